What follows belongs to an exercise in optimizing a design on an open flow for small area; a production flow would make more cautious choices.
In this exercise RTL edits were held to simulation tests only and were not proved equivalent to the original.
The runs stand in the order in which they began. Some may have run side by side, so a run need not build on the results above it, and the first need not be the original design.
Some runs may be left out. An edit can pass the tests and still lose a function that they never use.
Power and IR drop assume default switching activity. The flow treats the clock pin as an ideal source, which a real chip does not have.

--- design.v ---
`default_nettype none
module cordic
( input  var        i_clk
, input  var        i_ld    
, input  var [ 4:0] i_it    
, input  var [15:0] i_ph    
, input  var [15:0] i_phf   
, output var [15:0] o_sin   
);
logic [15:0] qph;   
always_comb qph = i_ph[14] ? {~i_ph[13:0], 2'b11} : {i_ph[13:0], 2'b01};
logic [15:0] qphf;
always_comb qphf = i_phf[14] ? {~i_phf[13:0], 2'b11} : {i_phf[13:0], 2'b01};
logic [22:0] angle;
always_comb
  case (i_it)
    5'd1:  angle = 23'h25C80A;
    5'd2:  angle = 23'h13F670;
    5'd3:  angle = 23'h0A2223;
    5'd4:  angle = 23'h05161A;
    5'd5:  angle = 23'h028BAF;
    5'd6:  angle = 23'h0145EC;
    5'd7:  angle = 23'h00A2F8;
    5'd8:  angle = 23'h00517C;
    5'd9:  angle = 23'h0028BE;
    5'd10: angle = 23'h00145F;
    5'd11: angle = 23'h000A2F;
    5'd12: angle = 23'h000517;
    5'd13: angle = 23'h00028B;
    5'd14: angle = 23'h000145;
    5'd15: angle = 23'h0000A2;
    5'd16: angle = 23'h000051;
    5'd17: angle = 23'h000028;
    5'd18: angle = 23'h000014;
    5'd19: angle = 23'h00000A;
    default: angle = 23'h000000;
  endcase
logic signed [18:0] x, y;
logic        [22:0] p;
logic signed [18:0] xs, ys;
always_comb begin
  xs = x >>> i_it;
  ys = y >>> i_it;
end
always_ff @(posedge i_clk)
  if (i_ld) begin
    x <= qph[15] ? 19'd0 : {1'b0, 16'hDBD9, 2'b00};
    y <= qph[15] ? {1'b0, 16'hDBD9, 2'b00} : 19'd0;
    p <= {qph, 7'd0};
  end else if (p[22]) begin
    x <= x + ys;
    y <= y - xs;
    p <= p + angle;
  end else begin
    x <= x - ys;
    y <= y + xs;
    p <= p - angle;
  end
always_comb
  if (qphf > 16'd65508)   o_sin = 16'hFFFE;
  else if (qphf < 16'd32) o_sin = qphf + (qphf >> 1);
  else                    o_sin = y[17:2];
endmodule
`default_nettype none
module saw2sin
( input  var [15:0] i_saw
, input  var [15:0] i_qsin
, output var [15:0] o_sin
);
logic invert;
always_comb invert = i_saw[15];
logic reverse;
always_comb reverse = i_saw[14];
logic [16:0] sin;
always_comb sin = reverse
  ? (invert ? ~{1'b1, i_qsin[15:0]}           
            : {1'b1, i_qsin[15:0]} + 17'd1)   
  : (invert ? ~{1'b1, i_qsin[15:0]} + 17'd2   
            : {1'b1, i_qsin[15:0]} + 17'd0);  
always_comb o_sin = {~sin[16], sin[15:1]};
endmodule
`default_nettype none
module genWave
( input  var        i_clk48     
, input  var        i_rst48_n   
, input  var        i_pause     
, input  var [ 4:0] i_osc_sel   
, input  var [23:0] i_t_freq    
, input  var        i_tf_valid  
, input  var [ 7:0] i_wav_sel   
, input  var        i_ws_valid  
, output var [15:0] o_sample    
, output var        o_pulse     
);
localparam int L  = 21;         
localparam int TF = 20;         
localparam int PEND = 1 + 31 * L + TF;  
logic [9:0] c;
always_ff @(posedge i_clk48)
  if (!i_rst48_n)         c <= 10'd999;
  else if (c == 10'd999)  c <= 10'd0;
  else                    c <= c + 10'd1;
always_comb o_pulse = (c == 10'd0);
logic [4:0] rot;
always_ff @(posedge i_clk48) rot <= rot + 5'd1;
logic [23:0] int_phase_step;
always_comb int_phase_step = 24'd699 * i_t_freq;
logic [14:0] st_in;
always_comb st_in = int_phase_step[23:9];
logic [1:0] w_in;
always_comb w_in = (i_wav_sel[7:2] == 6'd0) ? i_wav_sel[1:0] : 2'd0;
logic [4:0] wpos;  
always_comb wpos = i_osc_sel + rot + 5'd1;
logic [15:0] ph_r [0:31];
logic [14:0] st_r [0:31];
logic [ 1:0] w_r  [0:31];
logic        vis;      
logic        fin;      
logic [15:0] ph_new;   
for (genvar p = 0; p < 32; p++) begin: l_ring
  localparam int Q = (p + 31) % 32;
  if (p == 1) begin: l_upd
    always_ff @(posedge i_clk48) ph_r[p] <= vis ? ph_new : ph_r[Q];
  end else begin: l_shift
    always_ff @(posedge i_clk48) ph_r[p] <= ph_r[Q];
  end
  always_ff @(posedge i_clk48) begin
    st_r[p] <= (i_tf_valid && wpos == 5'(p)) ? st_in : st_r[Q];
    w_r[p]  <= (i_ws_valid && wpos == 5'(p)) ? w_in  : w_r[Q];
  end
end
logic fp;  
logic [4:0] cyc;
always_ff @(posedge i_clk48)
  if (c == 10'd0 || cyc == 5'(L - 1)) cyc <= 5'd0;
  else                                 cyc <= cyc + 5'd1;
logic in_sweep;
always_comb in_sweep = (c != 10'd0) && (c <= 10'(PEND));
always_comb vis = in_sweep && (cyc == 5'd0);
always_comb fin = in_sweep && (cyc == 5'(TF));
always_ff @(posedge i_clk48)
  if (!i_rst48_n)                   fp <= 1'b1;
  else if (fin && c == 10'(PEND))   fp <= 1'b0;
logic [15:0] ph0, ph;
logic [14:0] st0;
logic [ 1:0] w;
always_comb begin
  ph0 = ph_r[0];
  st0 = st_r[0];
  ph  = ph_r[TF];  
  w   = w_r[TF];
end
always_comb
  if (fp)                ph_new = 16'd0;
  else if (st0 == 15'd0) ph_new = {ph0[15], ph0[15:1]};
  else if (!i_pause)     ph_new = ph0 + {1'b0, st0};
  else                   ph_new = ph0;
logic [15:0] qsin;
cordic m_cordic
( .i_clk (i_clk48)
, .i_ld  (cyc == 5'd0)
, .i_it  (cyc)
, .i_ph  (ph_new)
, .i_phf (ph)
, .o_sin (qsin)
);
logic [15:0] sine;
saw2sin m_saw2sin
( .i_saw  (ph)
, .i_qsin (qsin)
, .o_sin  (sine)
);
logic [15:0] sample;
always_comb
  case (w)
    2'd0: sample = ph;
    2'd1: sample = {~ph[15], {15{ph[15]}}};
    2'd2: sample = ph[15] ? {ph[14], ~ph[13:0], 1'b1} : {~ph[14], ph[13:0], 1'b0};
    default: sample = sine;
  endcase
logic [20:0] acc;
logic [ 5:0] m;  
logic post;
always_comb post = (c > 10'(PEND));
always_ff @(posedge i_clk48)
  if (c == 10'd0) begin
    acc <= 21'd0;
    m   <= 6'h3F;
  end else if (fin) begin
    acc <= acc + {{5{sample[15]}}, sample};
    m   <= m + {5'd0, (ph != 16'd0)};
  end else if (post && m != 6'd0) begin
    acc <= {acc[20], acc[20:1]};
    m   <= {1'b0, m[5:1]};
  end
always_comb o_sample = acc[15:0];
endmodule
--- run.sh ---
#!/bin/bash
# synth_recipe.tcl (not shown) runs the flow's synth.tcl, then flattens the netlist and writes it again
# the make line also repeats each setting of config.mk as NAME=value (left out here)
make -C /OpenROAD-flow-scripts/flow DESIGN_CONFIG=/design/flow/config.mk WORK_HOME=/design/flow/orfs CLKGATE_MAP_FILE= SYNTH_SCRIPT=/design/flow/synth_recipe.tcl finish
--- config.mk ---
export PLATFORM = sky130hd
export DESIGN_NAME = genWave
export DESIGN_NICKNAME = genWave
export VERILOG_FILES = /design/flow/design.v
export SDC_FILE = /design/flow/constraint.sdc
export NUM_CORES = 4
export LEC_CHECK = 0
export CAP_MARGIN = 20
export CORE_MARGIN = 2
export CORE_UTILIZATION = 40
export PLACE_DENSITY = 0.6
export SLEW_MARGIN = 20
--- constraint.sdc ---
create_clock -name core_clock -period 20.8 [get_ports {i_clk48}]
set_input_delay 4.1600 -clock core_clock [delete_from_list [all_inputs] [get_ports {i_clk48}]]
set_output_delay 4.1600 -clock core_clock [all_outputs]
set_load 0.01 [all_outputs]
==> notes.md, run 1 <==
TritonCTS clock tree=done; largest family of logic cells by synthesized area=compound AO/OA/AOI/OAI gates; slew of the pin with the lowest slew margin=approximately 1100 ps; Synth-to-Final Area Change=12.6%; overall routing resource usage=0.164; RR Endpoint=acc[20]$_SDFFE_PP0P_; status=finished clean; Final HPWL DP=between 60000 and 70000 um; Mapped Area=between 0.04 and 0.05 mm2; GR Overflow Total=0; flop-to-flop setup slack=~13000 ps; Final Util=0.452; M3 GR Usage=0.0267; Post-layout nets=4908; Clock Tree Root=clkbuf_16; DRT iter0 DRCs=between 1500 and 2000; top cell type's share of synthesized area=0.511; num rows=approximately 130; initial core utilization=0.402; die footprint=roughly 0.12 mm2; CTS clk-pin slew, worst paths=roughly 60 ps; 1st-pass router iterations=5; largest stage delay on the critical path=630 ps; H-tree level count=3; Post-Synthesis Cells=around 4600; Post-synth EDFFs=0; GR Util met1=0.232; Startpoint Class=primary input; Core ar.=around 0.12 mm2; Final Non-Filler Cells=just over 6000; Synthesis Warnings=6; Die Ht=~340 um; drt drc=0; Final Slew Violations=0; setup violators final=0; Syn Nets=slightly below 5000; post-synthesis compound-gate area fraction=0.127; Critical Path RT=roughly 21000 ps; Final Cycle Share=0.470; Arr. time, crit path=slightly above 10000 ps; Setup TNS=0 ps; hold path depth=0; share of cells above drive strength 1=0.111; synth top area cells=dfxtp_1 51%, ha_1 5.6%, o21ai_0 5.2%; Clock Path Buffers=3; HP Class=flip-flop to flip-flop; maxcap violations=0; Most common cell on crit path=fa_1; post-synthesis simple-gate area fraction=0.112; CP max FO=32; via density per instance=about 5; register area share after synthesis=0.511; worst path cell trace=clkdlybuf4s50_1, ha_1, fa_1, inv_1, fa_1, fa_1, inv_1, fa_1, ha_1, nand3_1, o21ai_0, nand2_1, a211oi_1, o31ai_1, o2111ai_1, a21o_1, a21oi_1, xnor2_4, o21ai_0; register bit count reported by yosys=1187; most common cell in the netlist=dfxtp_1; Tmin final=about 9800 ps; Reg2Reg Depth=27; WL final=between 90000 and 100000 um; multiplexer share of the synthesized area=0.0730; Die Wd=around 340 um; Setup crit end kind=flip-flop; syn avg cell area=about 10 um2; grt met2 use=0.256; fmax=between 0.1 and 0.15 GHz; Synth top cells by count=1187 x dfxtp_1, 615 x nand2_1, 479 x o21ai_0, 220 x nor2_1; global placer's final weighted congestion=0.855; crit path kind=primary input to flip-flop; Setup Buffers After CTS=0; Worst R2R Start=ph_r[20][14]$_DFF_P_; cts bufs inserted=between 100 and 150; Skew-Pair Late Insertion Delay=around 720 ps; post-CTS sizing=0; asr flop ratio synth=0; clk_skew=between 60 and 70 ps; HP Start=ph_r[15][15]$_DFF_P_; post-synth cell types=83; commonest register cell after synthesis=dfxtp_1; placed cell count=approximately 6000; Hold Crit Endpoint=ph_r[16][15]$_DFF_P_; Fin Hold WS=279 ps; vias=31000; number of global-route vias before repair=29800; Synth Area in XOR/XNOR=0.0443; GRT busiest layer=met2; largest net degree at the start of global routing=62; largest area contributor in the netlist=dfxtp_1; initial antenna violation count=2; post-detailed-route count of antenna-violating nets=0; RSZ-0062 raised after global routing=false; first-pass GRT wire length=~160000 um; IO Count=59; CTS Sinks=1187; Hold-fix buffers, CTS=0; # port buffers=58; Hold Violations, Final=0; Adder-Cell Fraction of Synth Area=0.0927; Slew HR=0.254; slowest CP cell=xnor2_4; Routed WL per cell=roughly 16 um
[cells in the final DEF (no fill, tap or decap), types with 58 or more instances in the layout]
cell,synthesis,final
nor3_1,71,70
mux2_2,181,181
nor2_1,220,220
dfxtp_1,1187,1183
ha_1,207,207
nand2_1,615,615
fa_1,86,86
xor2_1,108,106
xnor2_1,127,117
inv_1,207,207
clkdlybuf4s50_1,0,58
a21oi_1,170,170
o21ai_0,479,479
nand3_1,62,62
clkbuf_16,0,116
[routing by layer]
metal	up-vias	part of all wire
met3	153	0.040
met5	-	0
met2	547	0.44
met1	14600	0.49
met4	0	0.024
li1	15700	-
[critical path, delay by kind of cell]
| kind | cells | cell delay (ps) |
|---|---|---|
| compound gates | 7 | 1900 |
| xor+xnor | 1 | 630 |
| fa+ha+maj | 6 | 2720 |
| buf+inv | 3 | 670 |
| simple gates | 2 | 230 |
[stage by stage]
step	area, um2	setup slack, ps
2_1_floorplan	46500	11860
3_3_place_gp	48300	9980
3_5_place_dp	48300	10220
4_1_cts	52300	10970
5_1_grt	52400	10570
6_report	52400	11020
[cells by family after synthesis]
| family | Yosys count |
|---|---|
| adder cells (fa/ha/maj) | 293 |
| flip-flops | 1187 |
| AND/OR/NAND/NOR | 1176 |
| multiplexers | 269 |
| AO/OA/AOI/OAI | 986 |
| buffers and inverters | 468 |
| XOR/XNOR | 235 |
[state kept, by name, summed over array words and instances, names as in the netlist]
| signal | count |
|---|---|
| ph_r | 512 |
| cyc | 5 |
| w_r | 64 |
| c | 10 |
| m_cordic.p | 23 |
| m_cordic.x | 19 |
| st_r | 480 |
| rot | 5 |
| acc | 21 |
| fp | 1 |
| m_cordic.y | 19 |
| m | 6 |
| m_cordic.angle | 22 |
[worst max path at each step]
stage / end / startpoint / slack, ps
2_1_floorplan: st_r[0][14]$_DFF_P_ / i_t_freq[3] / 11860
3_3_place_gp: st_r[21][14]$_DFF_P_ / i_t_freq[7] / 9980
3_5_place_dp: st_r[14][14]$_DFF_P_ / i_t_freq[7] / 10220
4_1_cts: st_r[14][14]$_DFF_P_ / i_t_freq[7] / 10970
5_1_grt: st_r[1][14]$_DFF_P_ / i_t_freq[5] / 10570
6_report: st_r[17][14]$_DFF_P_ / i_t_freq[5] / 11020
[layout make-up]
class                   instances  area (um2)
clock inverters                58         696
well taps                    1524        1910
flip-flops and latches       1187       23800
multi-input cells            2959       21000
diodes                          1        2.50
inverters                     207         777
repair buffers                103         933
clock buffers                 159        3290
fillers                     11000       63400
Power of run 1 is not shown: the default activity estimate is doubtful for this run.
==> run 2, diff against run 1 <==
==> design.v (replaced) <==
`default_nettype none
module cordic
( input  var        i_clk
, input  var        i_ld    
, input  var [ 4:0] i_it    
, input  var [15:0] i_ph    
, input  var [15:0] i_phf   
, output var [15:0] o_sin   
);
logic [15:0] qph;   
always_comb qph = i_ph[14] ? {~i_ph[13:0], 2'b11} : {i_ph[13:0], 2'b01};
logic [15:0] qphf;
always_comb qphf = i_phf[14] ? {~i_phf[13:0], 2'b11} : {i_phf[13:0], 2'b01};
logic [22:0] angle;
always_comb
  case (i_it)
    5'd1:  angle = 23'h25C80A;
    5'd2:  angle = 23'h13F670;
    5'd3:  angle = 23'h0A2223;
    5'd4:  angle = 23'h05161A;
    5'd5:  angle = 23'h028BAF;
    5'd6:  angle = 23'h0145EC;
    5'd7:  angle = 23'h00A2F8;
    5'd8:  angle = 23'h00517C;
    5'd9:  angle = 23'h0028BE;
    5'd10: angle = 23'h00145F;
    5'd11: angle = 23'h000A2F;
    5'd12: angle = 23'h000517;
    5'd13: angle = 23'h00028B;
    5'd14: angle = 23'h000145;
    5'd15: angle = 23'h0000A2;
    5'd16: angle = 23'h000051;
    5'd17: angle = 23'h000028;
    5'd18: angle = 23'h000014;
    5'd19: angle = 23'h00000A;
    default: angle = 23'h000000;
  endcase
logic [17:0] x, y;
logic [22:0] p;
logic        d;  
always_comb d = p[22];
logic [17:0] xs, ys;
always_comb begin
  xs = x >> i_it;
  ys = y >> i_it;
end
logic [17:0] x_n, y_n;
logic [22:0] p_n;
gw_add #(.W(18)) m_xadd (.i_a(x), .i_b(ys ^ {18{!d}}),    .i_c(!d), .o_s(x_n));
gw_add #(.W(18)) m_yadd (.i_a(y), .i_b(xs ^ {18{d}}),     .i_c(d),  .o_s(y_n));
gw_add #(.W(23)) m_padd (.i_a(p), .i_b(angle ^ {23{!d}}), .i_c(!d), .o_s(p_n));
always_ff @(posedge i_clk)
  if (i_ld) begin
    x <= qph[15] ? 18'd0 : {16'hDBD9, 2'b00};
    y <= qph[15] ? {16'hDBD9, 2'b00} : 18'd0;
    p <= {qph, 7'd0};
  end else begin
    x <= x_n;
    y <= y_n;
    p <= p_n;
  end
always_comb
  if (qphf > 16'd65508)   o_sin = 16'hFFFE;
  else if (qphf < 16'd32) o_sin = qphf + (qphf >> 1);
  else                    o_sin = y[17:2];
endmodule
`default_nettype none
module saw2sin
( input  var [15:0] i_saw
, input  var [15:0] i_qsin
, output var [15:0] o_sin
, output var        o_c
);
logic invert;
always_comb invert = i_saw[15];
logic reverse;
always_comb reverse = i_saw[14];
always_comb o_sin = {invert, i_qsin[15:1] ^ {15{invert}}};
always_comb o_c   = reverse ? (!invert && i_qsin[0]) : invert;
endmodule
`default_nettype none
module genWave
( input  var        i_clk48     
, input  var        i_rst48_n   
, input  var        i_pause     
, input  var [ 4:0] i_osc_sel   
, input  var [23:0] i_t_freq    
, input  var        i_tf_valid  
, input  var [ 7:0] i_wav_sel   
, input  var        i_ws_valid  
, output var [15:0] o_sample    
, output var        o_pulse     
);
logic [5:0] slot;
logic [4:0] cyc;
logic       slot_end;
always_comb slot_end = (slot == 6'd47) ? (cyc == 5'd12) : (cyc == 5'd20);
always_ff @(posedge i_clk48)
  if (!i_rst48_n) begin
    slot <= 6'd47;
    cyc  <= 5'd12;
  end else if (slot_end) begin
    slot <= (slot == 6'd47) ? 6'd0 : slot + 6'd1;
    cyc  <= 5'd0;
  end else begin
    cyc  <= cyc + 5'd1;
  end
logic sweep;       
logic pulse;
logic vis;         
logic fin;         
always_comb begin
  sweep = !slot[5];
  pulse = (slot == 6'd0) && (cyc == 5'd0);
  vis   = sweep && (cyc == 5'd0);
  fin   = sweep && (cyc == 5'd20);
end
always_comb o_pulse = pulse;
logic fp;  
always_ff @(posedge i_clk48)
  if (!i_rst48_n)                  fp <= 1'b1;
  else if (fin && slot == 6'd31)   fp <= 1'b0;
logic [4:0] rot;
always_ff @(posedge i_clk48) rot <= rot + 5'd1;
logic [14:0] st_in;
gw_step m_step
( .i_f  (i_t_freq)
, .o_st (st_in)
);
logic [1:0] w_in;
always_comb w_in = (i_wav_sel[7:2] == 6'd0) ? i_wav_sel[1:0] : 2'd0;
logic [4:0] wpos;  
always_comb wpos = i_osc_sel + rot;
logic [15:0] ph_r [0:31];
logic [14:0] st_r [0:31];
logic [ 1:0] w_r  [0:31];
logic [15:0] ph_new;   
for (genvar p = 0; p < 32; p++) begin: l_ring
  localparam int Q = (p + 31) % 32;
  logic wst, wws;
  always_comb begin
    wst = i_tf_valid && (wpos == 5'(p));
    wws = i_ws_valid && (wpos == 5'(p));
  end
  if (p == 1) begin: l_upd
    always_ff @(posedge i_clk48) ph_r[p] <= ph_new;
  end else begin: l_shift
    always_ff @(posedge i_clk48) ph_r[p] <= ph_r[Q];
  end
  if (p % 2 == 0) begin: l_even
    always_ff @(posedge i_clk48) begin
      st_r[p] <= ~(wst ? ~st_in : st_r[Q]);
      w_r[p]  <= ~(wws ? ~w_in  : w_r[Q]);
    end
  end else begin: l_odd
    always_ff @(posedge i_clk48) begin
      st_r[p] <= ~(wst ? st_in : st_r[Q]);
      w_r[p]  <= ~(wws ? w_in  : w_r[Q]);
    end
  end
end
logic [15:0] ph0;
logic [14:0] st0;
always_comb begin
  ph0 = ph_r[0];
  st0 = st_r[0];
end
logic st_zero, do_add, do_half;
always_comb begin
  st_zero = (st0 == 15'd0);
  do_add  = vis && !st_zero && !i_pause;
  do_half = vis && st_zero;
end
logic [15:0] ph_sum;
gw_add #(.W(16)) m_phadd
( .i_a  (ph0)
, .i_b  ({1'b0, st0 & {15{do_add}}})
, .i_c  (1'b0)
, .o_s  (ph_sum)
);
always_comb
  if (vis && fp)    ph_new = 16'd0;
  else if (do_half) ph_new = {ph0[15], ph0[15:1]};
  else              ph_new = ph_sum;
logic [15:0] ph;
logic [ 1:0] w;
always_comb begin
  ph = ph_r[20];  
  w  = w_r[20];
end
logic [15:0] qsin;
cordic m_cordic
( .i_clk (i_clk48)
, .i_ld  (cyc == 5'd0)
, .i_it  (cyc)
, .i_ph  (ph_new)
, .i_phf (ph)
, .o_sin (qsin)
);
logic [15:0] sine;   
logic        sine_c;
saw2sin m_saw2sin
( .i_saw  (ph)
, .i_qsin (qsin)
, .o_sin  (sine)
, .o_c    (sine_c)
);
logic [15:0] sample;
logic        sample_c;
always_comb begin
  sample_c = 1'b0;
  case (w)
    2'd0: sample = ph;
    2'd1: sample = {~ph[15], {15{ph[15]}}};
    2'd2: sample = ph[15] ? {ph[14], ~ph[13:0], 1'b1} : {~ph[14], ph[13:0], 1'b0};
    default: begin
      sample   = sine;
      sample_c = sine_c;
    end
  endcase
end
logic [20:0] acc;
logic [ 5:0] m;  
logic        shift;
always_comb shift = slot[5] && (m != 6'd0);
logic [15:0] addend;
always_comb addend = sample & {16{fin}};
logic [20:0] acc_in, acc_sum;
always_comb acc_in = shift ? {acc[20], acc[20:1]} : acc;
gw_add #(.W(21)) m_accadd
( .i_a  (acc_in)
, .i_b  ({{5{addend[15]}}, addend})
, .i_c  (fin && sample_c)
, .o_s  (acc_sum)
);
always_ff @(posedge i_clk48)
  if (pulse) begin
    acc <= 21'd0;
    m   <= 6'h3F;
  end else begin
    acc <= acc_sum;
    if (fin)        m <= m + {5'd0, (ph != 16'd0)};
    else if (shift) m <= {1'b0, m[5:1]};
  end
always_comb o_sample = acc[15:0];
endmodule
module gw_add #(parameter int W = 8)
( input  var [W-1:0] i_a
, input  var [W-1:0] i_b
, input  var         i_c
, output var [W-1:0] o_s
);
logic [W:0] c;
always_comb c[0] = i_c;
for (genvar i = 0; i < W; i++) begin: l_bit
  always_comb begin
    o_s[i]  = i_a[i] ^ i_b[i] ^ c[i];
    c[i+1]  = (i_a[i] & i_b[i]) | (i_a[i] & c[i]) | (i_b[i] & c[i]);
  end
end
endmodule
module gw_step
( input  var [23:0] i_f
, output var [14:0] o_st
);
logic [23:0] t0, t1, t2, t3, t4;
always_comb begin
  t0 = {i_f[14:0], 9'd0};
  t1 = {i_f[16:0], 7'd0};
  t2 = {i_f[17:0], 6'd0};
  t3 = ~{i_f[21:0], 2'd0};
  t4 = ~i_f;
end
logic [23:0] s0, c0, s1, c1, s2, c2;
always_comb begin
  s0 = t0 ^ t1 ^ t2;
  c0 = {((t0[22:0] & t1[22:0]) | (t0[22:0] & t2[22:0]) | (t1[22:0] & t2[22:0])), 1'b0} | 24'd2;
  s1 = s0 ^ c0 ^ t3;
  c1 = {((s0[22:0] & c0[22:0]) | (s0[22:0] & t3[22:0]) | (c0[22:0] & t3[22:0])), 1'b0};
  s2 = s1 ^ c1 ^ t4;
  c2 = {((s1[22:0] & c1[22:0]) | (s1[22:0] & t4[22:0]) | (c1[22:0] & t4[22:0])), 1'b0};
end
logic [23:0] prod;
gw_add #(.W(24)) m_add
( .i_a (s2)
, .i_b (c2)
, .i_c (1'b0)
, .o_s (prod)
);
always_comb o_st = prod[23:9];
endmodule
--- a/config.mk
+++ b/config.mk
@@ -6,7 +6,9 @@
 export NUM_CORES = 4
 export LEC_CHECK = 0
+export ABC_AREA = 1
 export CAP_MARGIN = 20
 export CORE_MARGIN = 2
-export CORE_UTILIZATION = 40
-export PLACE_DENSITY = 0.6
+export CORE_UTILIZATION = 70
+export CTS_BUF_LIST = sky130_fd_sc_hd__clkbuf_8
+export PLACE_DENSITY = 0.78
 export SLEW_MARGIN = 20
==> run 2 against run 1 <==
Still clean. First-iteration DRC count is 24% higher. Die area is 51% lower. Final cell count is 18% lower. Setup slack worse by 3500 ps. Critical path depth is 11 higher. Worst hold slack better by 21 ps. Clock skew is 20 ps lower. Synthesized area is 14% lower. Fmax is 27% lower. Wire length is 3.1% lower. Critical endpoint is now st_r[12][14]$_DFF_P_.
==> notes.md, run 2 <==
status=finished clean; vias=28100 (-9.2%); maxcap violations=0 (unchanged); Critical Path RT=21460 ps (+110 ps); Setup crit end kind=flip-flop; most common cell after layout, fill and taps aside=dfxtp_1; Hold Violations, Final=0 (unchanged); Post-synth EDFFs=0 (unchanged); synth top area cells=dfxtp_1 58%, a21oi_1 7.7%, fa_1 7.4%; register bit count reported by yosys=1159 (-2.4%); syn avg cell area=9.48 um2 (-5.9%); post-detailed-route count of antenna-violating nets=0 (unchanged); register area share after synthesis=0.583 (+0.0718); Area after DPL=0.0406 mm2 (-16%); number of global-route vias before repair=27600 (-7.1%); Final Util=0.780 (+0.328); WL final=94200 um (-3.1%); CTS Sinks=1159 (-2.4%); most frequent cells in the layout=1158 x dfxtp_1, 712 x nor2_1, 610 x a21oi_1; largest registers=ph_r: 512 flops, st_r: 480 flops, w_r: 64 flops; Reg2Reg Depth=30 (+11%); RR Endpoint=m_cordic.p[21]$_DFF_P_; Clock Path Buffers=3 (unchanged); Worst Setup SP=i_t_freq[2]; largest net degree at the start of global routing=76 (+23%); top cell type's share of synthesized area=0.583 (+0.0718); overall routing resource usage=0.324 (+0.160); global placer's final weighted congestion=0.947 (+11%); Sw Share=0.368; Slew HR=0.305 (+0.0512); Setup Buffers After CTS=0 (unchanged); fmax=0.0751 GHz (-27%); cts bufs inserted=165 (+43%); # port buffers=58 (unchanged); drt drc=0 (unchanged); IO Count=59 (unchanged); Synth-to-Final Area Change=10.3%; share of cells above drive strength 1=0.0815 (-0.0291); Synth top cells by count=1159 x dfxtp_1, 712 x nor2_1, 611 x a21oi_1, 368 x nand2_1, 311 x inv_1; HP Class=flip-flop to flip-flop; CTS clk-pin slew, worst paths=70 ps (about the same); crit path kind=primary input to flip-flop; Int Pwr=4.70 mW; Mapped Area=0.0398 mm2 (-14%); Die Ht=242 um (-30%); first-pass GRT wire length=149000 um (-6.5%); Worst R2R Start=cyc[3]$_SDFF_PN1_; CP max FO=17 (-47%); Setup TNS=0 ps (unchanged); Final Slew Violations=0 (unchanged); post-CTS sizing=0 (unchanged); Most common cell on crit path=fa_1; setup violators final=0 (unchanged); Clock Tree Root=clkbuf_8; num rows=87 (-30%); Routed WL per cell=18.5 um (+18%); via density per instance=5.52 (+10%); Core ar.=0.0563 mm2 (-51%); post-synth cell types=52 (-37%); Post-layout nets=4460 (-9.1%); commonest register cell after synthesis=dfxtp_1; Lkg Pwr=between 15 and 20 nW; Synthesis Warnings=12 (+6); Die Wd=242 um (-30%); Arr. time, crit path=13980 ps (+3650 ps); most common cell in the netlist=dfxtp_1; Comb power frac=0.341; Startpoint Class=primary input; 1st-pass router iterations=6 (+1); Final HPWL DP=59900 um (-7.9%); largest area contributor in the netlist=dfxtp_1; DRT iter0 DRCs=2404 (+24%); Final Cycle Share=0.640 (+0.170); Design Area, Final=0.0439 mm2 (-16%); Reg with most FFs=ph_r; pwr/cell area=169 mW/mm2; largest stage delay on the critical path=750 ps (+120 ps); die footprint=0.0588 mm2 (-51%); initial antenna violation count=4 (+2); slowest CP cell=xor2_2; GR Overflow Total=0 (unchanged); asr flop ratio synth=0 (unchanged); RSZ-0062 raised after global routing=false; Skew-Pair Late Insertion Delay=820 ps (+100 ps); flop-to-flop setup slack=8930 ps (-4380 ps); Syn Nets=4432 (-10%); worst setup path end=st_r[12][14]$_DFF_P_; Post-Synthesis Cells=4198 (-9.0%); Fin Hold WS=300 ps (+21.1 ps); Hold-fix buffers, CTS=0 (unchanged); Largest register FFs=512 (unchanged); Tmin final=13320 ps (+3540 ps); Max VDD drop=~0.00014 V; slew of the pin with the lowest slew margin=1040 ps (-80.0 ps); H-tree level count=4 (+1); clk_skew=47.2 ps (-19.8 ps); Reg power frac=0.423; Clock power frac=0.236; initial core utilization=0.707 (+0.306); TritonCTS clock tree=done; Switch Pwr=about 2.7 mW
run 2: how the worst min path moves through the flow:
stage	startpoint	end	slack, ps	cells past startpoint
2_1_floorplan	ph_r[31][0]$_DFF_P_	ph_r[0][0]$_DFF_P_	310	0
3_3_place_gp	ph_r[3][6]$_DFF_P_	ph_r[4][6]$_DFF_P_	310	0
5_1_grt	ph_r[21][0]$_DFF_P_	ph_r[22][0]$_DFF_P_	300	0
3_5_place_dp	ph_r[9][2]$_DFF_P_	ph_r[10][2]$_DFF_P_	310	0
6_report	ph_r[7][14]$_DFF_P_	ph_r[8][14]$_DFF_P_	300	0
4_1_cts	ph_r[21][0]$_DFF_P_	ph_r[22][0]$_DFF_P_	290	0
run 2: per-stage QoR:
stage / setup WS, ps / cells / total power, mW
global route: 6980 / 5099 / 7.92
finish: 7480 / 5099 / 7.44
CTS: 7540 / 5098 / 7.44
floorplan: 8270 / 4198 / 4.89
detailed placement: 6760 / 4815 / 5.66
global placement: 6810 / 4815 / 5.59
run 2: final cells by class:
class / instances / area (um2)
antenna: 1 / 2.50
inverter: 333 / 1250
multi-input combinational: 2456 / 14200
tap: 756 / 946
fill: 3757 / 12400
sequential: 1159 / 23200
clock inverter: 87 / 576
timing repair buffer: 111 / 973
clock buffer: 196 / 2700
run 2: worst max-delay path: cells and delay by family:
| family | cells | cell delay [ps] |
|---|---|---|
| adder cells (fa/ha/maj) | 17 | 6940 |
| buffers and inverters | 6 | 1250 |
| XOR/XNOR | 3 | 1020 |
| AO/OA/AOI/OAI | 3 | 370 |
| AND/OR/NAND/NOR | 1 | 220 |
run 2: cell families (layout without fill, tap and decap cells):
kind of cell               count (synthesis)  count (layout)  synth area share
buffers and inverters                    583             727            0.0600
adders and majority gates                192             192            0.0881
muxes                                      8               8           0.00201
xor gates and xnor gates                  91              91            0.0206
other                                      0               1                 0
AOI/OAI and AO/OA                        850             850             0.112
and+or+nand+nor                         1315            1315             0.135
DFF                                     1159            1159             0.583
run 2: layer usage:
metal | GRT usage | part of all wire | vias up
li1 | - | - | 13400
met1 | 0.425 | 0.42 | 13500
met2 | 0.526 | 0.47 | 1035
met3 | 0.0719 | 0.077 | 186
met4 | 0.127 | 0.030 | 4
met5 | 0 | 0.00028 | -
run 2: power by group through the flow:
stage / combinational (mW) / clock (mW) / sequential [mW]
after detailed placement: 2.49 / 0 / 3.17
after CTS: 2.52 / 1.78 / 3.14
after global placement: 2.43 / 0 / 3.16
after floorplan: 1.81 / 0 / 3.08
final: 2.53 / 1.76 / 3.14
after global routing: 2.85 / 1.87 / 3.19
==> run 3, diff against run 2 <==
--- a/config.mk
+++ b/config.mk
@@ -10,5 +10,7 @@
 export CORE_MARGIN = 2
 export CORE_UTILIZATION = 70
-export CTS_BUF_LIST = sky130_fd_sc_hd__clkbuf_8
+export CTS_BUF_LIST = sky130_fd_sc_hd__clkbuf_16
+export CTS_CLUSTER_DIAMETER = 100
+export CTS_CLUSTER_SIZE = 30
 export PLACE_DENSITY = 0.78
 export SLEW_MARGIN = 20
==> run 3 against run 2 <==
Still clean on timing, DRC and antenna. Sequential share of layout area rose by 2.6 points. Fmax fell by 0.37%. Synthesized area did not move. Clock power fell by about 40%. Total power fell by 9.7%. Utilization fell by 3.6 points. Critical path type unchanged. Largest power group unchanged.
==> notes.md, run 3 <==
setup violators final=0 (unchanged); die footprint=0.0588 mm2 (unchanged); Synth top cells by count=1159 x dfxtp_1, 712 x nor2_1, 611 x a21oi_1, 368 x nand2_1, 311 x inv_1; slowest CP cell=xor2_2; maxcap violations=0 (unchanged); Die Wd=242 um (unchanged); Clock Tree Root=clkbuf_16; synth top area cells=dfxtp_1 58%, a21oi_1 7.7%, fa_1 7.4%; Fin Hold WS=328 ps (+27.9 ps); overall routing resource usage=0.303 (-0.0209); Post-layout nets=4340 (-2.7%); global placer's final weighted congestion=0.947 (unchanged); fmax=0.0748 GHz (-0.37%); Final Cycle Share=0.643 (+0.00238); drt drc=0 (unchanged); Lkg Pwr=18.3 nW (-6.6%); most frequent cells in the layout=1158 x dfxtp_1, 712 x nor2_1, 610 x a21oi_1; number of global-route vias before repair=25600 (-7.4%); syn avg cell area=9.48 um2 (unchanged); Slew HR=0.306 (+0.00156); TritonCTS clock tree=done; Routed WL per cell=18.3 um (-1.1%); IO Count=59 (unchanged); slew of the pin with the lowest slew margin=1040 ps (-0.224 ps); largest area contributor in the netlist=dfxtp_1; WL final=89000 um (-5.5%); HP Start=ph_r[29][13]$_DFF_P_; Post-synth EDFFs=0 (unchanged); Final HPWL DP=59900 um (unchanged); clk_skew=15.8 ps (-31.4 ps); largest stage delay on the critical path=710 ps (-40 ps); pwr/cell area=160 mW/mm2 (-5.3%); Worst R2R Start=cyc[3]$_SDFF_PN1_; CTS clk-pin slew, worst paths=110 ps (+40 ps); most common cell after layout, fill and taps aside=dfxtp_1; total chip power=6.71 mW (-9.7%); cts bufs inserted=45 (-73%); Reg2Reg Depth=30 (unchanged); slack of the critical path=7430 ps (-49.5 ps); commonest register cell after synthesis=dfxtp_1; Buf+Inv Stages, Crit Path=6 (unchanged); RR Endpoint=m_cordic.p[21]$_DFF_P_; initial antenna violation count=2 (-2); via density per instance=5.54 (+0.37%); first-pass GRT wire length=141000 um (-5.3%); DRT iter0 DRCs=2557 (+6.4%); 1st-pass router iterations=5 (-1); top cell type's share of synthesized area=0.583 (unchanged); Core ar.=0.0563 mm2 (unchanged); largest net degree at the start of global routing=76 (unchanged); GR Overflow Total=0 (unchanged); Setup TNS=0 ps (unchanged); Hold-fix buffers, CTS=0 (unchanged); Critical Path RT=21290 ps (-170 ps); Clock Path Buffers=3 (unchanged); register area share after synthesis=0.583 (unchanged); HP Class=flip-flop to flip-flop; hold path depth=0 (unchanged); flop-to-flop setup slack=8980 ps (+50 ps); Die Ht=242 um (unchanged); post-CTS sizing=0 (unchanged); most common cell in the netlist=dfxtp_1; crit path kind=primary input to flip-flop; Reg with most FFs=ph_r; Post-Synthesis Cells=4198 (unchanged); Setup Buffers After CTS=0 (unchanged); largest registers=ph_r: 512 flops, st_r: 480 flops, w_r: 64 flops; Tmin final=13370 ps (+49.5 ps); filler cell count=4059 (+8.0%); Syn Nets=4432 (unchanged); Arr. time, crit path=13860 ps (-120 ps); Mapped Area=0.0398 mm2 (unchanged); Most common cell on crit path=fa_1; Hold Violations, Final=0 (unchanged); H-tree level count=2 (-2); Setup crit end kind=flip-flop; status=finished clean; Max VDD drop=0.000133 V (-6.0%); Hold Crit Endpoint=ph_r[30][13]$_DFF_P_; Startpoint Class=primary input; Skew-Pair Late Insertion Delay=620 ps (-200 ps); pre-CTS WS=6760 ps (unchanged); # port buffers=58 (unchanged); post-detailed-route count of antenna-violating nets=0 (unchanged); Largest register FFs=512 (unchanged); initial core utilization=0.707 (unchanged); asr flop ratio synth=0 (unchanged); delay-heaviest family, CP=adder cells; register bit count reported by yosys=1159 (unchanged); Synth-to-Final Area Change=5.16%; WP depth=30 (unchanged); Synthesis Warnings=12 (unchanged); CP max FO=17 (unchanged); Final Slew Violations=0 (unchanged); RSZ-0062 raised after global routing=false; share of cells above drive strength 1=0.0438 (-0.0378); num rows=87 (unchanged); CTS Sinks=1159 (unchanged); vias=27000 (-4.2%); post-synth cell types=52 (unchanged)
run 3: cell counts after synthesis:
Identical to the previous run, type by type.
run 3: report_power, final:
| group | total, mW | switching (mW) | leakage [nW] | internal, mW |
|---|---|---|---|---|
| Sequential | 3.13 | 0.241 | 9.69 | 2.89 |
| Clock | 1.06 | 0.643 | 0.608 | 0.415 |
| Combinational | 2.52 | 1.63 | 8.04 | 0.893 |
| Total | 6.71 | 2.51 | 18.3 | 4.20 |
run 3: worst max path at each step:
stage / start / end / slack (ps)
floorplan: i_t_freq[1] / st_r[10][14]$_DFF_P_ / 8270
global placement: i_t_freq[2] / st_r[24][14]$_DFF_P_ / 6810
detailed placement: i_t_freq[2] / st_r[24][14]$_DFF_P_ / 6760
CTS: i_t_freq[2] / st_r[24][14]$_DFF_P_ / 7400
global route: i_t_freq[2] / st_r[26][14]$_DFF_P_ / 6880
finish: i_t_freq[2] / st_r[26][14]$_DFF_P_ / 7430
run 3: per-layer routing:
layer  GRT usage  part of all wire  up-vias
met5           0           0.00030        -
li1            -                 -    13100
met4      0.0714             0.022        4
met1       0.429              0.44    12800
met2       0.494              0.46      927
met3      0.0467             0.077      121
run 3: through the flow:
stage / utilization / instances / cell area [um2]
floorplan: - / 4198 / 39800
global placement: 0.722 / 4815 / 40600
detailed placement: 0.722 / 4815 / 40600
CTS: 0.744 / 4868 / 41900
global route: 0.744 / 4868 / 41900
finish: 0.744 / 4869 / 41900
run 3: area by class of cell:
| class | instances | area (um2) | area share |
|---|---|---|---|
| Clock inverter | 6 | 61.3 | 0.00146 |
| Sequential cell | 1159 | 23200 | 0.554 |
| Multi-Input combinational cell | 2456 | 14200 | 0.340 |
| Timing Repair Buffer | 111 | 973 | 0.0233 |
| Tap cell | 756 | 946 | 0.0226 |
| Antenna cell | 1 | 2.50 | 0.0000598 |
| Inverter | 333 | 1250 | 0.0300 |
| Clock buffer | 47 | 1180 | 0.0281 |
run 3: kinds of logic (layout without fill, tap and decap cells):
group,after synthesis,count (layout),synth area share
fa+ha+maj,192,192,0.0881
compound gates,850,850,0.112
xor+xnor,91,91,0.0206
other cells,0,1,0
mux,8,8,0.00201
simple gates,1315,1315,0.135
buf+inv,583,497,0.0600
flops,1159,1159,0.583
==> run 4, diff against run 3 <==
--- a/config.mk
+++ b/config.mk
@@ -10,7 +10,7 @@
 export CORE_MARGIN = 2
 export CORE_UTILIZATION = 70
-export CTS_BUF_LIST = sky130_fd_sc_hd__clkbuf_16
-export CTS_CLUSTER_DIAMETER = 100
-export CTS_CLUSTER_SIZE = 30
+export CTS_BUF_LIST = sky130_fd_sc_hd__clkbuf_4 sky130_fd_sc_hd__clkbuf_8
+export CTS_CLUSTER_DIAMETER = 60
+export CTS_CLUSTER_SIZE = 20
 export PLACE_DENSITY = 0.78
 export SLEW_MARGIN = 20
==> run 4 against run 3 <==
Still clean. Combinational power barely moved. Total power fell by 0.40%. Sequential power barely moved. Fmax rose by 0.55%. Clock skew rose by 28 ps. Worst hold slack got worse by 4.1 ps. Utilization barely moved. Count of clock-buffer cells in the layout rose by 28. Die area did not move.
==> notes.md, run 4 <==
largest registers=ph_r: 512 flops, st_r: 480 flops, w_r: 64 flops; register area share after synthesis=0.583 (unchanged); Critical Path RT=21390 ps (+100 ps); Lkg Pwr=18.4 nW (+0.16%); syn avg cell area=9.48 um2 (unchanged); setup violators final=0 (unchanged); Die Wd=242 um (unchanged); maxcap violations=0 (unchanged); Fin Hold WS=324 ps (-4.09 ps); Post-Synthesis Cells=4198 (unchanged); overall routing resource usage=0.303 (-0.000348); delay-heaviest family, CP=adder cells; GR Overflow Total=0 (unchanged); Clock power frac=0.156 (-0.002); Hold-fix buffers, CTS=0 (unchanged); CP max FO=17 (unchanged); Synth-to-Final Area Change=5.18% (about the same); slew of the pin with the lowest slew margin=1040 ps (-0.511 ps); vias=27100 (+0.38%); DRT iter0 DRCs=2342 (-8.4%); # port buffers=58 (unchanged); cts bufs inserted=72 (+60%); commonest register cell after synthesis=dfxtp_1; Tmin final=13300 ps (-73.7 ps); IO Count=59 (unchanged); Slew HR=0.305 (-0.00107); Arr. time, crit path=13890 ps (+30 ps); status=finished clean; WP depth=30 (unchanged); Setup crit end kind=flip-flop; worst setup path end=st_r[16][14]$_DFF_P_; drt drc=0 (unchanged); Synthesis Warnings=12 (unchanged); first-pass GRT wire length=140000 um (-0.47%); RSZ-0062 raised after global routing=false; num rows=87 (unchanged); Hold Violations, Final=0 (unchanged); largest stage delay on the critical path=720 ps (about the same); HP Class=flip-flop to flip-flop; Post-synth EDFFs=0 (unchanged); RR Endpoint=m_cordic.p[21]$_DFF_P_; Startpoint Class=primary input; Reg2Reg Depth=31 (+3.3%); synth top area cells=dfxtp_1 58%, a21oi_1 7.7%, fa_1 7.4%; H-tree level count=3 (+1); Clock Tree Root=clkbuf_8; most common cell after layout, fill and taps aside=dfxtp_1; Skew-Pair Late Insertion Delay=730 ps (+110 ps); Sw Share=0.379 (+0.00434); die footprint=0.0588 mm2 (unchanged); Clock Path Buffers=3 (unchanged); WL final=88400 um (-0.74%); largest net degree at the start of global routing=76 (unchanged); most common cell in the netlist=dfxtp_1; Buf+Inv Stages, Crit Path=6 (unchanged); slowest CP cell=xor2_2; Largest register FFs=512 (unchanged); CTS Sinks=1159 (unchanged); fmax=0.0752 GHz (+0.55%); initial core utilization=0.707 (unchanged); Max VDD drop=0.000141 V (+6.3%); Worst R2R Start=cyc[0]$_SDFF_PP0_; Reg with most FFs=ph_r; via density per instance=5.52 (-0.40%); register bit count reported by yosys=1159 (unchanged); Synth top cells by count=1159 x dfxtp_1, 712 x nor2_1, 611 x a21oi_1, 368 x nand2_1, 311 x inv_1; Syn Nets=4432 (unchanged); Mapped Area=0.0398 mm2 (unchanged); Most common cell on crit path=fa_1; Die Ht=242 um (unchanged); Setup TNS=0 ps (unchanged); 1st-pass router iterations=5 (unchanged); TritonCTS clock tree=done; pwr/cell area=160 mW/mm2 (-0.42%); post-detailed-route count of antenna-violating nets=0 (unchanged); share of cells above drive strength 1=0.0525 (+0.00876); global placer's final weighted congestion=0.947 (unchanged); post-CTS sizing=0 (unchanged); most frequent cells in the layout=1158 x dfxtp_1, 712 x nor2_1, 610 x a21oi_1; Routed WL per cell=18.0 um (-1.5%); flop-to-flop setup slack=8960 ps (-20 ps); number of global-route vias before repair=25800 (+0.66%); Int Pwr=4.15 mW (-1.1%); Final HPWL DP=59900 um (unchanged); Comb power frac=0.376 (about the same); initial antenna violation count=3 (+1); crit path kind=primary input to flip-flop; total chip power=6.69 mW (-0.40%); asr flop ratio synth=0 (unchanged); top cell type's share of synthesized area=0.583 (unchanged); CTS clk-pin slew, worst paths=120 ps (about the same); Setup Buffers After CTS=0 (unchanged); clk_skew=43.8 ps (+28.0 ps); largest area contributor in the netlist=dfxtp_1; Final Cycle Share=0.639 (-0.00354); Core ar.=0.0563 mm2 (unchanged); Final Slew Violations=0 (unchanged); Worst Setup SP=i_t_freq[2]; Switch Pwr=2.53 mW (+0.76%); Reg power frac=0.468 (about the same); post-synth cell types=52 (unchanged); Post-layout nets=4367 (+0.62%)
[run 4: cell counts after synthesis]
Identical to the previous run, type by type.
[run 4: metal layers]
| layer | global-route usage | wire, um | vias to the layer above | part of all wire |
|---|---|---|---|---|
| met1 | 0.425 | 38900 | 12900 | 0.44 |
| met4 | 0.0830 | 2060 | 4 | 0.023 |
| li1 | - | - | 13100 | - |
| met5 | 0 | 27 | - | 0.00031 |
| met2 | 0.485 | 40500 | 897 | 0.46 |
| met3 | 0.0567 | 6910 | 143 | 0.078 |
[run 4: cells by family (layout without fill, tap and decap cells)]
| logic type | count (synthesis) | after routing | share of synthesized area |
|---|---|---|---|
| DFF | 1159 | 1159 | 0.583 |
| xor gates and xnor gates | 91 | 91 | 0.0206 |
| muxes | 8 | 8 | 0.00201 |
| buffers and inverters | 583 | 535 | 0.0600 |
| and+or+nand+nor | 1315 | 1315 | 0.135 |
| other | 0 | 1 | 0 |
| adders and majority gates | 192 | 192 | 0.0881 |
| AOI/OAI and AO/OA | 850 | 850 | 0.112 |
[run 4: how the worst min path moves through the flow]
stage / startpoint / slack [ps] / endpoint / cells after the start
global route: ph_r[2][13]$_DFF_P_ / 320 / ph_r[3][13]$_DFF_P_ / 0
global placement: ph_r[3][6]$_DFF_P_ / 310 / ph_r[4][6]$_DFF_P_ / 0
floorplan: ph_r[31][0]$_DFF_P_ / 310 / ph_r[0][0]$_DFF_P_ / 0
detailed placement: ph_r[9][2]$_DFF_P_ / 310 / ph_r[10][2]$_DFF_P_ / 0
CTS: ph_r[2][13]$_DFF_P_ / 320 / ph_r[3][13]$_DFF_P_ / 0
finish: ph_r[2][13]$_DFF_P_ / 320 / ph_r[3][13]$_DFF_P_ / 0
[run 4: area by class of cell]
class                           count  area [um2]
Antenna cell                        1        2.50
Clock inverter                     16         213
Fill cell                        4082       14400
Tap cell                          756         946
Timing Repair Buffer              111         973
Clock buffer                       75        1030
Multi-Input combinational cell   2456       14200
Inverter                          333        1250
Sequential cell                  1159       23200
[run 4: power by group through the flow]
stage / Sequential, mW / Combinational [mW] / Clock [mW]
global route: 3.18 / 2.85 / 1.13
global placement: 3.16 / 2.43 / 0
floorplan: 3.08 / 1.81 / 0
detailed placement: 3.17 / 2.49 / 0
finish: 3.13 / 2.51 / 1.04
CTS: 3.12 / 2.51 / 1.06
[run 4: worst reg2reg max path: cells and delay by family (launching register included)]
kind | cells | cell delay (ps)
AOI/OAI and AO/OA | 1 | 170
DFF | 1 | 330
buffers and inverters | 3 | 1040
adders and majority gates | 22 | 9550
and+or+nand+nor | 5 | 680
[run 4: metrics by stage]
stage                     worst slack [ps]   util  std cells  instance area (um2)
final                                 7500  0.744       4907                41900
after global routing                  7000  0.744       4906                41900
after CTS                             7520  0.744       4906                41900
after detailed placement              6760  0.722       4815                40600
after floorplan                       8270      -       4198                39800
after global placement                6810  0.722       4815                40600
==> run 5, diff against run 4 <==
==> flow/run.sh (new file) <==
#!/bin/bash
# The standard layout (standard.sh), changed in three ways:
#  - synthesis maps the logic with ABC's area mapper (amap, flow/abc_area.script),
#    which turns the ring shift registers' write selects into one o22ai per bit;
#  - clock tree synthesis inserts no dummy loads;
#  - the ports are buffered with the smallest buffer.
# Registers, their names and their cell types are those of the standard synthesis:
# only the combinational mapping differs.
set -euo pipefail
WORK=$(pwd)
rm -rf "$WORK/scripts"
cp -r "$FLOW_HOME/scripts" "$WORK/scripts"
cp "$WORK/flow/abc_area.script" "$WORK/scripts/abc_area.script"
export SCRIPTS_DIR="$WORK/scripts"
export CTS_ARGS="-sink_clustering_enable -repair_clock_nets -sink_clustering_size 30 -sink_clustering_max_diameter 100 -buf_list sky130_fd_sc_hd__clkbuf_16 -dont_use_dummy_load"
export BUFFER_PORTS_ARGS="-buffer_cell sky130_fd_sc_hd__buf_1"
bash standard.sh synth > "$WORK/synth.log" 2>&1
bash standard.sh > "$WORK/layout.log" 2>&1
==> flow/abc_area.script (new file) <==
strash
dch
amap
==> standard.sh (new file) <==
#!/bin/bash
# synth_recipe.tcl (not shown) runs the flow's synth.tcl, then flattens the netlist and writes it again
# the make line also repeats each setting of config.mk as NAME=value (left out here)
make -C /OpenROAD-flow-scripts/flow DESIGN_CONFIG=/design/flow/config.mk WORK_HOME=/design/flow/orfs CLKGATE_MAP_FILE= SYNTH_SCRIPT=/design/flow/synth_recipe.tcl "${@:-finish}"
--- a/config.mk
+++ b/config.mk
@@ -10,7 +10,7 @@
 export CORE_MARGIN = 2
 export CORE_UTILIZATION = 70
-export CTS_BUF_LIST = sky130_fd_sc_hd__clkbuf_4 sky130_fd_sc_hd__clkbuf_8
-export CTS_CLUSTER_DIAMETER = 60
-export CTS_CLUSTER_SIZE = 20
+export CTS_BUF_LIST = sky130_fd_sc_hd__clkbuf_16
+export CTS_CLUSTER_DIAMETER = 100
+export CTS_CLUSTER_SIZE = 30
 export PLACE_DENSITY = 0.78
 export SLEW_MARGIN = 20
removed: run.sh
==> run 5 against run 4 <==
Worst hold slack worse by 28 ps. First-iteration DRC count is 7.6% higher. Sequential power hardly changed. Count of clock-buffer cells in the layout is 30 lower. Via count is 4.0% lower. Non-clock buffer count is 4 lower. Final area is 6.0% lower. Largest cell class unchanged. Still clean. Synthesized area is 7.4% lower. Combinational power is 6% higher.
==> notes.md, run 5 <==
Most common cell on crit path=fa_1; vias=26000 (-4.0%); most frequent cells in the layout=1159 x dfxtp_1, 658 x o22ai_1, 342 x clkinv_1; first-pass GRT wire length=144000 um (+2.4%); post-CTS sizing=0 (unchanged); largest registers=ph_r: 512 flops, st_r: 480 flops, w_r: 64 flops; clk_skew=71.2 ps (+27.4 ps); Routed WL per cell=23.0 um (+27%); Max VDD drop=0.000168 V (+19%); Adder-Cell Fraction of Synth Area=0.0951 (+0.00707); Reg area=0.0232 mm2 (about the same); number of diodes=0 (-1); status=finished clean; slowest CP cell=xor2_2; DR top layer=met4; Core ar.=0.0523 mm2 (-7.0%); Buf+Inv Stages, Crit Path=5 (-1); Fin Hold WS=296 ps (-28.1 ps); WL final=93300 um (+5.5%); CTS Sinks=1159 (unchanged); global placer's final weighted congestion=0.934 (-1.4%); crit path kind=primary input to flip-flop; placed cell count=4015 (-17%); number of global-route vias before repair=25800 (-0.093%); # port buffers=58 (unchanged); commonest register cell after synthesis=dfxtp_1; Final Util=0.752 (+0.00771); synth top area cells=dfxtp_1 63%, o22ai_1 11%, fa_1 8.0%; Post-Synthesis Cells=3238 (-23%); syn avg cell area=11.4 um2 (+20%); DRT iter0 DRCs=2519 (+7.6%); CP max FO=17 (unchanged); Hold Violations, Final=0 (unchanged); Largest register FFs=512 (unchanged); post-detailed-route count of antenna-violating nets=0 (unchanged); TritonCTS clock tree=done; 1st-pass router iterations=6 (+1); drt drc=0 (unchanged); Final Non-Filler Cells=4062 (-17%); post-synthesis simple-gate area fraction=0.0604 (-0.0744); multi-input gate area in the final layout=0.0123 mm2 (-14%); Clock Tree Root=clkbuf_16; slew of the pin with the lowest slew margin=1230 ps (+195 ps); Skew-Pair Late Insertion Delay=620 ps (-110 ps); share of cells above drive strength 1=0.0314 (-0.0211); Tmin final=14120 ps (+821 ps); HP Class=flip-flop to flip-flop; die footprint=0.0545 mm2 (-7.3%); Mapped Area=0.0369 mm2 (-7.4%); Reg with most FFs=ph_r; via density per instance=6.40 (+16%); initial core utilization=0.704 (-0.00332); total chip power=6.82 mW (+2.0%); Die Ht=233 um (-3.7%); Setup Buffers After CTS=0 (unchanged); Arr. time, crit path=14620 ps (+730 ps); most common cell after layout, fill and taps aside=dfxtp_1; filler cell count=3389 (-17%); initial antenna violation count=0 (-3); Slew HR=0.176 (-0.129); register bit count reported by yosys=1159 (unchanged); multiplexer share of the synthesized area=0 (-0.00201); GR Overflow Total=0 (unchanged); Setup TNS=0 ps (unchanged); Critical Path RT=21300 ps (-90 ps); H-tree level count=2 (-1); Synth top cells by count=1159 x dfxtp_1, 658 x o22ai_1, 342 x clkinv_1, 242 x nor2_1, 147 x fa_1; Startpoint Class=primary input; top cell type's share of synthesized area=0.630 (+0.0468); fmax=0.0708 GHz (-5.8%); cts bufs inserted=45 (-38%); Final Cycle Share=0.679 (+0.0395); largest net degree at the start of global routing=59 (-22%); Final Slew Violations=0 (unchanged); IO Count=59 (unchanged); Hold-fix buffers, CTS=0 (unchanged); DR WL met2=45100 um (+11%); Final HPWL DP=61400 um (+2.5%); wire length on met3=6460 um (-6.5%); CTS clk-pin slew, worst paths=110 ps (about the same); delay-heaviest family, CP=adder cells; setup violators final=0 (unchanged); register area share after synthesis=0.630 (+0.0468); Synth Area in XOR/XNOR=0.000713 (-0.0199); Post-synth EDFFs=0 (unchanged); RSZ-0062 raised after global routing=false; Setup crit end kind=flip-flop; most common cell in the netlist=dfxtp_1; Synth-to-Final Area Change=6.77%; overall routing resource usage=0.341 (+0.0386); Synthesis Warnings=12 (unchanged); Metal-1 WL=36100 um (-7.2%); post-synth cell types=46 (-12%); post-synthesis compound-gate area fraction=0.176 (+0.0643); asr flop ratio synth=0 (unchanged); maxcap violations=0 (unchanged); Post-layout nets=3610 (-17%); num rows=84 (-3.4%); largest family of logic cells by synthesized area=compound AO/OA/AOI/OAI gates; pwr/cell area=173 mW/mm2 (+8.6%); largest area contributor in the netlist=dfxtp_1; Clock Path Buffers=3 (unchanged); Die Wd=233 um (-3.7%); Lkg Pwr=14.9 nW (-19%); largest stage delay on the critical path=720 ps (about the same); Syn Nets=3472 (-22%)
run 5: path summary, 6_finish.rpt:
check / startpoint / to / slack [ps] / depth (start not counted)
min: ph_r[3][1]$_DFF_P_ / ph_r[4][1]$_DFF_P_ / 300 / 0
max: i_t_freq[0] / st_r[31][14]$_DFF_P_ / 6680 / 31
max reg2reg: ph_r[20][14]$_DFF_P_ / acc[20]$_SDFF_PP0_ / 8290 / 35
min reg2reg: ph_r[3][1]$_DFF_P_ / ph_r[4][1]$_DFF_P_ / 300 / 0
run 5: cell type report:
type | count | area share
Inverter | 342 | 0.0326
Timing Repair Buffer | 107 | 0.0149
Multi-Input combinational cell | 1721 | 0.312
Tap cell | 688 | 0.0219
Clock buffer | 45 | 0.0286
Sequential cell | 1159 | 0.590
run 5: kinds of logic (layout without fill, tap and decap cells):
| family | Yosys count | after routing |
|---|---|---|
| AO/OA/AOI/OAI | 1028 | 1028 |
| XOR/XNOR | 3 | 3 |
| adder cells (fa/ha/maj) | 192 | 192 |
| buffers and inverters | 358 | 494 |
| flip-flops | 1159 | 1159 |
| AND/OR/NAND/NOR | 498 | 498 |
run 5: per-layer routing:
metal	vias up	GRT usage
met5	-	0
met4	0	0.190
met3	325	0.0472
met2	1350	0.577
met1	12500	0.424
li1	11800	-
run 5: worst reg2reg max path: cells and delay by family (launching register included):
family / cells / cell delay, ps
buffers and inverters: 3 / 980
DFF: 1 / 340
and+or+nand+nor: 3 / 620
adders and majority gates: 21 / 8390
AOI/OAI and AO/OA: 8 / 2130
run 5: report_power, final:
group          switching, mW  internal (mW)  total (mW)
logic                   1.75          0.922        2.67
registers              0.260           2.87        3.13
clock network          0.628          0.391        1.02
total                   2.64           4.19        6.82
run 5: through the flow:
step                      cell area [um2]  worst slack, ps
after floorplan                     36900             7300
after global placement              38200             6380
after detailed placement            38200             6170
after CTS                           39300             6770
after global routing                39300             6280
final                               39300             6680
==> run 6, diff against run 5 <==
--- a/config.mk
+++ b/config.mk
@@ -7,10 +7,10 @@
 export LEC_CHECK = 0
 export ABC_AREA = 1
-export CAP_MARGIN = 20
+export CAP_MARGIN = 0
 export CORE_MARGIN = 2
-export CORE_UTILIZATION = 70
+export CORE_UTILIZATION = 72
 export CTS_BUF_LIST = sky130_fd_sc_hd__clkbuf_16
 export CTS_CLUSTER_DIAMETER = 100
 export CTS_CLUSTER_SIZE = 30
-export PLACE_DENSITY = 0.78
-export SLEW_MARGIN = 20
+export PLACE_DENSITY = 0.8
+export SLEW_MARGIN = 0
==> run 6 against run 5 <==
Count of clock-buffer cells in the layout did not move. Clock power barely moved. Setup slack improved by 50 ps. Synthesized area did not move. Synthesized cell count did not move. First-iteration DRC count rose by 16%. Sequential share of layout area rose by 0.062 points. Clock skew rose by 39 ps. Via count rose by 2.2%. Utilization rose by 2.8 points. Global-route usage rose by 2.2 points. Fmax rose by 0.36%. Critical path type unchanged. Largest power group unchanged.
==> notes.md, run 6 <==
status=finished clean; Mapped Area=0.0369 mm2 (unchanged); Final Util=0.780 (+0.0285); Clock Path Buffers=3 (unchanged); initial core utilization=0.732 (+0.0275); asr flop ratio synth=0 (unchanged); Largest register FFs=512 (unchanged); Die Wd=230 um (-1.4%); commonest register cell after synthesis=dfxtp_1; Arr. time, crit path=14580 ps (-40 ps); post-CTS sizing=0 (unchanged); Die Ht=230 um (-1.4%); Final Slew Violations=0 (unchanged); GR Overflow Total=0 (unchanged); top cell type's share of synthesized area=0.630 (unchanged); Worst R2R Start=ph_r[20][14]$_DFF_P_; Routed WL per cell=23.8 um (+3.7%); first-pass GRT wire length=149000 um (+4.1%); cts bufs inserted=45 (unchanged); IO Count=59 (unchanged); register area share after synthesis=0.630 (unchanged); largest net degree at the start of global routing=59 (unchanged); Post-Synthesis Cells=3238 (unchanged); slowest CP cell=xor2_2; setup violators final=0 (unchanged); via density per instance=6.57 (+2.6%); flop-to-flop setup slack=8400 ps (+110 ps); post-detailed-route count of antenna-violating nets=0 (unchanged); pwr/cell area=173 mW/mm2 (about the same); delay-heaviest family, CP=adder cells; most common cell after layout, fill and taps aside=dfxtp_1; crit path kind=primary input to flip-flop; HP Start=ph_r[13][14]$_DFF_P_; hold path depth=0 (unchanged); Core ar.=0.0504 mm2 (-3.8%); maxcap violations=0 (unchanged); Setup crit end kind=flip-flop; Reg2Reg Depth=35 (unchanged); vias=26600 (+2.2%); synth top area cells=dfxtp_1 63%, o22ai_1 11%, fa_1 8.0%; Buf+Inv Stages, Crit Path=6 (+1); RSZ-0062 raised after global routing=false; Syn Nets=3472 (unchanged); slew of the pin with the lowest slew margin=1360 ps (+126 ps); Synthesis Warnings=12 (unchanged); Hold Crit Endpoint=ph_r[14][14]$_DFF_P_; CTS clk-pin slew, worst paths=110 ps (about the same); number of global-route vias before repair=26800 (+4.2%); largest registers=ph_r: 512 flops, st_r: 480 flops, w_r: 64 flops; num rows=82 (-2.4%); global placer's final weighted congestion=0.966 (+3.3%); TritonCTS clock tree=done; H-tree level count=2 (unchanged); most common cell in the netlist=dfxtp_1; Slew HR=0.0935 (-0.0829); Lkg Pwr=14.9 nW (about the same); WP depth=31 (unchanged); WL final=96400 um (+3.4%); Most common cell on crit path=fa_1; Setup Buffers After CTS=0 (unchanged); largest area contributor in the netlist=dfxtp_1; Setup TNS=0 ps (unchanged); Reg with most FFs=ph_r; CP max FO=17 (unchanged); overall routing resource usage=0.363 (+0.0216); Skew-Pair Late Insertion Delay=670 ps (+50 ps); DRT iter0 DRCs=2917 (+16%); die footprint=0.0530 mm2 (-2.7%); Critical Path RT=21320 ps (+20 ps); HP Class=flip-flop to flip-flop; # port buffers=58 (unchanged); fmax=0.0711 GHz (+0.36%); post-synth cell types=46 (unchanged); syn avg cell area=11.4 um2 (unchanged); register bit count reported by yosys=1159 (unchanged); share of cells above drive strength 1=0.0287 (-0.00267); largest stage delay on the critical path=770 ps (+50 ps); Final Cycle Share=0.676 (-0.00242); Post-layout nets=3610 (unchanged); Post-synth EDFFs=0 (unchanged); Tmin final=14070 ps (-50.4 ps); Synth-to-Final Area Change=6.66%; Startpoint Class=primary input; 1st-pass router iterations=8 (+2); Hold-fix buffers, CTS=0 (unchanged); Synth top cells by count=1159 x dfxtp_1, 658 x o22ai_1, 342 x clkinv_1, 242 x nor2_1, 147 x fa_1; Hold Violations, Final=0 (unchanged); Clock Tree Root=clkbuf_16; Max VDD drop=0.000244 V (+45%); CTS Sinks=1159 (unchanged); Final HPWL DP=62900 um (+2.4%); clk_skew=110 ps (+38.6 ps); most frequent cells in the layout=1159 x dfxtp_1, 658 x o22ai_1, 342 x clkinv_1; RR Endpoint=acc[20]$_SDFF_PP0_; initial antenna violation count=3 (+3); drt drc=0 (unchanged)
[run 6: cell counts after synthesis]
Identical to the previous run, type by type.
[run 6: per-layer routing]
metal | GRT usage | part of all wire | vias up
met3 | 0.0621 | 0.076 | 412
met4 | 0.215 | 0.065 | 0
li1 | - | - | 11800
met5 | 0 | 0 | -
met2 | 0.608 | 0.48 | 1557
met1 | 0.443 | 0.37 | 12800
[run 6: stage by stage]
stage | std cells | power (mW) | setup WS, ps | hold WS [ps] | instance area [um2]
floorplan | 3238 | 4.80 | 7300 | 310 | 36900
finish | 4048 | 6.82 | 6730 | 304 | 39300
global route | 4046 | 7.15 | 6220 | 298 | 39300
CTS | 4046 | 6.74 | 6800 | 298 | 39300
detailed placement | 4001 | 5.71 | 6200 | 312 | 38200
global placement | 4001 | 5.55 | 6330 | 309 | 38200
[run 6: kinds of logic after synthesis]
group,Yosys count,share of synthesized area
AOI/OAI and AO/OA,1028,0.176
xor gates and xnor gates,3,0.000713
adders and majority gates,192,0.0951
buffers and inverters,358,0.0381
DFF,1159,0.630
and+or+nand+nor,498,0.0604
[run 6: worst reg2reg max path: cells and delay by family (launching register included)]
family,cells,cell delay (ps)
fa+ha+maj,21,8440
buf+inv,3,1070
simple gates,3,580
flops,1,330
compound gates,8,1830
[run 6: worst max path at each step]
stage,start,end,slack (ps)
after floorplan,i_t_freq[1],st_r[11][14]$_DFF_P_,7300
after global placement,i_t_freq[0],st_r[1][14]$_DFF_P_,6330
after detailed placement,i_t_freq[2],st_r[5][14]$_DFF_P_,6200
after CTS,i_t_freq[2],st_r[7][14]$_DFF_P_,6800
after global routing,i_t_freq[2],st_r[13][14]$_DFF_P_,6220
final,i_t_freq[2],st_r[7][14]$_DFF_P_,6730
[run 6: cell type report]
type	count	area (um2)
Tap cell	672	841
Multi-Input combinational cell	1721	12300
Antenna cell	2	5.00
Fill cell	2936	11100
Clock buffer	45	1130
Inverter	342	1280
Timing Repair Buffer	107	586
Sequential cell	1159	23200
[run 6: report_power, final]
part           total, mW  leakage (nW)  switching (mW)  internal (mW)
clock network       1.03         0.555           0.637          0.391
registers           3.15          9.67           0.272           2.87
logic               2.65          4.66            1.73          0.916
==> run 7, diff against run 6 <==
--- a/design.v
+++ b/design.v
@@ -60,8 +60,15 @@
     p <= p_n;
   end
+logic at_edge, edge_hi;
+always_comb begin
+  at_edge = (qphf[15:5] == 11'h7FF) || (qphf[15:5] == 11'h000);
+  edge_hi = qphf[15] && (qphf[4:0] > 5'd4);
+end
+logic [5:0] lo_val;
+always_comb lo_val = {1'b0, qphf[4:0]} + {2'b0, qphf[4:1]};
 always_comb
-  if (qphf > 16'd65508)   o_sin = 16'hFFFE;
-  else if (qphf < 16'd32) o_sin = qphf + (qphf >> 1);
-  else                    o_sin = y[17:2];
+  if (!at_edge)        o_sin = y[17:2];
+  else if (edge_hi) o_sin = 16'hFFFE;
+  else              o_sin = qphf[15] ? y[17:2] : {10'd0, lo_val};
 endmodule
 `default_nettype none
@@ -76,5 +83,5 @@
 logic reverse;
 always_comb reverse = i_saw[14];
-always_comb o_sin = {invert, i_qsin[15:1] ^ {15{invert}}};
+always_comb o_sin = {1'b0, i_qsin[15:1]};  
 always_comb o_c   = reverse ? (!invert && i_qsin[0]) : invert;
 endmodule
@@ -132,4 +139,13 @@
 logic [4:0] wpos;  
 always_comb wpos = i_osc_sel + rot;
+logic [3:0] dec_st, dec_ws;
+logic [7:0] dec_hi;
+always_comb begin
+  for (int i = 0; i < 4; i++) begin
+    dec_st[i] = i_tf_valid && (wpos[1:0] == 2'(i));
+    dec_ws[i] = i_ws_valid && (wpos[1:0] == 2'(i));
+  end
+  for (int i = 0; i < 8; i++) dec_hi[i] = (wpos[4:2] == 3'(i));
+end
 logic [15:0] ph_r [0:31];
 logic [14:0] st_r [0:31];
@@ -140,6 +156,6 @@
   logic wst, wws;
   always_comb begin
-    wst = i_tf_valid && (wpos == 5'(p));
-    wws = i_ws_valid && (wpos == 5'(p));
+    wst = dec_st[p % 4] && dec_hi[p / 4];
+    wws = dec_ws[p % 4] && dec_hi[p / 4];
   end
   if (p == 1) begin: l_upd
@@ -206,17 +222,17 @@
 , .o_c    (sine_c)
 );
+logic [15:0] sample_src;
+always_comb
+  case (w)
+    2'd0:    sample_src = ph;
+    2'd1:    sample_src = 16'h8000;
+    2'd2:    sample_src = {~ph[14], ph[13:0], 1'b0};
+    default: sample_src = sine;
+  endcase
 logic [15:0] sample;
 logic        sample_c;
 always_comb begin
-  sample_c = 1'b0;
-  case (w)
-    2'd0: sample = ph;
-    2'd1: sample = {~ph[15], {15{ph[15]}}};
-    2'd2: sample = ph[15] ? {ph[14], ~ph[13:0], 1'b1} : {~ph[14], ph[13:0], 1'b0};
-    default: begin
-      sample   = sine;
-      sample_c = sine_c;
-    end
-  endcase
+  sample   = sample_src ^ {16{ph[15] && (w != 2'd0)}};
+  sample_c = (w == 2'd3) && sine_c;
 end
 logic [20:0] acc;
--- a/config.mk
+++ b/config.mk
@@ -7,10 +7,10 @@
 export LEC_CHECK = 0
 export ABC_AREA = 1
-export CAP_MARGIN = 0
+export CAP_MARGIN = 20
 export CORE_MARGIN = 2
-export CORE_UTILIZATION = 72
+export CORE_UTILIZATION = 70
 export CTS_BUF_LIST = sky130_fd_sc_hd__clkbuf_16
 export CTS_CLUSTER_DIAMETER = 100
 export CTS_CLUSTER_SIZE = 30
-export PLACE_DENSITY = 0.8
-export SLEW_MARGIN = 0
+export PLACE_DENSITY = 0.78
+export SLEW_MARGIN = 20
==> run 7 against run 6 <==
Still clean. Sequential share of layout area increased by 1.5 points. Combinational power shrank 8.3%. Fmax grew 1.8%. Clock skew fell by 36 ps. Register-to-register slack got worse by 30 ps. Critical path depth stayed put. Die area grew 0.23%. Total power is 3.7% lower. Largest cell class unchanged.
==> notes.md, run 7 <==
status=finished clean; HP Class=flip-flop to flip-flop; most common cell in the netlist=dfxtp_1; IO Count=59 (unchanged); syn avg cell area=11.6 um2 (+2.1%); Final Slew Violations=0 (unchanged); largest net degree at the start of global routing=63 (+6.8%); post-CTS sizing=0 (unchanged); asr flop ratio synth=0 (unchanged); Reg power frac=0.475 (+0.014); cts bufs inserted=45 (unchanged); maxcap violations=0 (unchanged); via density per instance=6.27 (-4.6%); Post-Synthesis Cells=3089 (-4.6%); TritonCTS clock tree=done; Setup TNS=0 ps (unchanged); 1st-pass router iterations=5 (-3); Comb power frac=0.370 (-0.018); most common cell after layout, fill and taps aside=dfxtp_1; DRT iter0 DRCs=2328 (-20%); fmax=0.0724 GHz (+1.8%); Tmin final=13820 ps (-246 ps); overall routing resource usage=0.327 (-0.0360); pre-CTS WS=6420 ps (+212 ps); Core ar.=0.0510 mm2 (+1.2%); clk_skew=74.1 ps (-35.7 ps); Routed WL per cell=22.2 um (-6.8%); num rows=83 (+1.2%); CTS clk-pin slew, worst paths=110 ps (about the same); Clock power frac=0.155 (+0.004); # port buffers=58 (unchanged); Reg2Reg Depth=29 (-17%); Design Area, Final=0.0384 mm2 (-2.4%); drt drc=0 (unchanged); Final Non-Filler Cells=3901 (-3.6%); Clock Path Buffers=3 (unchanged); placed cell count=3856 (-3.6%); Area after DPL=0.0372 mm2 (-2.5%); commonest register cell after synthesis=dfxtp_1; first-pass GRT wire length=136000 um (-9.1%); Synth top cells by count=1159 x dfxtp_1, 658 x o22ai_1, 321 x clkinv_1, 257 x nor2_1, 147 x fa_1; post-detailed-route count of antenna-violating nets=0 (unchanged); CTS Sinks=1159 (unchanged); Die Wd=231 um (+0.11%); Setup Buffers After CTS=0 (unchanged); register area share after synthesis=0.646 (+0.0165); pwr/cell area=171 mW/mm2 (-1.3%); Critical Path RT=21300 ps (-20 ps); Arr. time, crit path=14320 ps (-260 ps); number of global-route vias before repair=24200 (-9.8%); Setup crit end kind=flip-flop; die footprint=0.0531 mm2 (+0.23%); post-synth cell types=42 (-8.7%); RSZ-0062 raised after global routing=false; top cell type's share of synthesized area=0.646 (+0.0165); Switch Pwr=2.48 mW (-6.1%); Synthesis Warnings=12 (unchanged); Synth-to-Final Area Change=6.79%; Syn Nets=3313 (-4.6%); Post-layout nets=3447 (-4.5%); Final Cycle Share=0.664 (-0.0118); Startpoint Class=primary input; global placer's final weighted congestion=0.914 (-5.4%); Sw Share=0.378 (-0.00933); Reg with most FFs=ph_r; hold path depth=0 (unchanged); H-tree level count=2 (unchanged); flop-to-flop setup slack=8370 ps (-30 ps); Slew HR=0.257 (+0.164); CP max FO=17 (unchanged); setup violators final=0 (unchanged); Final Util=0.752 (-0.0281); initial antenna violation count=0 (-3); slowest CP cell=xor2_2; largest stage delay on the critical path=770 ps (about the same); Die Ht=231 um (+0.11%); number of diodes=0 (-2); Max VDD drop=0.000219 V (-10%); slew of the pin with the lowest slew margin=1110 ps (-250 ps); largest registers=ph_r: 512 flops, st_r: 480 flops, w_r: 64 flops; WL final=86500 um (-10%); synth top area cells=dfxtp_1 65%, o22ai_1 11%, fa_1 8.2%; Hold-fix buffers, CTS=0 (unchanged); Skew-Pair Late Insertion Delay=640 ps (-30 ps); Mapped Area=0.0359 mm2 (-2.6%); register bit count reported by yosys=1159 (unchanged); crit path kind=primary input to flip-flop; Most common cell on crit path=fa_1; Largest register FFs=512 (unchanged); Int Pwr=4.09 mW (-2.3%); Hold Violations, Final=0 (unchanged); Final HPWL DP=55700 um (-11%); filler cell count=3309 (+13%); largest area contributor in the netlist=dfxtp_1; initial core utilization=0.704 (-0.0273); Clock Tree Root=clkbuf_16; share of cells above drive strength 1=0.0298 (+0.00106); vias=24400 (-8.0%); most frequent cells in the layout=1158 x dfxtp_1, 658 x o22ai_1, 321 x clkinv_1; Post-synth EDFFs=0 (unchanged); GR Overflow Total=0 (unchanged); Lkg Pwr=14.4 nW (-2.9%); slack of the critical path=6980 ps (+246 ps)
-- run 7: worst max-delay path, delay by kind of cell --
family	cells	cell delay [ps]
and+or+nand+nor	2	120
AOI/OAI and AO/OA	5	1160
xor gates and xnor gates	1	770
adders and majority gates	17	6700
buffers and inverters	6	1370
-- run 7: area by class of cell --
cell class / count / area, um2 / area share
Timing Repair Buffer: 103 / 556 / 0.0145
Sequential cell: 1159 / 23200 / 0.605
Tap cell: 680 / 851 / 0.0222
Clock buffer: 45 / 1130 / 0.0294
Multi-Input combinational cell: 1593 / 11400 / 0.298
Inverter: 321 / 1200 / 0.0314
-- run 7: cells by family (layout without fill, tap and decap cells) --
group,after synthesis,after routing,synth area share
adders and majority gates,182,182,0.0941
DFF,1159,1159,0.646
xor gates and xnor gates,2,2,0.000488
buffers and inverters,337,469,0.0369
and+or+nand+nor,416,416,0.0497
AOI/OAI and AO/OA,993,993,0.173
-- run 7: final timing paths --
kind,endpoint,startpoint
worst min-delay path,ph_r[27][7]$_DFF_P_,ph_r[26][7]$_DFF_P_
worst max-delay path,st_r[23][14]$_DFF_P_,i_t_freq[2]
worst min register to register,ph_r[27][7]$_DFF_P_,ph_r[26][7]$_DFF_P_
worst max register to register,m_cordic.p[21]$_DFF_P_,cyc[3]$_SDFF_PN1_
-- run 7: through the flow --
stage / power [mW] / hold slack [ps]
floorplan: 4.63 / 310
CTS: 6.52 / 286
finish: 6.57 / 288
global route: 6.90 / 285
detailed placement: 5.51 / 312
global placement: 5.41 / 310
-- run 7: per-layer routing --
layer / up-vias / part of all wire / track usage / wire length [um]
li1: 11300 / - / - / -
met1: 11900 / 0.41 / 0.433 / 35400
met2: 1078 / 0.48 / 0.547 / 41900
met3: 209 / 0.068 / 0.0458 / 5900
met4: 0 / 0.038 / 0.129 / 3290
met5: - / 0 / 0 / 0
-- run 7: power groups by stage --
stage	Combinational, mW	Sequential, mW	Clock (mW)
after floorplan	1.55	3.08	0
after global placement	2.27	3.14	0
after detailed placement	2.37	3.14	0
after CTS	2.39	3.11	1.03
after global routing	2.64	3.16	1.10
final	2.43	3.12	1.02
==> run 8, diff against run 7 <==
--- a/config.mk
+++ b/config.mk
@@ -13,4 +13,5 @@
 export CTS_CLUSTER_DIAMETER = 100
 export CTS_CLUSTER_SIZE = 30
+export GPL_TIMING_DRIVEN = 0
 export PLACE_DENSITY = 0.78
 export SLEW_MARGIN = 20
==> run 8 against run 7 <==
Still clean. Final cell count shrank 0.13%. Via count is essentially flat. Clock power barely moved. Sequential power is essentially flat. Sequential cell count unchanged. First-iteration DRC count is 16% higher. Critical endpoint is now st_r[13][14]$_DFF_P_. Highest routed layer unchanged.
==> notes.md, run 8 <==
RSZ-0062 raised after global routing=false; overall routing resource usage=0.326 (-0.000560); Tmin final=13890 ps (+67.5 ps); largest registers=ph_r: 512 flops, st_r: 480 flops, w_r: 64 flops; slowest CP cell=clkinv_1; largest area contributor in the netlist=dfxtp_1; largest net degree at the start of global routing=53 (-16%); Max VDD drop=0.000223 V (+1.6%); Mapped Area=0.0359 mm2 (unchanged); Startpoint Class=primary input; Largest register FFs=512 (unchanged); initial core utilization=0.704 (unchanged); number of global-route vias before repair=23900 (-1.2%); vias=24400 (-0.065%); status=finished clean; DRT iter0 DRCs=2711 (+16%); CTS clk-pin slew, worst paths=100 ps (about the same); register area share after synthesis=0.646 (unchanged); filler cell count=3213 (-2.9%); syn avg cell area=11.6 um2 (unchanged); Lkg Pwr=14.4 nW (about the same); largest stage delay on the critical path=860 ps (+90 ps); Fin Hold WS=302 ps (+13.6 ps); IO Count=59 (unchanged); Post-layout nets=3436 (-0.32%); maxcap violations=0 (unchanged); Hold-fix buffers, CTS=0 (unchanged); most common cell after layout, fill and taps aside=dfxtp_1; cts bufs inserted=46 (+2.2%); slew of the pin with the lowest slew margin=1200 ps (+90.9 ps); total chip power=6.61 mW (+0.65%); Most common cell on crit path=fa_1; Critical Path RT=21320 ps (+20 ps); CP max FO=17 (unchanged); Synth-to-Final Area Change=7.03%; Clock Path Buffers=3 (unchanged); Die Ht=231 um (unchanged); Slew HR=0.198 (-0.0588); Final Slew Violations=0 (unchanged); fmax=0.0720 GHz (-0.49%); Syn Nets=3313 (unchanged); register bit count reported by yosys=1159 (unchanged); drt drc=0 (unchanged); post-detailed-route count of antenna-violating nets=0 (unchanged); share of cells above drive strength 1=0.0305 (+0.000725); Die Wd=231 um (unchanged); Core ar.=0.0510 mm2 (unchanged); setup violators final=0 (unchanged); 1st-pass router iterations=6 (+1); Reg with most FFs=ph_r; Arr. time, crit path=14410 ps (+90 ps); Setup TNS=0 ps (unchanged); die footprint=0.0531 mm2 (unchanged); Final Cycle Share=0.668 (+0.00324); crit path kind=primary input to flip-flop; Hold Violations, Final=0 (unchanged); commonest register cell after synthesis=dfxtp_1; Synthesis Warnings=12 (unchanged); Setup crit end kind=flip-flop; first-pass GRT wire length=135000 um (-0.75%); clk_skew=80.7 ps (+6.66 ps); global placer's final weighted congestion=0.894 (-2.2%); TritonCTS clock tree=done; # port buffers=58 (unchanged); Setup Buffers After CTS=0 (unchanged); initial antenna violation count=1 (+1); post-CTS sizing=0 (unchanged); most common cell in the netlist=dfxtp_1; Final Util=0.754 (+0.00164); Final HPWL DP=55400 um (-0.49%); H-tree level count=2 (unchanged); asr flop ratio synth=0 (unchanged); HP Class=flip-flop to flip-flop; via density per instance=6.27 (about the same); Post-synth EDFFs=0 (unchanged); post-synth cell types=42 (unchanged); top cell type's share of synthesized area=0.646 (unchanged); GR Overflow Total=0 (unchanged); CTS Sinks=1159 (unchanged); pwr/cell area=172 mW/mm2 (+0.43%); synth top area cells=dfxtp_1 65%, o22ai_1 11%, fa_1 8.2%; WL final=86600 um (+0.13%); Post-Synthesis Cells=3089 (unchanged); Routed WL per cell=22.2 um (+0.25%); num rows=83 (unchanged); Synth top cells by count=1159 x dfxtp_1, 658 x o22ai_1, 321 x clkinv_1, 257 x nor2_1, 147 x fa_1; most frequent cells in the layout=1156 x dfxtp_1, 658 x o22ai_1, 320 x clkinv_1; Clock Tree Root=clkbuf_16; Skew-Pair Late Insertion Delay=640 ps (about the same)
==> run 8: cell counts after synthesis <==
Identical to the previous run, type by type.
==> run 8: path summary, 6_finish.rpt <==
path	start	end	slack (ps)	depth (start not counted)
worst max-delay path	i_t_freq[2]	st_r[13][14]$_DFF_P_	6910	31
worst min-delay path	ph_r[8][12]$_DFF_P_	ph_r[9][12]$_DFF_P_	300	0
worst max register to register	cyc[4]$_SDFF_PP0_	m_cordic.p[21]$_DFF_P_	7750	27
worst min register to register	ph_r[8][12]$_DFF_P_	ph_r[9][12]$_DFF_P_	300	0
==> run 8: kinds of logic after synthesis <==
| group | after synthesis | synth area share |
|---|---|---|
| adder cells (fa/ha/maj) | 182 | 0.0941 |
| flip-flops | 1159 | 0.646 |
| buffers and inverters | 337 | 0.0369 |
| AO/OA/AOI/OAI | 993 | 0.173 |
| XOR/XNOR | 2 | 0.000488 |
| AND/OR/NAND/NOR | 416 | 0.0497 |
==> run 8: power breakdown <==
group          switching (mW)  internal (mW)  leakage [nW]
Clock                   0.627          0.399         0.567
Combinational            1.60          0.847          4.20
Sequential              0.267           2.87          9.67
==> run 8: metal layers <==
| layer | up-vias | part of all wire | routed length [um] | GRT usage |
|---|---|---|---|---|
| met5 | - | 0 | 0 | 0 |
| met4 | 0 | 0.035 | 3020 | 0.117 |
| met3 | 210 | 0.073 | 6280 | 0.0483 |
| met2 | 1158 | 0.47 | 40600 | 0.528 |
| met1 | 11800 | 0.42 | 36700 | 0.452 |
| li1 | 11300 | - | - | - |
==> run 8: layout make-up <==
| cell class | instances | area (um2) | area share |
|---|---|---|---|
| Clock buffer | 46 | 1150 | 0.0299 |
| Buffer | 16 | 120 | 0.00313 |
| Antenna cell | 6 | 15.0 | 0.000391 |
| Inverter | 321 | 1210 | 0.0314 |
| Sequential cell | 1159 | 23200 | 0.604 |
| Timing Repair Buffer | 75 | 428 | 0.0111 |
| Tap cell | 680 | 851 | 0.0221 |
| Multi-Input combinational cell | 1593 | 11500 | 0.298 |
==> run 8: per-stage QoR <==
stage / instances / setup slack, ps / instance area (um2)
final: 3896 / 6910 / 38400
after detailed placement: 3837 / 6170 / 37200
after floorplan: 3089 / 7580 / 35900
after CTS: 3883 / 6830 / 38300
after global placement: 3827 / 4930 / 37000
after global routing: 3890 / 6620 / 38400
==> run 8: critical path, delay by kind of cell <==
kind / cells / cell delay [ps]
XOR/XNOR: 1 / 640
AND/OR/NAND/NOR: 2 / 120
adder cells (fa/ha/maj): 17 / 6590
AO/OA/AOI/OAI: 5 / 1370
buffers and inverters: 6 / 1510
==> run 9, diff against run 8 <==
--- a/config.mk
+++ b/config.mk
@@ -9,9 +9,8 @@
 export CAP_MARGIN = 20
 export CORE_MARGIN = 2
-export CORE_UTILIZATION = 70
+export CORE_UTILIZATION = 60
 export CTS_BUF_LIST = sky130_fd_sc_hd__clkbuf_16
 export CTS_CLUSTER_DIAMETER = 100
 export CTS_CLUSTER_SIZE = 30
-export GPL_TIMING_DRIVEN = 0
-export PLACE_DENSITY = 0.78
+export PLACE_DENSITY = 0.7
 export SLEW_MARGIN = 20
==> run 9 against run 8 <==
First-iteration DRC count is 17% lower. Still clean on timing, DRC and antenna. Critical path type unchanged. Count of clock-buffer cells in the layout shrank 1. Utilization decreased by 10 points. Global-route usage fell by 6.5 points.
==> notes.md, run 9 <==
first-pass GRT wire length=129000 um (-4.5%); 1st-pass router iterations=21 (+15); # port buffers=58 (unchanged); post-synth cell types=42 (unchanged); HP Class=flip-flop to flip-flop; Mapped Area=0.0359 mm2 (unchanged); number of global-route vias before repair=23100 (-3.5%); commonest register cell after synthesis=dfxtp_1; CTS Sinks=1159 (unchanged); Final Non-Filler Cells=4000 (+2.7%); overall routing resource usage=0.261 (-0.0654); Synthesis Warnings=12 (unchanged); Core ar.=0.0591 mm2 (+16%); Slew HR=0.259 (+0.0607); asr flop ratio synth=0 (unchanged); TritonCTS clock tree=done; GR Overflow Total=0 (unchanged); synth top area cells=dfxtp_1 65%, o22ai_1 11%, fa_1 8.2%; initial core utilization=0.607 (-0.0970); Die Wd=249 um (+7.9%); Lkg Pwr=14.5 nW (+0.23%); pre-CTS WS=6360 ps (+197 ps); initial antenna violation count=1 (unchanged); post-CTS sizing=0 (unchanged); status=finished clean; slowest CP cell=clkinv_1; Critical Path RT=21300 ps (-20 ps); Hold-fix buffers, CTS=0 (unchanged); Clock power frac=0.155 (about the same); Setup Buffers After CTS=0 (unchanged); IO Count=59 (unchanged); Clock Path Buffers=3 (unchanged); largest registers=ph_r: 512 flops, st_r: 480 flops, w_r: 64 flops; Startpoint Class=primary input; share of cells above drive strength 1=0.0325 (+0.00202); vias=23800 (-2.5%); Setup TNS=0 ps (unchanged); Setup crit end kind=flip-flop; most common cell after layout, fill and taps aside=dfxtp_1; Synth-to-Final Area Change=7.26%; Reg power frac=0.475 (about the same); slew of the pin with the lowest slew margin=1110 ps (-93.8 ps); Comb power frac=0.371 (about the same); Synth top cells by count=1159 x dfxtp_1, 658 x o22ai_1, 321 x clkinv_1, 257 x nor2_1, 147 x fa_1; CTS clk-pin slew, worst paths=110 ps (about the same); cts bufs inserted=45 (-2.2%); num rows=89 (+7.2%); CP max FO=17 (unchanged); register area share after synthesis=0.646 (unchanged); hold path depth=0 (unchanged); register bit count reported by yosys=1159 (unchanged); drt drc=0 (unchanged); WL final=81900 um (-5.5%); DRT iter0 DRCs=2254 (-17%); syn avg cell area=11.6 um2 (unchanged); pwr/cell area=169 mW/mm2 (-1.5%); Hold Violations, Final=0 (unchanged); Post-synth EDFFs=0 (unchanged); crit path kind=primary input to flip-flop; setup violators final=0 (unchanged); placed cell count=3954 (+3.0%); Tmin final=13800 ps (-91.8 ps); Reg with most FFs=ph_r; via density per instance=5.96 (-5.0%); Arr. time, crit path=14300 ps (-110 ps); Syn Nets=3313 (unchanged); Clock Tree Root=clkbuf_16; largest area contributor in the netlist=dfxtp_1; Most common cell on crit path=fa_1; top cell type's share of synthesized area=0.646 (unchanged); Routed WL per cell=20.5 um (-8.0%); Post-Synthesis Cells=3089 (unchanged); maxcap violations=0 (unchanged); Post-layout nets=3452 (+0.47%); Final HPWL DP=54500 um (-1.7%); global placer's final weighted congestion=0.910 (+1.9%); RSZ-0062 raised after global routing=false; Final Util=0.651 (-0.102); Switch Pwr=2.44 mW (-2.0%); Skew-Pair Late Insertion Delay=630 ps (about the same); fmax=0.0725 GHz (+0.67%); Final Cycle Share=0.663 (-0.00441); post-detailed-route count of antenna-violating nets=0 (unchanged); most frequent cells in the layout=1158 x dfxtp_1, 658 x o22ai_1, 321 x clkinv_1; Max VDD drop=0.000105 V (-53%); largest net degree at the start of global routing=63 (+19%); Int Pwr=4.08 mW (-0.82%); Final Slew Violations=0 (unchanged); slack of the critical path=7000 ps (+91.8 ps); H-tree level count=2 (unchanged); Sw Share=0.374 (-0.00287); Largest register FFs=512 (unchanged); most common cell in the netlist=dfxtp_1; clk_skew=76.6 ps (-4.18 ps); Die Ht=249 um (+7.9%); largest stage delay on the critical path=740 ps (-120 ps); Reg2Reg Depth=29 (+7.4%); die footprint=0.0618 mm2 (+16%)
-- run 9: cell count changes in the layout (fill, tap and decap cells not counted), moves of 2 or more --
cell     before   now
buf_12        3     0
buf_4        22    50
buf_2         2     0
buf_8         3     0
buf_6         2     0
fa_2          3     0
dfxtp_2       3     1
dfxtp_1    1156  1158
fa_1        144   147
diode_2       6     1
-- run 9: through the flow --
stage / hold slack (ps) / total power, mW / cell area, um2
2_1_floorplan: 310 / 4.63 / 35900
3_3_place_gp: 310 / 5.42 / 37400
3_5_place_dp: 312 / 5.51 / 37400
4_1_cts: 285 / 6.51 / 38500
5_1_grt: 294 / 6.90 / 38500
6_report: 292 / 6.52 / 38500
-- run 9: power by group through the flow --
| stage | combinational, mW | clock (mW) | sequential (mW) |
|---|---|---|---|
| finish | 2.42 | 1.01 | 3.10 |
| floorplan | 1.55 | 0 | 3.08 |
| global placement | 2.29 | 0 | 3.13 |
| detailed placement | 2.39 | 0 | 3.13 |
| global route | 2.65 | 1.10 | 3.14 |
| CTS | 2.40 | 1.03 | 3.09 |
-- run 9: cells by family after synthesis --
family                   Yosys count  synth area share
XOR/XNOR                           2          0.000488
adder cells (fa/ha/maj)          182            0.0941
buffers and inverters            337            0.0369
AND/OR/NAND/NOR                  416            0.0497
flip-flops                      1159             0.646
AO/OA/AOI/OAI                    993             0.173
-- run 9: path summary, 6_finish.rpt --
kind,from,end,slack [ps]
worst max-delay path,i_t_freq[2],st_r[1][14]$_DFF_P_,7000
worst min-delay path,ph_r[4][2]$_DFF_P_,ph_r[5][2]$_DFF_P_,290
worst max register to register,cyc[2]$_SDFF_PN1_,m_cordic.p[22]$_DFF_P_,8440
worst min register to register,ph_r[4][2]$_DFF_P_,ph_r[5][2]$_DFF_P_,290
-- run 9: worst max-delay path: cells and delay by family --
kind,cells,cell delay [ps]
adder cells (fa/ha/maj),17,6690
buffers and inverters,6,1350
AO/OA/AOI/OAI,5,1210
XOR/XNOR,1,730
AND/OR/NAND/NOR,2,120
-- run 9: layout make-up --
class                   count  area [um2]
diodes                      1        2.50
repair buffers            108         593
inverters                 321        1200
fillers                  4582       20600
multi-input cells        1593       11400
clock buffers              45        1130
well taps                 773         967
flip-flops and latches   1159       23200
-- run 9: routing by layer --
| layer | part of all wire | global-route usage | wire [um] | vias to the layer above |
|---|---|---|---|---|
| met5 | 0 | 0 | 0 | - |
| met1 | 0.46 | 0.375 | 37700 | 11500 |
| met3 | 0.062 | 0.0359 | 5080 | 153 |
| met4 | 0.027 | 0.0772 | 2180 | 0 |
| li1 | - | - | - | 11300 |
| met2 | 0.45 | 0.415 | 36900 | 839 |
==> run 10, diff against run 9 <==
--- a/config.mk
+++ b/config.mk
@@ -9,8 +9,8 @@
 export CAP_MARGIN = 20
 export CORE_MARGIN = 2
-export CORE_UTILIZATION = 60
+export CORE_UTILIZATION = 75
 export CTS_BUF_LIST = sky130_fd_sc_hd__clkbuf_16
 export CTS_CLUSTER_DIAMETER = 100
 export CTS_CLUSTER_SIZE = 30
-export PLACE_DENSITY = 0.7
+export PLACE_DENSITY = 0.85
 export SLEW_MARGIN = 20
==> run 10 against run 9 <==
Clock skew rose by 35 ps. Worst hold slack worse by 10 ps. Largest cell class unchanged. Highest routed layer is now met5. Non-clock buffer count down 1. Critical path depth unchanged.
==> notes.md, run 10 <==
Hold-fix buffers, CTS=0 (unchanged); via density per instance=6.56 (+10%); cts bufs inserted=45 (unchanged); most frequent cells in the layout=1158 x dfxtp_1, 658 x o22ai_1, 321 x clkinv_1; slowest CP cell=xor2_2; Die Ht=223 um (-10%); clk_skew=112 ps (+35.4 ps); global placer's final weighted congestion=0.903 (-0.85%); CTS clk-pin slew, worst paths=110 ps (about the same); first-pass GRT wire length=140000 um (+8.5%); filler cell count=2640 (-42%); Arr. time, crit path=14520 ps (+220 ps); num rows=80 (-10%); Design Area, Final=0.0383 mm2 (-0.55%); Setup TNS=0 ps (unchanged); # port buffers=58 (unchanged); top cell type's share of synthesized area=0.646 (unchanged); setup violators final=0 (unchanged); Skew-Pair Late Insertion Delay=640 ps (about the same); H-tree level count=2 (unchanged); post-synth cell types=42 (unchanged); Routed WL per cell=23.6 um (+15%); HP Class=flip-flop to flip-flop; pwr/cell area=173 mW/mm2 (+2.0%); RSZ-0062 raised after global routing=false; maxcap violations=0 (unchanged); most common cell in the netlist=dfxtp_1; post-detailed-route count of antenna-violating nets=0 (unchanged); CTS Sinks=1159 (unchanged); hold path depth=0 (unchanged); share of cells above drive strength 1=0.0313 (-0.00123); WL final=90600 um (+11%); Setup Buffers After CTS=0 (unchanged); Reg area=0.0232 mm2 (unchanged); number of global-route vias before repair=24900 (+8.0%); CP max FO=17 (unchanged); 1st-pass router iterations=9 (-57%); largest stage delay on the critical path=800 ps (+60 ps); vias=25200 (+5.7%); most common cell after layout, fill and taps aside=dfxtp_1; Final Cycle Share=0.672 (+0.00877); Max VDD drop=0.000305 V (+190%); largest registers=ph_r: 512 flops, st_r: 480 flops, w_r: 64 flops; register bit count reported by yosys=1159 (unchanged); Syn Nets=3313 (unchanged); register area share after synthesis=0.646 (unchanged); status=finished clean; fmax=0.0715 GHz (-1.3%); Die Wd=223 um (-10%); syn avg cell area=11.6 um2 (unchanged); crit path kind=primary input to flip-flop; Reg2Reg Depth=35 (+21%); initial antenna violation count=1 (unchanged); Synthesis Warnings=12 (unchanged); drt drc=0 (unchanged); die footprint=0.0496 mm2 (-20%); largest area contributor in the netlist=dfxtp_1; Critical Path RT=21340 ps (+40 ps); post-CTS sizing=0 (unchanged); synth top area cells=dfxtp_1 65%, o22ai_1 11%, fa_1 8.2%; Final HPWL DP=57300 um (+5.1%); Setup crit end kind=flip-flop; initial core utilization=0.755 (+0.148); Clock Tree Root=clkbuf_16; Most common cell on crit path=fa_1; Hold Violations, Final=0 (unchanged); overall routing resource usage=0.362 (+0.101); Post-synth EDFFs=0 (unchanged); Startpoint Class=primary input; Clock Path Buffers=3 (unchanged); Area after DPL=0.0372 mm2 (-0.55%); IO Count=59 (unchanged); multi-input gate area in the final layout=0.0114 mm2 (about the same); Lkg Pwr=14.5 nW (about the same); Synth-to-Final Area Change=6.67%; Tmin final=13980 ps (+182 ps); Largest register FFs=512 (unchanged); GR Overflow Total=0 (unchanged); Slew HR=0.219 (-0.0398); Reg with most FFs=ph_r; Final Slew Violations=0 (unchanged); Post-Synthesis Cells=3089 (unchanged); Core ar.=0.0475 mm2 (-20%); TritonCTS clock tree=done; Synth top cells by count=1159 x dfxtp_1, 658 x o22ai_1, 321 x clkinv_1, 257 x nor2_1, 147 x fa_1; DRT iter0 DRCs=2999 (+33%); Post-layout nets=3451 (-0.029%); slew of the pin with the lowest slew margin=1170 ps (+62.4 ps); commonest register cell after synthesis=dfxtp_1; asr flop ratio synth=0 (unchanged); Mapped Area=0.0359 mm2 (unchanged); largest net degree at the start of global routing=63 (unchanged)
-- run 10: per-stage QoR --
step | total power [mW] | instances | worst slack [ps] | hold WS, ps | util
6_report | 6.62 | 3842 | 6820 | 282 | 0.806
5_1_grt | 6.91 | 3840 | 6330 | 286 | 0.806
4_1_cts | 6.54 | 3840 | 6920 | 269 | 0.805
3_5_place_dp | 5.51 | 3795 | 6260 | 312 | 0.782
3_3_place_gp | 5.38 | 3795 | 6470 | 310 | 0.782
2_1_floorplan | 4.63 | 3089 | 7580 | 310 | -
-- run 10: logic make-up (layout without fill, tap and decap cells) --
| family | after synthesis | in the layout | synth area share |
|---|---|---|---|
| buffers and inverters | 337 | 473 | 0.0369 |
| xor gates and xnor gates | 2 | 2 | 0.000488 |
| AOI/OAI and AO/OA | 993 | 993 | 0.173 |
| DFF | 1159 | 1159 | 0.646 |
| other | 0 | 2 | 0 |
| and+or+nand+nor | 416 | 416 | 0.0497 |
| adders and majority gates | 182 | 182 | 0.0941 |
-- run 10: area by class of cell --
class,instances,share of cell area
clock buffer,45,0.0294
tap,615,0.0201
multi-input combinational,1593,0.298
timing repair buffer,107,0.0153
inverter,321,0.0315
sequential,1159,0.606
antenna,2,0.000131
-- run 10: critical path, delay by kind of cell --
family	cells	cell delay [ps]
fa+ha+maj	17	6810
buf+inv	6	1370
simple gates	2	120
compound gates	5	1230
xor+xnor	1	800
-- run 10: per-layer routing --
metal / part of all wire / global-route usage / up-vias
met1: 0.40 / 0.485 / 12000
met5: 0.00011 / 0 / -
met4: 0.049 / 0.170 / 2
met3: 0.087 / 0.0610 / 358
li1: - / - / 11300
met2: 0.46 / 0.582 / 1556
-- run 10: power breakdown --
group          internal (mW)  total [mW]  switching [mW]  leakage [nW]
clock                  0.391        1.03           0.637         0.555
combinational          0.830        2.47            1.64          4.24
sequential              2.87        3.12           0.254          9.67
-- run 10: worst paths after layout --
path              slack, ps              endpoint            startpoint
setup / recovery       6820   st_r[3][14]$_DFF_P_           i_t_freq[2]
hold / removal          280  ph_r[27][10]$_DFF_P_  ph_r[26][10]$_DFF_P_
hold reg to reg         280  ph_r[27][10]$_DFF_P_  ph_r[26][10]$_DFF_P_
setup reg to reg       8260    acc[20]$_SDFF_PP0_  ph_r[20][14]$_DFF_P_

==> separate check: timing with driven ports <==
In the flow no input, the clock included, has a driving cell. The finished layouts below were timed again as built, in two steps. Step 1 assumes that a clkbuf_16 drives the clock port and a buf_2 every other input. Step 2 moves the port delays by t, midway between the first and last clock arrival at a register: inputs arrive t later, outputs are due t later. That takes back most of the time a late clock gives input paths. Slacks: ideal / step 1 / step 2; pairs: ideal / step 1.
run	t, ns	setup slack, ns	pins driven straight from the clock port
run 1	0.752	11.018 / 11.067 / 10.315	1
run 2	0.854	7.480 / 7.500 / 6.646	1
run 3	0.679	7.431 / 7.461 / 6.782	1
run 4	0.764	7.505 / 7.524 / 6.760	1
run 5	0.649	6.684 / 6.724 / 6.074	1
run 6	0.678	6.734 / 6.771 / 6.093	1
run 7	0.662	6.980 / 7.017 / 6.355	1
run 8	0.663	6.912 / 6.951 / 6.288	1
run 9	0.655	7.004 / 7.042 / 6.386	1
run 10	0.647	6.822 / 6.848 / 6.201	1
After both steps every run listed still meets setup and hold. The setup slack of run 2, which loses most, moves by +0.020 ns with the drivers and by -0.834 ns with both steps.
